This is an optimization exercise on Yosys and OpenROAD, whose aim is small area, not a production implementation. At most, simulation tests tie the RTL to the original design; equivalence was not proved. Runs are listed by start time; runs that overlapped did not see each other's results, and the first one shown may already differ from the original design. Not every run is shown, and edits may drop behaviour that the tests do not exercise. Function not checked in run 2: the RTL went through the layout flow alone. In runs 6 to 10 the design's own scripts or RTL, not TritonCTS, make the clock network. The clock input has no modelled driver; a real chip could not lean on it and would need a root buffer or a full tree. No activity file was given, so power comes from the tool's default toggle rates.

===== config.mk =====
export PLATFORM = sky130hd
export DESIGN_NAME = top
export DESIGN_NICKNAME = top
export VERILOG_FILES = /design/flow/design.v
export SDC_FILE = /design/flow/constraint.sdc
export NUM_CORES = 4
export LEC_CHECK = 0
export CAP_MARGIN = 20
export CORE_MARGIN = 2
export CORE_UTILIZATION = 40
export SLEW_MARGIN = 20

===== constraint.sdc =====
create_clock -name core_clock -period 5.0 [get_ports {clk}]
set_input_delay 1.0000 -clock core_clock [delete_from_list [all_inputs] [get_ports {clk}]]
set_output_delay 1.0000 -clock core_clock [all_outputs]
set_load 0.01 [all_outputs]

===== design.v =====
module pwm #(
    parameter PWM_INTERVAL = 1200
)(
    input logic clk,
    input logic reset,
    input logic [$clog2(PWM_INTERVAL)-1:0] pwm_value,
    output logic pwm_out
);
    logic [$clog2(PWM_INTERVAL)-1:0] pwm_count;
    always_ff @(posedge clk) begin
        if (reset) begin
            pwm_count <= 0;
        end
        else if (pwm_count == PWM_INTERVAL - 1) begin
            pwm_count <= 0;
        end
        else begin
            pwm_count <= pwm_count + 1;
        end
    end
    assign pwm_out = (pwm_count < pwm_value) ? 1'b1 : 1'b0;
endmodule
module cycle #(
    parameter PWM_INTERVAL = 1200,        
    parameter INC_DEC_INTERVAL = 5000,    
    parameter HOLD_OFF_INC = 800,       
    parameter RAMP_INC = 400,       
    parameter HOLD_ON_INC = 800,        
    parameter INIT_PHASE_OFFSET = 0       
)(
    input clk,
    input reset,
    output reg [10:0] pwm_value            
);
    localparam HOLD_OFF = 2'b00;
    localparam RAMP_UP = 2'b01;
    localparam HOLD_ON = 2'b10;
    localparam RAMP_DOWN = 2'b11;
    reg [1:0] state;                     
    reg [31:0] counter;                  
    reg [31:0] phase_counter;            
    wire [10:0] step_value = 3;          
    always @(posedge clk) begin
        if (reset) begin
            pwm_value <= 0;
            state <= HOLD_OFF;
            counter <= 0;
            phase_counter <= INIT_PHASE_OFFSET;
        end
        else if (counter >= INC_DEC_INTERVAL - 1) begin
            counter <= 0;
            if (phase_counter >= (HOLD_OFF_INC + RAMP_INC + HOLD_ON_INC + RAMP_INC) - 1) begin
                phase_counter <= 0;
            end 
            else begin
                phase_counter <= phase_counter + 1;
            end
            case (state)
                HOLD_OFF: begin
                    if (phase_counter >= HOLD_OFF_INC) begin
                        state <= RAMP_UP;
                    end
                end
                RAMP_UP: begin
                    if (pwm_value < PWM_INTERVAL - step_value) begin
                        pwm_value <= pwm_value + step_value;
                    end 
                    else begin
                        pwm_value <= PWM_INTERVAL;   
                        state <= HOLD_ON;
                    end
                end
                HOLD_ON: begin
                    if (phase_counter >= HOLD_OFF_INC + RAMP_INC + HOLD_ON_INC) begin
                        state <= RAMP_DOWN;
                    end
                end
                RAMP_DOWN: begin
                    if (pwm_value > step_value) begin
                        pwm_value <= pwm_value - step_value;
                    end 
                    else begin
                        pwm_value <= 0; 
                        state <= HOLD_OFF;
                    end
                end
            endcase
        end 
        else begin
            counter <= counter + 1;
        end
    end
endmodule
module top (
    input clk,
    input reset,
    output RGB_R,
    output RGB_G,
    output RGB_B
);
    localparam PWM_INTERVAL = 1200;
    localparam HOLD_OFF_INC = 800;      
    localparam RAMP_INC = 400;          
    localparam HOLD_ON_INC = 800;       
    localparam PHASE_SHIFT = 800;     
    localparam PHASE_SHIFT_2 = 2*PHASE_SHIFT;    
    wire [10:0] red_val, g_val, b_val;
    wire r_pwm, g_pwm, b_pwm;
    cycle #(
        .PWM_INTERVAL(PWM_INTERVAL),
        .INC_DEC_INTERVAL(5000),  
        .HOLD_OFF_INC(HOLD_OFF_INC),
        .RAMP_INC(RAMP_INC),
        .HOLD_ON_INC(HOLD_ON_INC),
        .INIT_PHASE_OFFSET(PHASE_SHIFT_2)
    ) red (
        .clk(clk),
        .reset(reset),
        .pwm_value(red_val)
    );
    cycle #(
        .PWM_INTERVAL(PWM_INTERVAL),
        .INC_DEC_INTERVAL(5000),  
        .HOLD_OFF_INC(HOLD_OFF_INC),
        .RAMP_INC(RAMP_INC),
        .HOLD_ON_INC(HOLD_ON_INC),
        .INIT_PHASE_OFFSET(PHASE_SHIFT)
    ) green (
        .clk(clk),
        .reset(reset),
        .pwm_value(g_val)
    );
    cycle #(
        .PWM_INTERVAL(PWM_INTERVAL),
        .INC_DEC_INTERVAL(5000),  
        .HOLD_OFF_INC(HOLD_OFF_INC),
        .RAMP_INC(RAMP_INC),
        .HOLD_ON_INC(HOLD_ON_INC),
        .INIT_PHASE_OFFSET(0)
    ) blue (
        .clk(clk),
        .reset(reset),
        .pwm_value(b_val)
    );
    pwm red_pwm (.clk(clk), .reset(reset), .pwm_value(red_val), .pwm_out(r_pwm));
    pwm green_pwm (.clk(clk), .reset(reset), .pwm_value(g_val), .pwm_out(g_pwm));
    pwm blue_pwm (.clk(clk), .reset(reset), .pwm_value(b_val), .pwm_out(b_pwm));
    assign RGB_R = ~r_pwm;
    assign RGB_G = ~g_pwm;
    assign RGB_B = ~b_pwm;
endmodule

===== run.sh =====
#!/bin/bash
# synth_recipe.tcl (not shown) runs the flow's synth.tcl, then flattens the netlist and writes it again
# the make line also repeats each setting of config.mk as NAME=value (left out here)
make -C /OpenROAD-flow-scripts/flow DESIGN_CONFIG=/design/flow/config.mk WORK_HOME=/design/flow/orfs CLKGATE_MAP_FILE= SYNTH_SCRIPT=/design/flow/synth_recipe.tcl finish

==> impl_metrics.yaml, run 1 <==
outcome:
  outcome: "complete, no violations"
worst_setup_path:
  cp_data_arrival_time_ns: 2.69
  cp-start-kind: "flip-flop"
  cp_data_required_time_ns: 4.00
  worstSetupPathType: "flip-flop to primary output"
  crit_path_max_incr_delay_ns: 0.56
  crit_path_end_kind: "primary output"
  path_delay_family: "buffers and inverters"
  cp_slowest_cell: "clkdlybuf4s50_1"
  worst-path-buf-inv: 2
  worstPathMaxFanout: 11
  cp_cell_sequence: "inv_1, ha_1, a21boi_0, o21ai_0, a21oi_1, o31a_1, clkdlybuf4s50_1"
die:
  rows: 64
  initial_core_util: 0.408
  die_w_um: 181
  core_area_mm2: 0.0308
  ioPinCount: 5
  dieArea_mm2: 0.0329
  die_y_um: 181
clock_tree:
  cts_hold_buf: 0
  numCtsBuffers: 29
  clock_latency_ns: 0.55
  root_buffer: "clkbuf_16"
  htreeDepth: 1
  cts.path.max_buffers: 3
  postCtsResizedCells: 0
  post_cts_buffers: 0
  cts.clk_slew.worst_paths_ns: 0.06
  clock-sinks: 264
  cts_tree: "built"
timing:
  fin_skew_ns: 0.0121
  hold_violations: 0
  fin_crit_ns: 3.69
  relSlewSlack: 0.280
  drv_slew: 0
  worst_pin_slew_ns: 1.07
  worst_slack_ns: 1.31
  rsz0062_at_grt: "no"
  timing.final.crit_share: 0.737
  setup_tns_ns: 0
  fmax_mhz: 271
  setup-violations-final: 0
synth:
  yosys_register_bits: 264
  netlist_instances: 1487
  yosys_warnings: 4
  async_reset_ff_frac: 0
  synthesis.area_mm2: 0.0126
  synth-edff-count: 0
  synth_ff_type: "dfxtp_1"
  synth_area_per_cell_um2: 8.47
  synth_cell_type_count: 79
  yosysSeqAreaShare: 0.420
layout:
  final_util: 0.462
  layout.nets: 1589
  n_antenna_cell: 0
  seq_area_mm2: 0.00529
  fillers: 2954
  multi_input_area_mm2: 0.00697
  post_route_cells_drive_above_1_share: 0.0561
  areaGrowthSynthToFinish_pct: 13.1
global_routing:
  grt_pass1_vias: 9775
  antenna_found_initial: 0
  track_usage: 0.161
  grt_max_degree: 58
  grt_overflow_total: 0
  grt_pass1_wl_um: 46300
routing:
  drt-vias-per-instance: 5.34
  via_count: 10400
  dr.first_iter.drc_count: 784
  wl_per_cell_um: 13.8
  remaining_drc_errors: 0
  wirelength_um: 26900
  firstDrtPassIters: 5
  ant_nets: 0
power:
  cellLeakagePower_nw: 5.17
  p_per_area_mw_per_mm2: 397
  ir_drop_v: 0.000246
  power_mw: 5.66
job:
  maxCapViolCount: 0
hold_path:
  hold_path_class: "flip-flop to flip-flop"
place:
  placement.io_buffers: 4
  routabilityCongestion: 0.886
  pre_cts_ws_ns: 1.91
  dpl.hpwl_um: 18200
## placed cells by master (no fill, tap or decap), types with 8 or more instances in the layout
cell	netlist	final
dfxtp_1	264	264
nor2_1	241	241
nand2_1	89	89
inv_1	65	65
o21ai_0	65	65
nand3_1	65	65
a21oi_1	64	64
ha_1	60	60
conb_1	1	57
xnor2_1	52	52
xor2_1	52	52
nor4_1	50	50
nor3_1	48	47
a31oi_1	37	37
nand4_1	36	36
and3_1	36	36
clkbuf_16	0	29
a211oi_1	19	19
o211ai_1	13	13
or3_1	13	13
buf_4	1	11
and2_1	10	10
o32ai_1	8	8
bufinv_16	0	8
## through the flow
stage,cell area [µm²],hold slack (ns),cells
after floorplan,12800,0.413,1543
after global placement,13100,0.427,1892
after detailed placement,13100,0.436,1892
after CTS,14200,0.455,1946
after global routing,14200,0.468,1946
final,14200,0.457,1946
## routing by layer
layer	GRT usage	up-vias	part of all wire
met5	0	-	0
met4	0.0514	0	0.030
met3	0.0197	53	0.029
met2	0.269	162	0.44
met1	0.217	4811	0.50
li1	-	5371	-
## final cells by class
class	instances	area share
multi-input combinational	1151	0.490
sequential	264	0.371
clock buffer	33	0.0548
tap	396	0.0348
clock inverter	21	0.0236
inverter	66	0.0174
timing repair buffer	15	0.00826
## cell usage after synthesis, types with 7 or more instances
master      n  share of area
dfxtp_1   264           0.42
nor2_1    241          0.072
nand2_1    89          0.027
inv_1      65          0.019
nand3_1    65          0.026
o21ai_0    65          0.026
a21oi_1    64          0.025
ha_1       60          0.060
xnor2_1    52          0.036
xor2_1     52          0.036
nor4_1     50          0.025
clkbuf_1   49          0.015
nor3_1     48          0.019
a31oi_1    37          0.018
and3_1     36          0.018
nand4_1    36          0.018
a211oi_1   19          0.011
o211ai_1   13         0.0078
or3_1      13         0.0065
and2_1     10         0.0050
o32ai_1     8         0.0056
a221o_1     7         0.0056
and4_1      7         0.0049
o21a_1      7         0.0042
o22ai_1     7         0.0035
or4_1       7         0.0042
## report_power, final
part	internal, mW	leakage [nW]	total (mW)	switching, mW
logic	0.389	2.48	0.924	0.535
registers	2.19	2.15	2.30	0.103
clock network	1.54	0.533	2.44	0.895
## cells by family (layout without fill, tap and decap cells)
family,count (synthesis),count (layout),share of synthesized area
AOI/OAI and AO/OA,294,294,0.154
other,1,57,0.000298
and+or+nand+nor,631,631,0.246
DFF,264,264,0.420
muxes,5,5,0.00407
xor gates and xnor gates,104,104,0.0724
adders and majority gates,60,60,0.0596
buffers and inverters,128,135,0.0443
## worst paths after layout
check | start | end | slack [ns] | depth (start not counted)
worst max-delay path | blue.pwm_value[2] | RGB_B | 1.31 | 7
worst min-delay path | blue.counter[0] | blue.counter[0] | 0.46 | 1
worst max register to register | green.pwm_value[4] | green.pwm_value[8] | 2.11 | 6
worst min register to register | blue.counter[0] | blue.counter[0] | 0.46 | 1
## sequential cells by signal, summed over array words and instances, names as in the netlist, 32 cells and up
register and cells:
blue.phase_counter 32, blue.counter 32, green.counter 32, green.phase_counter 32, red.counter 32, red.phase_counter 32
==> inputs of run 2 (changes only) <==
==> design.v (replaced) <==
module pwm (
    input  logic       clk,
    input  logic       reset,
    output logic [8:0] q,
    output logic       step
);
    localparam logic [9:0] C_START = 10'd51;
    localparam logic [9:0] C_LAST  = 10'd356;
    localparam logic [9:0] C_MASK  = 10'b0010111011;
    logic [1:0] r;
    logic [9:0] c;
    logic [2:0] low3;
    logic       c_last;
    assign c_last = ((c ^ C_LAST) & C_MASK) == 10'd0;
    always_ff @(posedge clk) begin
        if (reset) begin
            r <= 2'd0;
            q <= 9'd0;
        end else if (r == 2'd2) begin
            r <= 2'd0;
            q <= (q == 9'd399) ? 9'd0 : q + 9'd1;
        end else begin
            r <= r + 2'd1;
        end
        if (reset || c_last)
            c <= C_START;
        else
            c <= {c[8:0], c[9] ^ c[6]};
    end
    assign low3 = {q[1:0], 1'b0} + q[2:0] + {1'b0, r};
    assign step = c_last && (low3 == 3'd7);
endmodule
module cycle (
    input  logic       clk,
    input  logic       reset,
    input  logic       step,
    output logic [8:0] k,
    output logic [2:0] s,
    output logic       first
);
    always_ff @(posedge clk) begin
        if (reset) begin
            k <= 9'd1;
            s <= 3'd5;
            first <= 1'b1;
        end else if (step) begin
            k <= s[0] ? k - 9'd1 : k + 9'd1;
            if (s[0] ? (k == 9'd1) : (k == 9'd399))
                s <= (s == 3'd5) ? 3'd0 : s + 3'd1;
            if (s == 3'd2)
                first <= 1'b0;
        end
    end
endmodule
module top (
    input clk,
    input reset,
    output RGB_R,
    output RGB_G,
    output RGB_B
);
    logic [8:0] q, k;
    logic [2:0] s;
    logic step, first;
    logic cin, lit;
    logic r_on, g_on, b_on;
    pwm   carrier (.clk(clk), .reset(reset), .q(q), .step(step));
    cycle seq (.clk(clk), .reset(reset), .step(step), .k(k), .s(s), .first(first));
    assign cin = first && (s == 3'd1 || s == 3'd2);
    assign lit = ({1'b0, q} < {1'b0, k} + {9'd0, cin});
    always_comb begin
        case (s)
            3'd0: begin r_on = !first || lit; g_on = lit;  b_on = 1'b0; end
            3'd1: begin r_on = lit;          g_on = 1'b1; b_on = 1'b0; end
            3'd2: begin r_on = first && lit; g_on = 1'b1; b_on = !first && lit; end
            3'd3: begin r_on = 1'b0;         g_on = lit;  b_on = 1'b1; end
            3'd4: begin r_on = lit;          g_on = 1'b0; b_on = 1'b1; end
            default: begin r_on = !first;    g_on = 1'b0; b_on = !first && lit; end
        endcase
    end
    assign RGB_R = ~r_on;
    assign RGB_G = ~g_on;
    assign RGB_B = ~b_on;
endmodule
==> impl_metrics.yaml, run 2 <==
outcome:
  outcome: "complete, no violations"
timing:
  drv_slew: 0
  timing.final.crit_share: 0.893
  fin_crit_ns: 4.47
  worst_pin_slew_ns: 0.916
  fmax_mhz: 224
  hold_slack_ns: 0.434
  relSlewSlack: 0.387
  setup_tns_ns: 0
  rsz0062_at_grt: "no"
  setup-violations-final: 0
  fin_skew_ns: 0.00555
  hold_violations: 0
global_routing:
  grt_pass1_wl_um: 6550
  grt_max_degree: 25
  track_usage: 0.152
  grt_overflow_total: 0
  antenna_found_initial: 0
  grt_pass1_vias: 1455
synth:
  async_reset_ff_frac: 0
  synth-edff-count: 0
  synth_common_cells: "dfxtp_1, nor2_1, ha_1, xnor2_1, a21oi_1"
  synth_area_leaders: "dfxtp_1, ha_1, xnor2_1"
  synth_cell_type_count: 41
  yosys_warnings: 3
  synth_ff_type: "dfxtp_1"
  synthesis.area_mm2: 0.00203
  yosys_register_bits: 34
  yosysSeqAreaShare: 0.336
  synth_most_common_cell: "dfxtp_1"
  synth.largest_area_cell: "dfxtp_1"
  synth_area_per_cell_um2: 8.63
  netlist_instances: 235
  synth_top_area_frac: 0.336
power:
  p_per_area_mw_per_mm2: 284
  cellLeakagePower_nw: 0.896
  ir_drop_v: 0.000167
  power_mw: 0.637
place:
  postPlaceCellArea_mm2: 0.00210
  placement.io_buffers: 4
  dpl.hpwl_um: 2680
  routabilityCongestion: 0.748
layout:
  areaGrowthSynthToFinish_pct: 10.5
  final_cell_mix: "dfxtp_1, nor2_1, ha_1"
  finish.instance_area_mm2: 0.00224
  largest_register: "carrier.c"
  top_regs: "carrier.c (10), carrier.q (9), seq.k (9)"
  final_common_cell: "dfxtp_1"
  layout.nets: 256
  largest_register_ff_count: 10
  n_antenna_cell: 0
  final_util: 0.465
  post_route_cells_drive_above_1_share: 0.0638
die:
  rows: 25
  die_w_um: 75.2
  die_y_um: 75.2
  core_area_mm2: 0.00482
  ioPinCount: 5
  initial_core_util: 0.421
  dieArea_mm2: 0.00565
clock_tree:
  clock-sinks: 34
  cts_tree: "built"
  postCtsResizedCells: 0
  numCtsBuffers: 5
  root_buffer: "clkbuf_8"
  post_cts_buffers: 0
  clock_latency_ns: 0.29
  cts.path.max_buffers: 2
  htreeDepth: 2
  cts.clk_slew.worst_paths_ns: 0.07
  cts_hold_buf: 0
worst_setup_path:
  crit_end: "RGB_B"
  startpoint: "seq.s[1]"
  worstPathMaxFanout: 9
  crit_path_end_kind: "primary output"
  worstSetupPathType: "flip-flop to primary output"
  cp-start-kind: "flip-flop"
  cp_data_required_time_ns: 4.00
  rr_startpoint: "carrier.q[0]"
  ff2ff_setup_slack_ns: 2.36
  r2r_cells: 7
  r2r-end: "seq.k[7]"
  cp_data_arrival_time_ns: 3.47
routing:
  ant_nets: 0
  via_count: 1537
  remaining_drc_errors: 0
  dr.first_iter.drc_count: 72
  wirelength_um: 3720
  wl_per_cell_um: 12.3
  drt-vias-per-instance: 5.09
  firstDrtPassIters: 4
job:
  maxCapViolCount: 0
hold_path:
  hold_start: "carrier.c[2]"
  hold_path_class: "flip-flop to flip-flop"
## run 2: cell types whose count changed after synthesis, sizes merged, moves of 41 or more
cell and change:
a21oi -51, inv -58, nand3 -57, nor2 -212, o21ai -56, nor3 -41
nand2 -77, ha -41, xor2 -44, nor4 -50, dfxtp -230, clkbuf -41
## run 2: area by class of cell
class	count	area (µm²)
fill	495	2580
multi-input combinational	180	1260
sequential	34	681
tap	67	83.8
clock buffer	5	68.8
clock inverter	3	68.8
timing repair buffer	5	47.5
inverter	8	30.0
## run 2: kinds of logic (layout without fill, tap and decap cells)
kind of cell             count (synthesis)  in the layout  synth area share
buffers and inverters                   21             21            0.0426
AND/OR/NAND/NOR                         97             97             0.258
AO/OA/AOI/OAI                           36             36             0.111
flip-flops                              34             34             0.336
XOR/XNOR                                24             24             0.110
adder cells (fa/ha/maj)                 20             20             0.127
multiplexers                             3              3            0.0154
## run 2: stage by stage
step / setup WS, ns / std cells
5_1_grt: 0.257 / 302
3_5_place_dp: 0.809 / 294
4_1_cts: 0.496 / 302
2_1_floorplan: 0.888 / 235
6_report: 0.534 / 302
3_3_place_gp: 0.865 / 294
## run 2: worst min-delay path by stage
| stage | cells after the start | endpoint | slack [ns] |
|---|---|---|---|
| 5_1_grt | 1 | carrier.c[3] | 0.47 |
| 2_1_floorplan | 1 | carrier.c[3] | 0.41 |
| 3_3_place_gp | 1 | carrier.c[3] | 0.41 |
| 4_1_cts | 1 | carrier.c[3] | 0.44 |
| 6_report | 1 | carrier.c[3] | 0.43 |
| 3_5_place_dp | 1 | carrier.c[3] | 0.42 |
## run 2: power by group
part / leakage [nW] / switching, mW / total, mW / internal, mW
Sequential: 0.277 / 0.00881 / 0.290 / 0.281
Combinational: 0.550 / 0.0206 / 0.0405 / 0.0199
Clock: 0.0683 / 0.107 / 0.306 / 0.200
Total: 0.896 / 0.136 / 0.637 / 0.501
## run 2: worst max-delay path: stages, from the launching register on
cell and delay, ns:
dfxtp_1 0.47, xnor2_1 0.10, nor3_1 0.14, ha_1 0.21, and3_1 0.20, nand3_1 0.12, xor2_1 0.18, ha_1 0.30
and3_1 0.18, a221oi_1 0.32, o21ai_0 0.19, o31a_1 0.30, clkdlybuf4s50_1 0.48
## run 2: per-layer routing
layer | up-vias | share of wire | global-route usage
li1 | 816 | - | -
met1 | 706 | 0.54 | 0.211
met2 | 8 | 0.43 | 0.230
met3 | 7 | 0.017 | 0.0402
met4 | 0 | 0.017 | 0.0526
met5 | - | 0 | 0
==> inputs of run 3 (changes only) <==
--- a/design.v
+++ b/design.v
@@ -39,4 +39,10 @@
     output logic       first
 );
+    logic [8:0] tog;
+    always_comb begin
+        tog[0] = step;
+        for (int i = 1; i < 9; i++)
+            tog[i] = tog[i-1] & (k[i-1] ^ s[0]);
+    end
     always_ff @(posedge clk) begin
         if (reset) begin
@@ -44,10 +50,12 @@
             s <= 3'd5;
             first <= 1'b1;
-        end else if (step) begin
-            k <= s[0] ? k - 9'd1 : k + 9'd1;
-            if (s[0] ? (k == 9'd1) : (k == 9'd399))
-                s <= (s == 3'd5) ? 3'd0 : s + 3'd1;
-            if (s == 3'd2)
-                first <= 1'b0;
+        end else begin
+            k <= k ^ tog;
+            if (step) begin
+                if (s[0] ? (k == 9'd1) : (k == 9'd399))
+                    s <= (s == 3'd5) ? 3'd0 : s + 3'd1;
+                if (s == 3'd2)
+                    first <= 1'b0;
+            end
         end
     end
@@ -68,5 +76,11 @@
     cycle seq (.clk(clk), .reset(reset), .step(step), .k(k), .s(s), .first(first));
     assign cin = first && (s == 3'd1 || s == 3'd2);
-    assign lit = ({1'b0, q} < {1'b0, k} + {9'd0, cin});
+    logic [9:0] cy;
+    always_comb begin
+        cy[0] = cin;
+        for (int i = 0; i < 9; i++)
+            cy[i+1] = (k[i] & ~q[i]) | (cy[i] & (k[i] | ~q[i]));
+    end
+    assign lit = cy[9];
     always_comb begin
         case (s)
--- a/config.mk
+++ b/config.mk
@@ -9,3 +9,6 @@
 export CORE_MARGIN = 2
 export CORE_UTILIZATION = 40
+export CTS_BUF_LIST = sky130_fd_sc_hd__clkbuf_4
+export CTS_CLUSTER_DIAMETER = 500
+export CTS_CLUSTER_SIZE = 100
 export SLEW_MARGIN = 20
==> impl_metrics.yaml, run 3 <==
power:
  p_comb_frac: 0.084
  p_per_area_mw_per_mm2: 270
  p_sw_mw: 0.125
  power_mw: 0.530
  clkPwrFrac: 0.368
  p_seq_frac: 0.548
  ir_drop_v: 0.000160
  netSwitchingFraction: 0.236
  cellLeakagePower_nw: 0.748
  p_int_mw: 0.405
global_routing:
  grt_pass1_wl_um: 5530
  grt_pass1_vias: 1217
  antenna_found_initial: 0
  grt_overflow_total: 0
  track_usage: 0.139
  grt_max_degree: 29
synth:
  yosys_warnings: 3
  synth_xor_area_frac: 0.113
  synth_top_family_by_area: "simple AND/OR/NAND/NOR gates"
  netlist_instances: 206
  synthesis.area_mm2: 0.00184
  synth-simple-area-share: 0.253
  synth-edff-count: 0
  synth_ff_type: "dfxtp_1"
  async_reset_ff_frac: 0
  synth_most_common_cell: "dfxtp_1"
  synth_top_area_frac: 0.369
  synth-compound-area-share: 0.122
  yosysSeqAreaShare: 0.369
  synthAdderAreaFrac: 0.0625
  synth_cell_type_count: 46
  synth_area_leaders: "dfxtp_1, nor2_1, xnor2_1"
  synth.largest_area_cell: "dfxtp_1"
  synth_common_cells: "dfxtp_1, nor2_1, xnor2_1, nand2_1"
  synth_area_per_cell_um2: 8.95
  muxShareOfSynthArea: 0.0244
  yosys_register_bits: 34
clock_tree:
  htreeDepth: 2
  postCtsResizedCells: 0
  post_cts_buffers: 0
  root_buffer: "clkbuf_4"
  cts_tree: "built"
  cts.path.max_buffers: 2
  cts.clk_slew.worst_paths_ns: 0.11
  numCtsBuffers: 5
  cts_hold_buf: 0
  clock-sinks: 34
  clock_latency_ns: 0.34
timing:
  worst_slack_ns: 1.13
  fmax_mhz: 258
  relSlewSlack: 0.501
  worst_pin_slew_ns: 0.745
  fin_skew_ns: 0.00331
  hold_violations: 0
  timing.final.crit_share: 0.775
  setup-violations-final: 0
  rsz0062_at_grt: "no"
  drv_slew: 0
  setup_tns_ns: 0
  fin_crit_ns: 3.87
place:
  dp.cells: 253
  pre_cts_ws_ns: 1.52
  dpl.hpwl_um: 2230
  placement.io_buffers: 4
  routabilityCongestion: 0.777
hold_path:
  holdPathStages: 1
  hold_path_class: "flip-flop to flip-flop"
  hold_start: "carrier.c[8]"
worst_setup_path:
  worstPathMaxFanout: 28
  cp-start-kind: "flip-flop"
  r2r_cells: 8
  startpoint: "seq.s[0]"
  cp_data_required_time_ns: 4.00
  rr_startpoint: "carrier.q[0]"
  crit_path_end_kind: "primary output"
  worstSetupPathType: "flip-flop to primary output"
  cp_data_arrival_time_ns: 2.87
routing:
  firstDrtPassIters: 4
  ant_nets: 0
  wl_per_cell_um: 12.0
  drt-vias-per-instance: 5.15
  via_count: 1339
  dr.first_iter.drc_count: 33
  wirelength_um: 3110
  remaining_drc_errors: 0
die:
  initial_core_util: 0.420
  die_w_um: 71.9
  core_area_mm2: 0.00438
  rows: 24
  ioPinCount: 5
  dieArea_mm2: 0.00517
  die_y_um: 71.9
layout:
  final_cell_mix: "dfxtp_1, nor2_1, xnor2_1"
  n_antenna_cell: 0
  multi_input_area_mm2: 0.00106
  largest_register_ff_count: 10
  post_route_cells_drive_above_1_share: 0.0769
  seq_area_um2: 681
  top_regs: "carrier.c (10), carrier.q (9), seq.k (9)"
  final_common_cell: "dfxtp_1"
  largest_register: "carrier.c"
  finalNonFillerCells: 260
  layout.nets: 217
  areaGrowthSynthToFinish_pct: 6.38
  fillers: 451
outcome:
  outcome: "complete, no violations"
job:
  maxCapViolCount: 0
==> run 3: cell types whose count changed after synthesis, moves of 5 or more <==
cell	change
ha_1	-13
clkbuf_1	-8
nand2b_1	+5
nand4_1	-5
or3_1	-5
o22ai_1	+5
o21ai_0	-9
==> run 3: final timing paths <==
check,to,slack [ns]
min,carrier.c[9],0.44
max reg2reg,seq.s[1],2.29
min reg2reg,carrier.c[9],0.44
max,RGB_G,1.13
==> run 3: power by group through the flow <==
| stage | logic, mW | clock network (mW) | registers (mW) |
|---|---|---|---|
| 6_report | 0.0443 | 0.195 | 0.291 |
| 5_1_grt | 0.0515 | 0.210 | 0.293 |
| 4_1_cts | 0.0454 | 0.200 | 0.291 |
| 3_5_place_dp | 0.0453 | 0 | 0.297 |
| 3_3_place_gp | 0.0450 | 0 | 0.297 |
| 2_1_floorplan | 0.0388 | 0 | 0.294 |
==> run 3: kinds of logic (layout without fill, tap and decap cells) <==
group	count (synthesis)	count (layout)
simple gates	87	87
flops	34	34
fa+ha+maj	9	9
buf+inv	20	22
mux	4	4
xor+xnor	22	22
compound gates	30	30
==> run 3: through the flow <==
stage | utilization | hold slack [ns] | area [µm²]
after global placement | 0.431 | 0.409 | 1890
after detailed placement | 0.431 | 0.418 | 1890
after floorplan | - | 0.406 | 1840
after CTS | 0.447 | 0.447 | 1960
final | 0.447 | 0.439 | 1960
after global routing | 0.447 | 0.465 | 1960
==> run 3: worst max-delay path, cell delays in order (launching register included) <==
cell	delay (ns)
dfxtp_1	0.31
buf_4	0.21
xor2_1	0.19
a311oi_1	0.28
o221ai_1	0.16
a211oi_2	0.32
o31ai_2	0.12
a222oi_1	0.35
clkdlybuf4s50_1	0.59
==> run 3: layout make-up <==
type                    instances  share of cell area
well taps                      52              0.0332
inverters                      10              0.0191
clock buffers                   5              0.0191
repair buffers                  5              0.0243
flip-flops and latches         34               0.347
multi-input cells             152               0.540
clock inverters                 2              0.0172
==> run 3: routing by layer <==
metal | global-route usage | vias to the layer above | wire [µm]
met3 | 0.0422 | 7 | 121
met1 | 0.187 | 609 | 1620
met4 | 0.0629 | 0 | 61
met2 | 0.206 | 17 | 1300
met5 | 0 | - | 0
li1 | - | 706 | -
==> inputs of run 4 (changes only) <==
--- a/config.mk
+++ b/config.mk
@@ -9,5 +9,4 @@
 export CORE_MARGIN = 2
 export CORE_UTILIZATION = 40
-export CTS_BUF_LIST = sky130_fd_sc_hd__clkbuf_4
 export CTS_CLUSTER_DIAMETER = 500
 export CTS_CLUSTER_SIZE = 100
==> impl_metrics.yaml, run 4 <==
clock_tree:
  postCtsResizedCells: 0
  root_buffer: "clkbuf_8"
  cts_hold_buf: 0
  clock-sinks: 34
  htreeDepth: 2
  post_cts_buffers: 0
  clock_latency_ns: 0.27
  numCtsBuffers: 5
  cts_tree: "built"
  cts.path.max_buffers: 2
  cts.clk_slew.worst_paths_ns: 0.07
die:
  die_w_um: 71.9
  core_area_mm2: 0.00438
  ioPinCount: 5
  rows: 24
  initial_core_util: 0.420
  dieArea_mm2: 0.00517
  die_y_um: 71.9
synth:
  netlist_instances: 206
  synth.largest_area_cell: "dfxtp_1"
  synth_top_area_frac: 0.369
  yosys_register_bits: 34
  yosys_warnings: 3
  synth_most_common_cell: "dfxtp_1"
  synth-edff-count: 0
  synth_area_leaders: "dfxtp_1, nor2_1, xnor2_1"
  async_reset_ff_frac: 0
  synth_cell_type_count: 46
  synthesis.area_mm2: 0.00184
  synth_area_per_cell_um2: 8.95
  yosysSeqAreaShare: 0.369
  synth_ff_type: "dfxtp_1"
  synth_common_cells: "dfxtp_1, nor2_1, xnor2_1, nand2_1"
global_routing:
  grt_pass1_wl_um: 5550
  track_usage: 0.137
  antenna_found_initial: 0
  grt_overflow_total: 0
  grt_pass1_vias: 1210
  grt_max_degree: 29
timing:
  fin_skew_ns: 0.00429
  setup_tns_ns: 0
  relSlewSlack: 0.502
  worst_slack_ns: 1.21
  rsz0062_at_grt: "no"
  worst_pin_slew_ns: 0.745
  timing.final.crit_share: 0.759
  fin_crit_ns: 3.79
  fmax_mhz: 264
  setup-violations-final: 0
  drv_slew: 0
  hold_violations: 0
worst_setup_path:
  ff2ff_setup_slack_ns: 2.29
  r2r_cells: 8
  cp-start-kind: "flip-flop"
  cp_data_required_time_ns: 4.00
  worstPathMaxFanout: 28
  cp_data_arrival_time_ns: 2.79
  worstSetupPathType: "flip-flop to primary output"
  crit_path_end_kind: "primary output"
routing:
  drt-vias-per-instance: 5.10
  wirelength_um: 3110
  wl_per_cell_um: 12.0
  firstDrtPassIters: 4
  dr.first_iter.drc_count: 36
  ant_nets: 0
  remaining_drc_errors: 0
  via_count: 1325
layout:
  areaGrowthSynthToFinish_pct: 8.62
  post_route_cells_drive_above_1_share: 0.0817
  largest_register_ff_count: 10
  n_antenna_cell: 0
  top_regs: "carrier.c (10), carrier.q (9), seq.k (9)"
  final_common_cell: "dfxtp_1"
  layout.nets: 217
  final_cell_mix: "dfxtp_1, nor2_1, xnor2_1"
  largest_register: "carrier.c"
power:
  p_int_mw: 0.464
  p_comb_frac: 0.076
  ir_drop_v: 0.000167
  cellLeakagePower_nw: 0.766
  netSwitchingFraction: 0.214
  p_sw_mw: 0.127
  clkPwrFrac: 0.432
  p_seq_frac: 0.493
  p_per_area_mw_per_mm2: 295
  power_mw: 0.590
place:
  routabilityCongestion: 0.777
  dpl.hpwl_um: 2230
  pre_cts_ws_ns: 1.52
  placement.io_buffers: 4
outcome:
  outcome: "complete, no violations"
hold_path:
  hold_path_class: "flip-flop to flip-flop"
  holdPathStages: 1
job:
  maxCapViolCount: 0
run 4: per-layer routing:
layer / vias up / part of all wire / GRT usage
met5: - / 0 / 0
met4: 0 / 0.012 / 0.0440
met3: 4 / 0.023 / 0.0338
met2: 12 / 0.43 / 0.212
met1: 606 / 0.54 / 0.187
li1: 703 / - / -
run 4: worst paths after layout:
kind,start,end
min reg2reg,carrier.c[2],carrier.c[3]
max,seq.s[0],RGB_G
max reg2reg,carrier.q[0],seq.s[1]
min,carrier.c[2],carrier.c[3]
run 4: final cells by class:
type / count / area, µm²
Timing Repair Buffer: 5 / 47.5
Tap cell: 52 / 65.1
Clock inverter: 1 / 30.0
Fill cell: 447 / 2380
Clock buffer: 6 / 82.6
Multi-Input combinational cell: 152 / 1060
Sequential cell: 34 / 681
Inverter: 10 / 37.5
run 4: cells by family (layout without fill, tap and decap cells):
group,count (synthesis),in the layout,synth area share
and+or+nand+nor,87,87,0.253
buffers and inverters,20,22,0.0563
adders and majority gates,9,9,0.0625
AOI/OAI and AO/OA,30,30,0.122
DFF,34,34,0.369
xor gates and xnor gates,22,22,0.113
muxes,4,4,0.0244
run 4: worst max-delay path, cell delays in order (launching register included):
cell and delay [ns]:
dfxtp_1 0.30, buf_4 0.21, xor2_1 0.19, a311oi_1 0.28
o221ai_1 0.16, a211oi_2 0.32, o31ai_2 0.12, a222oi_1 0.35
clkdlybuf4s50_1 0.59
run 4: stage by stage:
stage	util	hold slack, ns	cells	instance area, µm²
after CTS	0.457	0.438	260	2000
after global placement	0.431	0.409	253	1890
after floorplan	-	0.406	206	1840
final	0.457	0.429	260	2000
after global routing	0.457	0.456	260	2000
after detailed placement	0.431	0.418	253	1890
run 4: power groups by stage:
stage | sequential (mW) | combinational, mW | clock [mW]
detailed placement | 0.297 | 0.0453 | 0
global route | 0.293 | 0.0517 | 0.273
global placement | 0.297 | 0.0450 | 0
finish | 0.291 | 0.0446 | 0.255
floorplan | 0.294 | 0.0388 | 0
CTS | 0.291 | 0.0458 | 0.263
==> inputs of run 5 (changes only) <==
--- a/config.mk
+++ b/config.mk
@@ -9,5 +9,3 @@
 export CORE_MARGIN = 2
 export CORE_UTILIZATION = 40
-export CTS_CLUSTER_DIAMETER = 500
-export CTS_CLUSTER_SIZE = 100
 export SLEW_MARGIN = 20
==> impl_metrics.yaml, run 5 <==
worst_setup_path:
  cp_data_required_time_ns: 4.00
  startpoint: "seq.s[0]"
  worstPathMaxFanout: 28
  cp-start-kind: "flip-flop"
  worstSetupPathType: "flip-flop to primary output"
  r2r_cells: 8
  rr_startpoint: "carrier.q[0]"
  cp_data_arrival_time_ns: 2.79
  crit_path_end_kind: "primary output"
layout:
  final_common_cell: "dfxtp_1"
  largest_register_ff_count: 10
  final_cell_mix: "dfxtp_1, nor2_1, xnor2_1"
  n_antenna_cell: 0
  layout.nets: 217
  finalNonFillerCells: 260
  top_regs: "carrier.c (10), carrier.q (9), seq.k (9)"
  largest_register: "carrier.c"
  post_route_cells_drive_above_1_share: 0.0817
  areaGrowthSynthToFinish_pct: 8.62
place:
  pre_cts_ws_ns: 1.52
  placement.io_buffers: 4
  dpl.hpwl_um: 2230
  dp.cells: 253
  routabilityCongestion: 0.777
global_routing:
  grt_pass1_wl_um: 5550
  grt_max_degree: 29
  track_usage: 0.137
  grt_overflow_total: 0
  grt_pass1_vias: 1210
  antenna_found_initial: 0
routing:
  wl_met3_um: 70
  via_count: 1325
  drt-vias-per-instance: 5.10
  wl_met2_um: 1320
  wirelength_um: 3110
  dr.first_iter.drc_count: 36
  ant_nets: 0
  remaining_drc_errors: 0
  wl_per_cell_um: 12.0
  firstDrtPassIters: 4
  wl_met1_um: 1680
  highest-signal-layer: "met4"
power:
  power_mw: 0.590
  cellLeakagePower_nw: 0.766
  ir_drop_v: 0.000167
  p_per_area_mw_per_mm2: 295
clock_tree:
  postCtsResizedCells: 0
  post_cts_buffers: 0
  clock-sinks: 34
  root_buffer: "clkbuf_8"
  cts_tree: "built"
  cts.path.max_buffers: 2
  cts_hold_buf: 0
  numCtsBuffers: 5
  htreeDepth: 2
  clock_latency_ns: 0.27
  cts.clk_slew.worst_paths_ns: 0.07
synth:
  synth_top_family_by_area: "simple AND/OR/NAND/NOR gates"
  synth-edff-count: 0
  netlist_instances: 206
  synth_ff_type: "dfxtp_1"
  synthAdderAreaFrac: 0.0625
  yosysSeqAreaShare: 0.369
  muxShareOfSynthArea: 0.0244
  synthesis.area_mm2: 0.00184
  yosys_warnings: 3
  synth_xor_area_frac: 0.113
  synth_area_leaders: "dfxtp_1, nor2_1, xnor2_1"
  synth_top_area_frac: 0.369
  synth.largest_area_cell: "dfxtp_1"
  synth_area_per_cell_um2: 8.95
  synth_most_common_cell: "dfxtp_1"
  synth-simple-area-share: 0.253
  async_reset_ff_frac: 0
  yosys_register_bits: 34
  synth_cell_type_count: 46
  synth-compound-area-share: 0.122
  synth_common_cells: "dfxtp_1, nor2_1, xnor2_1, nand2_1"
timing:
  timing.final.crit_share: 0.759
  hold_violations: 0
  setup_tns_ns: 0
  worst_slack_ns: 1.21
  relSlewSlack: 0.502
  fmax_mhz: 264
  fin_skew_ns: 0.00429
  fin_crit_ns: 3.79
  worst_pin_slew_ns: 0.745
  drv_slew: 0
  rsz0062_at_grt: "no"
  setup-violations-final: 0
die:
  ioPinCount: 5
  dieArea_mm2: 0.00517
  core_area_mm2: 0.00438
  die_w_um: 71.9
  rows: 24
  initial_core_util: 0.420
  die_y_um: 71.9
hold_path:
  hold_start: "carrier.c[2]"
  holdPathStages: 1
  hold_path_class: "flip-flop to flip-flop"
job:
  maxCapViolCount: 0
outcome:
  outcome: "complete, no violations"
run 5: cell type report:
class	instances	area [µm²]
Tap cell	52	65.1
Multi-Input combinational cell	152	1060
Clock inverter	1	30.0
Fill cell	447	2380
Timing Repair Buffer	5	47.5
Sequential cell	34	681
Clock buffer	6	82.6
Inverter	10	37.5
run 5: final timing paths:
| path | slack [ns] | to |
|---|---|---|
| max | 1.21 | RGB_G |
| min | 0.43 | carrier.c[3] |
| max reg2reg | 2.29 | seq.s[1] |
| min reg2reg | 0.43 | carrier.c[3] |
run 5: cell families (layout without fill, tap and decap cells):
group / Yosys count / in the layout
AO/OA/AOI/OAI: 30 / 30
XOR/XNOR: 22 / 22
flip-flops: 34 / 34
adder cells (fa/ha/maj): 9 / 9
AND/OR/NAND/NOR: 87 / 87
multiplexers: 4 / 4
buffers and inverters: 20 / 22
run 5: critical path, stage by stage (launching register included):
cell	delay, ns
dfxtp_1	0.30
buf_4	0.21
xor2_1	0.19
a311oi_1	0.28
o221ai_1	0.16
a211oi_2	0.32
o31ai_2	0.12
a222oi_1	0.35
clkdlybuf4s50_1	0.59
run 5: through the flow:
| step | hold WS [ns] | utilization | instance area, µm² |
|---|---|---|---|
| CTS | 0.438 | 0.457 | 2000 |
| detailed placement | 0.418 | 0.431 | 1890 |
| global route | 0.456 | 0.457 | 2000 |
| floorplan | 0.406 | - | 1840 |
| finish | 0.429 | 0.457 | 2000 |
| global placement | 0.409 | 0.431 | 1890 |
run 5: layer usage:
metal  vias to the layer above  track usage
met5                         -            0
met4                         0       0.0440
met3                         4       0.0338
met2                        12        0.212
met1                       606        0.187
li1                        703            -
run 5: report_power, final:
| group | switching (mW) | internal (mW) |
|---|---|---|
| sequential | 0.00991 | 0.281 |
| combinational | 0.0213 | 0.0233 |
| clock | 0.0953 | 0.159 |
| total | 0.127 | 0.464 |
==> inputs of run 6 (changes only) <==
==> design.v (replaced) <==
module pwm (
    input  logic       clk,
    input  logic       reset,
    output logic [8:0] q,
    output logic       step
);
    localparam logic [9:0] C_START = 10'd51;
    localparam logic [9:0] C_LAST  = 10'd356;
    localparam logic [9:0] C_MASK  = 10'b0010111011;
    logic [1:0] r;
    logic [9:0] c;
    logic       low7;
    logic       c_last, q_wrap, q_clr;
    logic [8:0] cy;
    assign c_last = ((c ^ C_LAST) & C_MASK) == 10'd0;
    assign q_wrap = r[1] & q[8] & q[7] & q[3] & q[2] & q[1] & q[0];
    assign q_clr  = reset | q_wrap;
    always_comb begin
        for (int i = 0; i < 9; i++)
            cy[i] = r[1] & ((q | ~(9'h1ff >> (9 - i))) == 9'h1ff);
    end
    always_ff @(posedge clk) begin
        r[1] <= !reset && r[0];
        r[0] <= !(reset || r[1] || r[0]);
        q <= q_clr ? 9'd0 : q ^ cy;
        if (reset || c_last)
            c <= C_START;
        else
            c <= {c[8:0], c[9] ^ c[6]};
    end
    always_comb begin
        case (r)
            2'd0:    low7 = (q[2:0] == 3'd5);
            2'd1:    low7 = (q[2:0] == 3'd2);
            default: low7 = (q[2:0] == 3'd7);
        endcase
    end
    assign step = c_last && low7;
endmodule
module cycle (
    input  logic       clk,
    input  logic       reset,
    input  logic       step,
    output logic [8:0] k,
    output logic [2:0] s,
    output logic       first
);
    logic       down, seg_end;
    logic [8:0] tog;
    assign down = s[0] ^ s[1] ^ s[2];
    always_comb begin
        tog[0] = step;
        for (int i = 1; i < 9; i++)
            tog[i] = tog[i-1] & (k[i-1] ^ down);
    end
    assign seg_end = step && (down ? (k[8:1] == 8'd0)
                                   : (k[8] & k[7] & k[3] & k[2] & k[1] & k[0]));
    always_ff @(posedge clk) begin
        if (reset) begin
            k <= 9'd1;
            s <= 3'b100;
            first <= 1'b1;
        end else begin
            k <= k ^ tog;
            if (seg_end)
                s <= {s[1:0], ~s[2]};
            if (step && s[1])
                first <= 1'b0;
        end
    end
endmodule
module top (
    input clk,
    input reset,
    output RGB_R,
    output RGB_G,
    output RGB_B
);
    logic [8:0] q, k;
    logic [2:0] s;
    logic step, first;
    logic cin, lit;
    logic r_on, g_on, b_on;
    logic [9:0] cy;
    pwm   carrier (.clk(clk), .reset(reset), .q(q), .step(step));
    cycle seq (.clk(clk), .reset(reset), .step(step), .k(k), .s(s), .first(first));
    assign cin = first & s[0];
    always_comb begin
        cy[0] = cin;
        for (int i = 0; i < 9; i++)
            cy[i+1] = (k[i] & ~q[i]) | (cy[i] & (k[i] | ~q[i]));
    end
    assign lit = cy[9];
    always_comb begin
        r_on = first ? (!s[2] && lit)
                     : (s[0] ^ s[1]) ? lit : !s[0];
        g_on = (s[0] ^~ s[2]) ? lit : s[0];
        b_on = !first && ((s[1] ^ s[2]) ? lit : s[1]);
    end
    assign RGB_R = ~r_on;
    assign RGB_G = ~g_on;
    assign RGB_B = ~b_on;
endmodule
==> flow/run.sh (new file) <==
#!/bin/bash
set -euo pipefail
W=$(pwd)
F=$W/flow
{ head -n 1 synth_recipe.tcl; cat "$F/abc_proc.tcl"; tail -n +2 synth_recipe.tcl; } > my_synth.tcl
sed "s#SYNTH_SCRIPT=[^ ]*#SYNTH_SCRIPT=$W/my_synth.tcl#" standard.sh > my_standard.sh
grep -q "SYNTH_SCRIPT=$W/my_synth.tcl" my_standard.sh
best=""
best_area=""
for script in "$F"/abc*.script; do
  rm -rf orfs
  MY_ABC_SCRIPT=$script bash my_standard.sh synth > "synth_$(basename "$script" .script).log" 2>&1
  area=$(awk '/Chip area for (top )?module/ {a=$NF} END {print a}' orfs/reports/*/top/base/synth_stat.txt)
  echo "$script: $area" >> synth_choice.log
  if [[ -z "$best" ]] || awk -v a="$area" -v b="$best_area" 'BEGIN {exit !(a < b)}'; then
    best=$script
    best_area=$area
  fi
done
echo "chosen: $best ($best_area)" >> synth_choice.log
rm -rf orfs
export MY_ABC_SCRIPT=$best
export POST_CTS_TCL=$F/cts_post.tcl
export CLK_NET_NAME=clk
export CLK_CONFIGS="1 sky130_fd_sc_hd__clkbuf_8 2 sky130_fd_sc_hd__clkbuf_4 3 sky130_fd_sc_hd__clkbuf_4 1 sky130_fd_sc_hd__clkbuf_16 2 sky130_fd_sc_hd__clkbuf_8 3 sky130_fd_sc_hd__clkbuf_8 4 sky130_fd_sc_hd__clkbuf_8"
export CLK_SLEW_TARGET=0.112
export BUFFER_PORTS_ARGS="-buffer_cell sky130_fd_sc_hd__buf_1"
bash my_standard.sh > flow.log 2>&1
==> flow/abc1.script (new file) <==
strash
dch -f
amap
topo
==> flow/abc2.script (new file) <==
strash
dc2
dch -f
amap
topo
==> flow/abc3.script (new file) <==
strash
balance
rewrite
refactor
balance
rewrite
rewrite -z
balance
refactor -z
rewrite -z
balance
resub -K 8
resub -K 10 -N 2
dch -f
amap
topo
==> flow/abc4.script (new file) <==
strash
dch -f
amap
topo
strash
dch -f
amap
topo
==> flow/abc_proc.tcl (new file) <==
# ABC's mapping call uses flow/abc.script (area-oriented mapping) in place
# of ORFS's script; the rest of the standard flow's synthesis is unchanged.
proc abc {args} {
  set i [lsearch -exact $args -script]
  if {$i >= 0 && [info exists ::env(MY_ABC_SCRIPT)]} {
    lset args [expr {$i + 1}] $::env(MY_ABC_SCRIPT)
  }
  yosys abc {*}$args
}
==> flow/cts_post.tcl (new file) <==
# Replace the clock tree that clock_tree_synthesis built with a flat one:
# the clock port drives a few clock buffers (at most CLK_MAX_BUFS, one per
# cluster of registers), and each buffer drives its cluster's registers
# directly. The design has only a few dozen registers, so this is enough.
# The configurations in CLK_CONFIGS ("count cell" pairs, smallest area
# first) are tried in turn; the first whose estimated clock-pin slew stays
# under CLK_SLEW_TARGET (ns) is kept. Registers are clustered by k-means on
# their positions, and each buffer sits at its cluster's centre.
set block [ord::get_db_block]
set clk_port_net [$block findNet $::env(CLK_NET_NAME)]
set sinks {}
set cts_insts {}
foreach net [$block getNets] {
  if {![string match clknet_* [$net getName]]} { continue }
  foreach it [$net getITerms] {
    set inst [$it getInst]
    set iname [$inst getName]
    if {[string match clkbuf_* $iname] || [string match clkload* $iname]} {
      if {[lsearch -exact $cts_insts $inst] < 0} { lappend cts_insts $inst }
    } elseif {[$it isInputSignal]} {
      lappend sinks $it
    }
  }
}
puts "flat clock tree: [llength $sinks] sinks, removing [llength $cts_insts] tree cells"
foreach it $sinks { $it disconnect }
foreach inst $cts_insts { odb::dbInst_destroy $inst }
foreach net [$block getNets] {
  if {[string match clknet_* [$net getName]]} { odb::dbNet_destroy $net }
}

proc sink_xy {it} {
  set b [[$it getInst] getBBox]
  return [list [expr {([$b xMin] + [$b xMax]) / 2.0}] [expr {([$b yMin] + [$b yMax]) / 2.0}]]
}

# k-means clusters of the sinks; returns a list of k lists of sinks
proc clusters {sinks k} {
  set pts {}
  foreach it $sinks { lappend pts [sink_xy $it] }
  set sorted [lsort -real -index 0 [lmap p $pts {lindex $p 0}]]
  set n [llength $sinks]
  set cs {}
  for {set i 0} {$i < $k} {incr i} {
    set idx [expr {int(($i + 0.5) * $n / $k)}]
    set x [lindex $sorted $idx]
    lappend cs [list $x [lindex [lindex $pts $idx] 1]]
  }
  for {set iter 0} {$iter < 50} {incr iter} {
    set assign {}
    foreach p $pts {
      set best 0
      set bd 1e30
      for {set i 0} {$i < $k} {incr i} {
        set c [lindex $cs $i]
        set d [expr {abs([lindex $p 0] - [lindex $c 0]) + abs([lindex $p 1] - [lindex $c 1])}]
        if {$d < $bd} { set bd $d; set best $i }
      }
      lappend assign $best
    }
    set ncs {}
    for {set i 0} {$i < $k} {incr i} {
      set sx 0.0; set sy 0.0; set m 0
      foreach p $pts a $assign {
        if {$a == $i} { set sx [expr {$sx + [lindex $p 0]}]; set sy [expr {$sy + [lindex $p 1]}]; incr m }
      }
      if {$m > 0} { lappend ncs [list [expr {$sx / $m}] [expr {$sy / $m}]] } else { lappend ncs [lindex $cs $i] }
    }
    set cs $ncs
  }
  set groups {}
  for {set i 0} {$i < $k} {incr i} {
    set g {}
    foreach it $sinks a $assign { if {$a == $i} { lappend g $it } }
    if {[llength $g] > 0} { lappend groups $g }
  }
  return $groups
}

proc max_clk_slew {nets} {
  set worst 0.0
  foreach net $nets {
    foreach it [$net getITerms] {
      if {![$it isInputSignal]} { continue }
      set pin [get_pins [[$it getInst] getName]/[[$it getMTerm] getName]]
      foreach p {slew_max_rise slew_max_fall} {
        set s [get_property $pin $p]
        if {$s > $worst} { set worst $s }
      }
    }
  }
  return $worst
}

set configs $::env(CLK_CONFIGS)
set ci 0
foreach {k cell} $configs {
  incr ci
  set master [[ord::get_db] findMaster $cell]
  set bufs {}
  set nets {}
  set i 0
  foreach g [clusters $sinks $k] {
    set buf [odb::dbInst_create $block $master clkbuf_${i}_clk]
    set net [odb::dbNet_create $block clknet_${i}_clk]
    $net setSigType CLOCK
    [$buf findITerm A] connect $clk_port_net
    [$buf findITerm X] connect $net
    set sx 0.0; set sy 0.0
    foreach it $g {
      $it connect $net
      set p [sink_xy $it]
      set sx [expr {$sx + [lindex $p 0]}]; set sy [expr {$sy + [lindex $p 1]}]
    }
    set m [llength $g]
    $buf setLocation [expr {int($sx / $m)}] [expr {int($sy / $m)}]
    $buf setPlacementStatus PLACED
    lappend bufs $buf
    lappend nets $net
    incr i
  }
  global_connect
  detailed_placement
  estimate_parasitics -placement
  set s [max_clk_slew $nets]
  puts "clock buffers [llength $bufs] x $cell: estimated max clock-pin slew $s"
  if {$s < $::env(CLK_SLEW_TARGET) || $ci == [llength $configs] / 2} { break }
  foreach it $sinks { $it disconnect }
  foreach buf $bufs { odb::dbInst_destroy $buf }
  foreach net $nets { odb::dbNet_destroy $net }
}
check_placement -verbose
report_clock_skew
==> standard.sh (new file) <==
#!/bin/bash
# synth_recipe.tcl (not shown) runs the flow's synth.tcl, then flattens the netlist and writes it again
# the make line also repeats each setting of config.mk as NAME=value (left out here)
make -C /OpenROAD-flow-scripts/flow DESIGN_CONFIG=/design/flow/config.mk WORK_HOME=/design/flow/orfs CLKGATE_MAP_FILE= SYNTH_SCRIPT=/design/flow/synth_recipe.tcl "${@:-finish}"
--- a/config.mk
+++ b/config.mk
@@ -8,4 +8,4 @@
 export CAP_MARGIN = 20
 export CORE_MARGIN = 2
-export CORE_UTILIZATION = 40
+export CORE_UTILIZATION = 70
 export SLEW_MARGIN = 20
removed: run.sh
==> impl_metrics.yaml, run 6 <==
die:
  rows: 16
  die_w_um: 49
  initial_core_util: 0.730
  dieArea_mm2: 0.00240
  core_area_mm2: 0.00194
  ioPinCount: 5
  die_y_um: 49
worst_setup_path:
  cp-start-kind: "flip-flop"
  r2r-end: "seq.k[8]"
  rr_startpoint: "seq.s[0]"
  ff2ff_setup_slack_ns: 0.63
  worstPathMaxFanout: 10
  cp_data_arrival_time_ns: 4.44
  cp_data_required_time_ns: 5.08
  worstSetupPathType: "flip-flop to flip-flop"
  crit_path_end_kind: "flip-flop"
  r2r_cells: 22
job:
  maxCapViolCount: 0
outcome:
  outcome: "complete, no violations"
routing:
  dr.first_iter.drc_count: 40
  remaining_drc_errors: 0
  wirelength_um: 2780
  drt-vias-per-instance: 6.25
  wl_per_cell_um: 13.9
  firstDrtPassIters: 4
  via_count: 1249
  ant_nets: 0
global_routing:
  grt_pass1_wl_um: 4900
  antenna_found_initial: 0
  track_usage: 0.257
  grt_pass1_vias: 1126
  grt_overflow_total: 0
  grt_max_degree: 19
timing:
  worst_pin_slew_ns: 0.762
  hold_violations: 0
  fin_crit_ns: 4.37
  drv_slew: 0
  fmax_mhz: 229
  setup-violations-final: 0
  setup_tns_ns: 0
  fin_skew_ns: 0.00493
  relSlewSlack: 0.492
  rsz0062_at_grt: "no"
  timing.final.crit_share: 0.873
synth:
  synth_cell_type_count: 23
  synth-edff-count: 0
  yosysSeqAreaShare: 0.480
  synth.largest_area_cell: "dfxtp_1"
  synth_common_cells: "clkinv_1, dfxtp_1, nor2_1, o221ai_1, a221oi_1"
  synthesis.area_mm2: 0.00142
  synth_area_per_cell_um2: 8.49
  async_reset_ff_frac: 0
  yosys_register_bits: 34
  yosys_warnings: 3
  synth_area_leaders: "dfxtp_1, clkinv_1, o221ai_1"
  synth_ff_type: "dfxtp_1"
  netlist_instances: 167
  synth-compound-area-share: 0.259
  synth-simple-area-share: 0.159
  muxShareOfSynthArea: 0
  synth_most_common_cell: "clkinv_1"
  synth_top_area_frac: 0.480
  synth_top_family_by_area: "compound AO/OA/AOI/OAI gates"
  synth_xor_area_frac: 0
  synthAdderAreaFrac: 0.00883
layout:
  post_route_cells_drive_above_1_share: 0.0116
  final_cell_mix: "clkinv_1, dfxtp_1, nor2_1"
  n_antenna_cell: 0
  largest_register: "carrier.c"
  final_common_cell: "clkinv_1"
  layout.nets: 178
  finish.instance_area_mm2: 0.00149
  largest_register_ff_count: 10
  top_regs: "carrier.c (10), carrier.q (9), seq.k (9)"
  fillers: 150
  areaGrowthSynthToFinish_pct: 5.38
hold_path:
  hold_start: "carrier.c[5]"
  holdPathStages: 2
  hold_path_class: "flip-flop to flip-flop"
  hold_path_end: "carrier.c[6]"
place:
  placement.io_buffers: 4
  dpl.hpwl_um: 2040
  routabilityCongestion: 0.923
  postPlaceCellArea_mm2: 0.00147
clock_tree:
  clock_latency_ns: 0.16
  cts.clk_slew.worst_paths_ns: 0.10
  clock-sinks: 34
power:
  cellLeakagePower_nw: 0.497
  p_per_area_mw_per_mm2: 269
  ir_drop_v: 0.000364
-- run 6: worst max path at each step --
stage / startpoint / end / slack [ns] / depth (start not counted)
after floorplan: seq.s[1] / seq.k[8] / 1.53 / 21
after global placement: seq.s[0] / seq.k[8] / 1.03 / 22
after detailed placement: seq.s[0] / seq.k[8] / 0.78 / 22
after global routing: seq.s[0] / seq.k[8] / 0.04 / 22
final: seq.s[0] / seq.k[8] / 0.63 / 22
-- run 6: final cells by class --
class	count	area, µm²	share of cell area
plain buffers	2	27.5	0.0184
inverters	35	131	0.0879
multi-input cells	98	606	0.405
flip-flops and latches	34	681	0.456
well taps	27	33.8	0.0226
repair buffers	4	15.0	0.0101
-- run 6: metrics by stage --
stage	total power, mW	hold WS [ns]	worst slack (ns)	cells	utilization
floorplan	0.300	0.400	1.53	167	-
global placement	0.305	0.403	1.03	198	0.755
detailed placement	0.306	0.420	0.775	198	0.755
global route	0.417	0.466	0.0447	200	0.769
finish	0.402	0.438	0.635	200	0.769
-- run 6: metal layers --
metal  part of all wire  vias to the layer above  wire length [µm]  global-route usage
met5                  0                        -                 0                   0
met4             0.0093                        0                26              0.0476
met3              0.038                        3               105              0.0276
met2               0.47                       32              1300               0.427
met1               0.48                      586              1350               0.366
li1                   -                      628                 -                   -
-- run 6: where the power goes --
group / total, mW / internal [mW] / switching [mW]
Combinational: 0.0183 / 0.00724 / 0.0111
Sequential: 0.282 / 0.278 / 0.00412
Clock: 0.102 / 0.0371 / 0.0647
Total: 0.402 / 0.322 / 0.0799
-- run 6: cells by family (layout without fill, tap and decap cells) --
group                      count (synthesis)  in the layout
buffers and inverters                     35             41
AOI/OAI and AO/OA                         50             50
adders and majority gates                  1              1
and+or+nand+nor                           47             47
DFF                                       34             34
-- run 6: worst max-delay path, cell delays in order (launching register included) --
cell and delay [ns]:
dfxtp_1 0.47, nand2_1 0.08, o21ai_0 0.13, clkinv_1 0.13, o22ai_1 0.61, clkinv_1 0.45, o221ai_1 0.33, clkinv_1 0.14
o221ai_1 0.11, clkinv_1 0.13, o221ai_1 0.12, clkinv_1 0.14, o221ai_1 0.11, clkinv_1 0.14, o221ai_1 0.12, clkinv_1 0.15
o221ai_1 0.12, clkinv_1 0.14, o221ai_1 0.11, clkinv_1 0.13, o221ai_1 0.11, nor2_1 0.08, a211oi_1 0.21
==> inputs of run 7 (changes only) <==
--- a/config.mk
+++ b/config.mk
@@ -7,5 +7,5 @@
 export LEC_CHECK = 0
 export CAP_MARGIN = 20
-export CORE_MARGIN = 2
-export CORE_UTILIZATION = 70
+export CORE_AREA = 2 2 62 62
+export DIE_AREA = 0 0 64 64
 export SLEW_MARGIN = 20
==> impl_metrics.yaml, run 7 <==
layout:
  n_antenna_cell: 0
  seq_area_um2: 681
  finish.instance_area_mm2: 0.00154
  finalNonFillerCells: 221
  final_cell_mix: "clkinv_1, dfxtp_1, nor2_1"
  fillers: 331
  top_regs: "carrier.c (10), carrier.q (9), seq.k (9)"
  multi_input_area_um2: 606
  largest_register_ff_count: 10
  final_util: 0.454
  largest_register: "carrier.c"
  post_route_cells_drive_above_1_share: 0.0229
  final_common_cell: "clkinv_1"
  layout.nets: 180
  areaGrowthSynthToFinish_pct: 8.56
routing:
  drt-vias-per-instance: 5.48
  ant_nets: 0
  via_count: 1212
  wl_per_cell_um: 12.3
  dr.first_iter.drc_count: 93
  remaining_drc_errors: 0
  wirelength_um: 2730
  firstDrtPassIters: 4
outcome:
  outcome: "complete, no violations"
synth:
  synth_most_common_cell: "clkinv_1"
  yosys_warnings: 3
  synth_common_cells: "clkinv_1, dfxtp_1, nor2_1, o221ai_1, a221oi_1"
  synth_ff_type: "dfxtp_1"
  synth_top_area_frac: 0.480
  yosys_register_bits: 34
  synth-simple-area-share: 0.159
  synthAdderAreaFrac: 0.00883
  synth_area_leaders: "dfxtp_1, clkinv_1, o221ai_1"
  synth_xor_area_frac: 0
  synth_area_per_cell_um2: 8.49
  async_reset_ff_frac: 0
  synth_top_family_by_area: "compound AO/OA/AOI/OAI gates"
  yosysSeqAreaShare: 0.480
  muxShareOfSynthArea: 0
  synth.largest_area_cell: "dfxtp_1"
  netlist_instances: 167
  synth-edff-count: 0
  synthesis.area_mm2: 0.00142
  synth_cell_type_count: 23
  synth-compound-area-share: 0.259
timing:
  hold_slack_ns: 0.427
  worst_pin_slew_ns: 0.732
  timing.final.crit_share: 0.737
  setup_tns_ns: 0
  worst_slack_ns: 1.32
  relSlewSlack: 0.512
  setup-violations-final: 0
  rsz0062_at_grt: "no"
  fmax_mhz: 271
  fin_crit_ns: 3.68
  hold_violations: 0
  drv_slew: 0
  fin_skew_ns: 0.0203
worst_setup_path:
  crit_path_end_kind: "flip-flop"
  worstPathMaxFanout: 10
  cp_data_arrival_time_ns: 3.72
  cp-start-kind: "flip-flop"
  cp_data_required_time_ns: 5.03
  worstSetupPathType: "flip-flop to flip-flop"
place:
  postPlaceCellArea_mm2: 0.00150
  routabilityCongestion: 0.767
  dpl.hpwl_um: 2080
  pre_cts_ws_ns: 1.40
  dp.cells: 218
  placement.io_buffers: 4
global_routing:
  grt_max_degree: 17
  grt_overflow_total: 0
  track_usage: 0.140
  grt_pass1_vias: 1045
  antenna_found_initial: 0
  grt_pass1_wl_um: 4510
  use_met1: 0.175
  grt-busiest-layer: "met2"
  grt_use_met2: 0.232
  met3_usage: 0.0423
power:
  p_per_area_mw_per_mm2: 276
  ir_drop_v: 0.000180
  power_mw: 0.424
  cellLeakagePower_nw: 0.510
die:
  ioPinCount: 5
  initial_core_util: 0.418
  rows: 21
  core_area_mm2: 0.00339
  die_w_um: 64
  dieArea_mm2: 0.00410
  die_y_um: 64
clock_tree:
  clock_latency_ns: 0.14
  clock-sinks: 34
  cts.clk_slew.worst_paths_ns: 0.08
hold_path:
  hold_path_class: "flip-flop to flip-flop"
job:
  maxCapViolCount: 0
-- run 7: cell counts after synthesis --
Identical to the previous run, type by type.
-- run 7: power by group --
group / total [mW] / switching, mW / internal (mW)
Clock: 0.124 / 0.0694 / 0.0549
Sequential: 0.282 / 0.00395 / 0.278
Combinational: 0.0181 / 0.0110 / 0.00712
-- run 7: kinds of logic (layout without fill, tap and decap cells) --
family                     after synthesis  count (layout)
and+or+nand+nor                         47              47
DFF                                     34              34
AOI/OAI and AO/OA                       50              50
adders and majority gates                1               1
buffers and inverters                   35              43
-- run 7: final timing paths --
| check | from | endpoint | slack (ns) | cells past startpoint |
|---|---|---|---|---|
| worst max-delay path | seq.s[0] | seq.k[8] | 1.32 | 23 |
| worst min-delay path | carrier.c[5] | carrier.c[6] | 0.43 | 2 |
| worst max register to register | seq.s[0] | seq.k[8] | 1.32 | 23 |
| worst min register to register | carrier.c[5] | carrier.c[6] | 0.43 | 2 |
-- run 7: layer usage --
metal  routed length [µm]  part of all wire  up-vias
met5                    0                 0        -
met2                 1310              0.48       12
met3                   73             0.027        3
li1                     -                 -      633
met4                   32             0.012        0
met1                 1300              0.48      564
-- run 7: critical path, cell delays in order, from the launching register on --
cell      delay (ns)
dfxtp_1         0.44
nand2_1         0.07
o21ai_0         0.11
clkinv_1        0.12
o22ai_1         0.19
buf_4           0.20
clkinv_1        0.23
o221ai_1        0.28
clkinv_1        0.13
o221ai_1        0.11
clkinv_1        0.12
o221ai_1        0.10
clkinv_1        0.12
o221ai_1        0.11
clkinv_1        0.13
o221ai_1        0.12
clkinv_1        0.13
o221ai_1        0.11
clkinv_1        0.13
o221ai_1        0.12
clkinv_1        0.13
o221ai_1        0.11
nor2_1          0.07
a211oi_1        0.21
-- run 7: final cells by class --
cell class,instances,area share
inverters,35,0.0854
repair buffers,5,0.0146
multi-input cells,98,0.393
well taps,46,0.0374
plain buffers,3,0.0268
flip-flops and latches,34,0.442
==> inputs of run 8 (changes only) <==
--- a/config.mk
+++ b/config.mk
@@ -9,3 +9,4 @@
 export CORE_AREA = 2 2 62 62
 export DIE_AREA = 0 0 64 64
+export PLACE_DENSITY = 0.95
 export SLEW_MARGIN = 20
==> impl_metrics.yaml, run 8 <==
routing:
  wirelength_um: 2690
  remaining_drc_errors: 0
  via_count: 1229
  drt-vias-per-instance: 5.59
  dr.first_iter.drc_count: 76
  ant_nets: 0
  firstDrtPassIters: 4
  wl_per_cell_um: 12.2
hold_path:
  hold_path_class: "flip-flop to flip-flop"
  holdPathStages: 2
  hold_start: "carrier.c[5]"
timing:
  hold_violations: 0
  relSlewSlack: 0.530
  timing.final.crit_share: 0.753
  setup_tns_ns: 0
  fin_skew_ns: 0.00676
  fin_crit_ns: 3.76
  worst_pin_slew_ns: 0.705
  fmax_mhz: 266
  setup-violations-final: 0
  rsz0062_at_grt: "no"
  drv_slew: 0
worst_setup_path:
  worstSetupPathType: "flip-flop to primary output"
  r2r-end: "seq.k[8]"
  worstPathMaxFanout: 6
  crit_end: "RGB_G"
  cp_data_required_time_ns: 4.00
  cp-start-kind: "flip-flop"
  crit_path_end_kind: "primary output"
  rr_startpoint: "seq.s[0]"
  r2r_cells: 23
  ff2ff_setup_slack_ns: 1.33
  cp_data_arrival_time_ns: 2.76
  startpoint: "seq.k[1]"
global_routing:
  grt_pass1_wl_um: 4770
  grt_pass1_vias: 1128
  grt_max_degree: 18
  antenna_found_initial: 0
  track_usage: 0.146
  grt_overflow_total: 0
synth:
  synth_most_common_cell: "clkinv_1"
  synth_xor_area_frac: 0
  synth_cell_type_count: 23
  synth_top_family_by_area: "compound AO/OA/AOI/OAI gates"
  synth.largest_area_cell: "dfxtp_1"
  yosysSeqAreaShare: 0.480
  muxShareOfSynthArea: 0
  synth-compound-area-share: 0.259
  async_reset_ff_frac: 0
  synth-edff-count: 0
  synth_top_area_frac: 0.480
  yosys_warnings: 3
  synth_ff_type: "dfxtp_1"
  synth-simple-area-share: 0.159
  yosys_register_bits: 34
  synth_area_leaders: "dfxtp_1, clkinv_1, o221ai_1"
  synth_common_cells: "clkinv_1, dfxtp_1, nor2_1, o221ai_1, a221oi_1"
  synthAdderAreaFrac: 0.00883
  synthesis.area_mm2: 0.00142
  synth_area_per_cell_um2: 8.49
  netlist_instances: 167
clock_tree:
  cts.clk_slew.worst_paths_ns: 0.10
  clock-sinks: 34
  clock_latency_ns: 0.16
power:
  power_mw: 0.402
  cellLeakagePower_nw: 0.503
  ir_drop_v: 0.000125
  p_per_area_mw_per_mm2: 263
layout:
  areaGrowthSynthToFinish_pct: 7.59
  n_antenna_cell: 0
  final_cell_mix: "clkinv_1, dfxtp_1, nor2_1"
  top_regs: "carrier.c (10), carrier.q (9), seq.k (9)"
  final_common_cell: "clkinv_1"
  largest_register_ff_count: 10
  layout.nets: 179
  post_route_cells_drive_above_1_share: 0.0172
  fillers: 322
  finalNonFillerCells: 220
  largest_register: "carrier.c"
die:
  rows: 21
  ioPinCount: 5
  die_w_um: 64
  core_area_mm2: 0.00339
  initial_core_util: 0.418
  dieArea_mm2: 0.00410
  die_y_um: 64
place:
  placement.io_buffers: 4
  dpl.hpwl_um: 1980
  routabilityCongestion: 0.829
  dp.cells: 218
job:
  maxCapViolCount: 0
outcome:
  outcome: "complete, no violations"
[run 8: cell counts after synthesis]
No cell type changed its count.
[run 8: routing by layer]
metal  vias to the layer above  routed length (µm)  global-route usage
met1                       565                1260               0.183
met4                         0                  58              0.0870
met2                        24                1290               0.234
li1                        635                   -                   -
met5                         -                   0                   0
met3                         5                  78              0.0211
[run 8: worst min path at each step]
stage | to | slack [ns]
after floorplan | carrier.c[1] | 0.40
after global placement | carrier.c[6] | 0.42
after detailed placement | carrier.c[6] | 0.42
after global routing | carrier.c[6] | 0.46
final | carrier.c[6] | 0.43
[run 8: layout make-up]
type	count	area [µm²]	share of cell area
flip-flops and latches	34	681	0.446
multi-input cells	98	606	0.397
inverters	35	131	0.0861
well taps	46	57.6	0.0377
plain buffers	2	27.5	0.0180
repair buffers	5	22.5	0.0148
[run 8: power breakdown]
group	internal (mW)	total [mW]	switching, mW
sequential	0.278	0.282	0.00391
clock	0.0371	0.102	0.0647
combinational	0.00713	0.0183	0.0112
total	0.322	0.402	0.0798
[run 8: critical path: stages (launching register included)]
cell and delay [ns]:
dfxtp_1 0.44, clkinv_1 0.14, o22ai_1 0.18, o21ai_0 0.12
a222oi_1 0.26, nor2_1 0.09, a221oi_1 0.22, a221oi_1 0.09
o32ai_1 0.50, clkinv_1 0.17, nor2_1 0.15, o22ai_1 0.08
buf_1 0.14
[run 8: per-stage QoR]
step	utilization	area, µm²	setup slack [ns]	hold WS [ns]
6_report	0.450	1530	1.24	0.430
5_1_grt	0.450	1530	0.881	0.459
3_5_place_dp	0.442	1500	1.40	0.420
3_3_place_gp	0.442	1500	1.52	0.416
2_1_floorplan	-	1420	1.53	0.400
[run 8: logic make-up after synthesis]
logic type | count (synthesis)
compound gates | 50
simple gates | 47
buf+inv | 35
flops | 34
fa+ha+maj | 1
==> inputs of run 9 (changes only) <==
--- a/design.v
+++ b/design.v
@@ -5,13 +5,10 @@
     output logic       step
 );
-    localparam logic [9:0] C_START = 10'd51;
-    localparam logic [9:0] C_LAST  = 10'd356;
-    localparam logic [9:0] C_MASK  = 10'b0010111011;
+    localparam logic [4:0] C_START = 5'd5;
     logic [1:0] r;
-    logic [9:0] c;
-    logic       low7;
-    logic       c_last, q_wrap, q_clr;
+    logic [4:0] c;
+    logic       low7, e200, c_last, q_wrap, q_clr;
     logic [8:0] cy;
-    assign c_last = ((c ^ C_LAST) & C_MASK) == 10'd0;
+    assign c_last = !c[4] && !c[2] && !c[1];
     assign q_wrap = r[1] & q[8] & q[7] & q[3] & q[2] & q[1] & q[0];
     assign q_clr  = reset | q_wrap;
@@ -20,21 +17,21 @@
             cy[i] = r[1] & ((q | ~(9'h1ff >> (9 - i))) == 9'h1ff);
     end
+    always_comb begin
+        case (r)
+            2'd0:    begin low7 = (q[2:0] == 3'd5); e200 = (q[8:3] == 6'd16 || q[8:3] == 6'd41); end
+            2'd1:    begin low7 = (q[2:0] == 3'd2); e200 = (q[8:3] == 6'd8 || q[8:3] == 6'd33); end
+            default: begin low7 = (q[2:0] == 3'd7); e200 = (q[8:3] == 6'd24 || q[8:3] == 6'd49); end
+        endcase
+    end
     always_ff @(posedge clk) begin
         r[1] <= !reset && r[0];
         r[0] <= !(reset || r[1] || r[0]);
         q <= q_clr ? 9'd0 : q ^ cy;
-        if (reset || c_last)
+        if (reset || (low7 && e200 && c_last))
             c <= C_START;
-        else
-            c <= {c[8:0], c[9] ^ c[6]};
+        else if (low7 && e200)
+            c <= {c[3:0], c[4] ^ c[2]};
     end
-    always_comb begin
-        case (r)
-            2'd0:    low7 = (q[2:0] == 3'd5);
-            2'd1:    low7 = (q[2:0] == 3'd2);
-            default: low7 = (q[2:0] == 3'd7);
-        endcase
-    end
-    assign step = c_last && low7;
+    assign step = low7 && e200 && c_last;
 endmodule
 module cycle (
==> impl_metrics.yaml, run 9 <==
power:
  cellLeakagePower_nw: 0.456
  p_per_area_mw_per_mm2: 230
  ir_drop_v: 0.000152
  power_mw: 0.346
worst_setup_path:
  worstSetupPathType: "flip-flop to flip-flop"
  cp-start-kind: "flip-flop"
  worstPathMaxFanout: 7
  cp_data_arrival_time_ns: 4.14
  cp_data_required_time_ns: 5.08
  crit_path_end_kind: "flip-flop"
global_routing:
  grt_pass1_wl_um: 5000
  grt_pass1_vias: 1172
  grt_overflow_total: 0
  antenna_found_initial: 0
  track_usage: 0.149
  grt_max_degree: 30
timing:
  worst_pin_slew_ns: 0.861
  setup-violations-final: 0
  drv_slew: 0
  relSlewSlack: 0.420
  fmax_mhz: 246
  fin_crit_ns: 4.06
  setup_tns_ns: 0
  rsz0062_at_grt: "no"
  timing.final.crit_share: 0.812
  hold_violations: 0
  fin_skew_ns: 0.00753
layout:
  n_antenna_cell: 0
  final_common_cell: "clkinv_1"
  post_route_cells_drive_above_1_share: 0.00535
  areaGrowthSynthToFinish_pct: 6.95
  fillers: 327
  finish.instance_area_mm2: 0.00150
  final_cell_mix: "clkinv_1, nor2_1, dfxtp_1"
  layout.nets: 193
  top_regs: "carrier.q (9), seq.k (9), carrier.c (5)"
synth:
  netlist_instances: 182
  synth_cell_type_count: 26
  synth_top_area_frac: 0.413
  synth_most_common_cell: "clkinv_1"
  yosysSeqAreaShare: 0.413
  synth-edff-count: 0
  synth_common_cells: "clkinv_1, nor2_1, dfxtp_1, o221ai_1"
  synth_area_leaders: "dfxtp_1, clkinv_1, nor2_1"
  yosys_warnings: 3
  synth_ff_type: "dfxtp_1"
  synth.largest_area_cell: "dfxtp_1"
  synth_area_per_cell_um2: 7.72
  async_reset_ff_frac: 0
  synthesis.area_mm2: 0.00141
  yosys_register_bits: 29
die:
  core_area_mm2: 0.00339
  die_w_um: 64
  die_y_um: 64
  rows: 21
  initial_core_util: 0.415
  ioPinCount: 5
  dieArea_mm2: 0.00410
outcome:
  outcome: "complete, no violations"
routing:
  via_count: 1337
  firstDrtPassIters: 4
  drt-vias-per-instance: 5.74
  dr.first_iter.drc_count: 40
  wirelength_um: 2900
  remaining_drc_errors: 0
  wl_per_cell_um: 12.4
  ant_nets: 0
place:
  routabilityCongestion: 0.846
  postPlaceCellArea_mm2: 0.00148
  dpl.hpwl_um: 2060
  placement.io_buffers: 4
clock_tree:
  clock_latency_ns: 0.17
  cts.clk_slew.worst_paths_ns: 0.10
  clock-sinks: 29
job:
  maxCapViolCount: 0
hold_path:
  hold_path_class: "flip-flop to flip-flop"
-- run 9: power by group --
group          total (mW)  internal, mW  switching [mW]  leakage, nW
clock network      0.0933        0.0371          0.0562       0.0123
logic              0.0178       0.00693          0.0109        0.209
registers           0.235         0.233         0.00193        0.234
total               0.346         0.277          0.0690        0.456
-- run 9: final cells by class --
cell class | count | area [µm²] | share of cell area
repair buffers | 4 | 15.0 | 0.00999
inverters | 38 | 143 | 0.0949
well taps | 46 | 57.6 | 0.0383
multi-input cells | 115 | 682 | 0.454
flip-flops and latches | 29 | 581 | 0.386
plain buffers | 1 | 25.0 | 0.0167
-- run 9: critical path, cell delays in order (launching register included) --
cell and delay (ns):
dfxtp_1 0.48, nand4_1 0.15, o22a_1 0.23, o22a_1 0.19
o32ai_1 0.64, nand3_1 0.28, clkinv_1 0.14, o221ai_1 0.17
nor2_1 0.25, o221ai_1 0.19, clkinv_1 0.11, o221ai_1 0.14
clkinv_1 0.10, o221ai_1 0.14, clkinv_1 0.10, o21ai_0 0.14
a221oi_1 0.30, nor2_1 0.07, a211oi_1 0.16
-- run 9: worst paths after layout --
check | start | end | slack (ns) | cells past startpoint
setup / recovery | carrier.q[7] | seq.k[8] | 0.94 | 18
hold / removal | carrier.r[0] | carrier.r[1] | 0.45 | 2
setup reg to reg | carrier.q[7] | seq.k[8] | 0.94 | 18
hold reg to reg | carrier.r[0] | carrier.r[1] | 0.45 | 2
-- run 9: layer usage --
| layer | routed length [µm] | part of all wire | up-vias | global-route usage |
|---|---|---|---|---|
| li1 | - | - | 679 | - |
| met1 | 1410 | 0.48 | 626 | 0.196 |
| met2 | 1360 | 0.47 | 30 | 0.257 |
| met3 | 116 | 0.040 | 2 | 0.0229 |
| met4 | 16 | 0.0055 | 0 | 0.0326 |
| met5 | 0 | 0 | - | 0 |
-- run 9: stage by stage --
stage,cells,util,hold WS [ns],worst slack (ns)
floorplan,182,-,0.415,1.59
global placement,232,0.436,0.426,1.15
detailed placement,232,0.436,0.436,1.09
global route,233,0.443,0.494,0.455
finish,233,0.443,0.451,0.941
-- run 9: cell families after synthesis --
logic type                 share of synthesized area
buffers and inverters                          0.102
and+or+nand+nor                                0.153
adders and majority gates                     0.0178
DFF                                            0.413
AOI/OAI and AO/OA                              0.314
==> inputs of run 10 (changes only) <==
==> flow/abc5.script (new file) <==
strash
&get -n
&deepsyn -T 20
&put
dch -f
amap
topo
==> flow/abc6.script (new file) <==
strash
&get -n
&deepsyn -T 15
&put
dch -f
amap
topo
strash
dch -f
amap
topo
==> flow/abc7.script (new file) <==
strash
&get -n
&deepsyn -T 15
&put
dch
amap
topo
==> impl_metrics.yaml, run 10 <==
timing:
  rsz0062_at_grt: "no"
  setup-violations-final: 0
  fmax_mhz: 270
  worst_slack_ns: 1.29
  fin_skew_ns: 0.00337
  hold_violations: 0
  timing.final.crit_share: 0.742
  relSlewSlack: 0.570
  worst_pin_slew_ns: 0.645
  drv_slew: 0
  fin_crit_ns: 3.71
  setup_tns_ns: 0
die:
  core_area_mm2: 0.00339
  die_y_um: 64
  die_w_um: 64
  initial_core_util: 0.399
  ioPinCount: 5
  rows: 21
  dieArea_mm2: 0.00410
layout:
  final_common_cell: "nor2_1"
  final_cell_mix: "nor2_1, clkinv_1, dfxtp_1"
  areaGrowthSynthToFinish_pct: 7.21
  n_antenna_cell: 0
  post_route_cells_drive_above_1_share: 0.00549
  top_regs: "carrier.q (9), seq.k (9), carrier.c (5)"
  layout.nets: 188
power:
  p_sw_mw: 0.0724
  power_mw: 0.349
  p_seq_frac: 0.677
  netSwitchingFraction: 0.208
  ir_drop_v: 0.000139
  p_per_area_mw_per_mm2: 240
  clkPwrFrac: 0.280
  p_int_mw: 0.276
  cellLeakagePower_nw: 0.459
  p_comb_frac: 0.043
routing:
  via_count: 1246
  dr.first_iter.drc_count: 68
  wirelength_um: 2730
  wl_per_cell_um: 12.0
  remaining_drc_errors: 0
  ant_nets: 0
  firstDrtPassIters: 4
  drt-vias-per-instance: 5.46
synth:
  netlist_instances: 177
  synth_area_leaders: "dfxtp_1, nor2_1, clkinv_1"
  synth_ff_type: "dfxtp_1"
  yosys_register_bits: 29
  synth_top_area_frac: 0.429
  synth.largest_area_cell: "dfxtp_1"
  synth_area_per_cell_um2: 7.65
  synth_cell_type_count: 23
  synthesis.area_mm2: 0.00135
  async_reset_ff_frac: 0
  yosys_warnings: 3
  synth_most_common_cell: "nor2_1"
  synth-edff-count: 0
  yosysSeqAreaShare: 0.429
  synth_common_cells: "nor2_1, clkinv_1, dfxtp_1, a211oi_1, o21ai_0"
worst_setup_path:
  cp_data_required_time_ns: 5.07
  cp_cell_sequence: "clkinv_1, nor4_1, a31oi_1, nor4_1, a31oi_1, nor2_1, a21oi_1, nor4_1, clkinv_1, nor2_1, o221ai_1, nor2_1, nand3_1, nor3_1, o21ai_0, or2_0, o22a_1"
  crit_path_end_kind: "flip-flop"
  worstSetupPathType: "flip-flop to flip-flop"
  path_delay_family: "simple AND/OR/NAND/NOR gates"
  cp_slowest_cell: "dfxtp_1"
  cp_data_arrival_time_ns: 3.78
  crit_path_max_incr_delay_ns: 0.41
  cp.depth: 17
  worstPathMaxFanout: 6
  cp-start-kind: "flip-flop"
  worst-path-buf-inv: 2
  ff2ff_setup_slack_ns: 1.29
  r2r_cells: 17
global_routing:
  track_usage: 0.143
  grt_pass1_wl_um: 4860
  antenna_found_initial: 0
  grt_overflow_total: 0
  grt_pass1_vias: 1151
  grt_max_degree: 30
job:
  maxCapViolCount: 0
hold_path:
  holdPathStages: 2
  hold_path_class: "flip-flop to flip-flop"
clock_tree:
  cts.clk_slew.worst_paths_ns: 0.11
  clock-sinks: 29
  clock_latency_ns: 0.17
place:
  dpl.hpwl_um: 2060
  routabilityCongestion: 0.833
  placement.io_buffers: 4
  pre_cts_ws_ns: 1.45
outcome:
  outcome: "complete, no violations"
run 10: layout make-up:
type,instances,area (µm²)
Tap cell,46,57.6
Multi-Input combinational cell,118,661
Inverter,30,113
Buffer,1,25.0
Sequential cell,29,581
Timing Repair Buffer,4,15.0
Fill cell,322,1940
run 10: tightest hold or removal path, cell delays in order, from the launching register on:
cell and delay [ns]:
dfxtp_1 0.33, clkinv_1 0.04, o22ai_1 0.06
run 10: power by group through the flow:
stage / Combinational (mW) / Clock, mW / Sequential [mW]
finish: 0.0151 / 0.0975 / 0.236
global route: 0.0172 / 0.106 / 0.236
detailed placement: 0.0151 / 0 / 0.241
global placement: 0.0141 / 0 / 0.241
floorplan: 0.0105 / 0 / 0.240
run 10: path summary, 6_finish.rpt:
check / from / end
worst max register to register: carrier.q[7] / seq.s[2]
worst min register to register: carrier.c[0] / carrier.c[1]
worst max-delay path: carrier.q[7] / seq.s[2]
worst min-delay path: carrier.c[0] / carrier.c[1]
run 10: routing by layer:
layer	wire length, µm	GRT usage	vias to the layer above
li1	-	-	653
met1	1310	0.180	568
met2	1320	0.253	21
met3	78	0.0229	4
met4	23	0.0353	0
met5	0	0	-
run 10: logic make-up after synthesis:
kind of cell | Yosys count | share of synthesized area
and+or+nand+nor | 61 | 0.196
AOI/OAI and AO/OA | 55 | 0.274
buffers and inverters | 30 | 0.0832
DFF | 29 | 0.429
adders and majority gates | 2 | 0.0185
run 10: metrics by stage:
stage	util	hold WS (ns)	cells	cell area [µm²]
floorplan	-	0.433	177	1350
global placement	0.421	0.447	227	1430
detailed placement	0.421	0.459	227	1430
global route	0.428	0.492	228	1450
finish	0.428	0.471	228	1450

[static timing again, ports no longer ideal]
The flow's constraints put no driver on any port. The routed layouts listed below were extracted and timed again, unchanged, in two steps. Step 1: set_driving_cell puts a clkbuf_16 on clk and a buf_2 on each other input, an assumption about the parent block. Step 2 adds t to the input delays and takes it off the output delays; t is the mean of the earliest and latest rising clock arrival at the registers after step 1. Input paths then give back, and output paths get back, about the clock's delay inside the block. a / b / c = ideal ports / drivers / drivers and shift; a / b = the first two.
run | t (ns) | setup WS [ns] | worst slew at a driven data input, ns
run 1 | 0.593 | 1.313 / 1.263 / 1.857 | 0.03
run 2 | 0.313 | 0.534 / 0.506 / 0.819 | 0.03
run 3 | 0.357 | 1.126 / 1.103 / 1.460 | 0.03
run 4 | 0.299 | 1.207 / 1.180 / 1.479 | 0.03
run 5 | 0.299 | 1.207 / 1.180 / 1.479 | 0.03
run 6 | 0.185 | 0.635 / 0.635 / 0.635 | 0.03
run 7 | 0.176 | 1.316 / 1.316 / 1.316 | 0.03
run 8 | 0.190 | 1.236 / 1.201 / 1.327 | 0.03
run 9 | 0.191 | 0.941 / 0.941 / 0.941 | 0.03
run 10 | 0.197 | 1.290 / 1.290 / 1.290 | 0.03
After both steps setup and hold are still met in every run listed.
